This is an optimization exercise on Yosys and OpenROAD, whose aim is small area and few clock cycles, not a production implementation. Only simulation tests tie the RTL to the original design; equivalence was not proved. Order is by start time. A run may have started before the one above it ended, and the first run may already hold edits. Some runs may be left out. An edit can pass the tests and still lose a function that they never use. Power and IR drop assume default switching activity.

===== flow/constraint.sdc =====
create_clock -name core_clock -period 10.0 [get_ports {aclk}]
set_input_delay 2.0000 -clock core_clock [delete_from_list [all_inputs] [get_ports {aclk}]]
set_output_delay 2.0000 -clock core_clock [all_outputs]
set_load 0.01 [all_outputs]

===== flow/design.v =====
module mux
#(
    parameter NINPUTS = 1,
	parameter WIDTH = 16
)
(
	input [NINPUTS*WIDTH-1:0] in,
	output [WIDTH-1:0] out,
	input [$clog2(NINPUTS)-1:0] sel
);
assign out = in >> (sel*WIDTH);
endmodule
module ramb18_wf_dualport
#(
    parameter ID = 0,
    parameter DWIDTH = 18,
    parameter AWIDTH = 10,
    parameter DEPTH = 2**AWIDTH,
    parameter MEM_INIT = "",
    parameter RAM_STYLE = "auto"
)
(
	input clk,
	input wea,
    input ena,
    input enqa,
	input [AWIDTH-1:0] addra,
	input [DWIDTH-1:0] wdataa,
	output reg [DWIDTH-1:0] rdqa,
	input web,
    input enb,
    input enqb,
	input [AWIDTH-1:0] addrb,
	input [DWIDTH-1:0] wdatab,
	output reg [DWIDTH-1:0] rdqb
);
reg [DWIDTH-1:0] mem[0:DEPTH-1];
reg [DWIDTH-1:0] rdataa;
reg [DWIDTH-1:0] rdatab;
always @(posedge clk) begin
    if(ena) begin
        if(wea)
            mem[addra] <= wdataa;
        rdataa <= mem[addra];
    end
    if(enqa)
        rdqa <= rdataa;
end
always @(posedge clk) begin
    if(enb) begin
        if(web)
            mem[addrb] <= wdatab;
        rdatab <= mem[addrb];
    end
    if(enqb)
        rdqb <= rdatab;
end
endmodule
module memstream_region
#(
    parameter OFFSET = 0,
    parameter DEPTH = 64,
    parameter AW = $clog2(DEPTH)
)
(
    input clk,
    input rst,
    input we,
    input [8:0] waddr,
    input [7:0] wdata,
    input afull,
    output tvalid,
    output [7:0] tdata
);
reg [7:0] mem [0:DEPTH-1];
wire [8:0] widx = waddr - OFFSET;
wire hit = we & (waddr >= OFFSET) & (waddr < OFFSET + DEPTH);
always @(posedge clk)
    if (hit)
        mem[widx[AW-1:0]] <= wdata;
reg afull_q, afull_qq, run;
always @(posedge clk) begin
    afull_q <= afull;
    afull_qq <= afull_q;
    run <= ~rst;
end
reg [AW-1:0] ptr;
assign tvalid = ~afull_qq;
always @(posedge clk)
    if (~run)
        ptr <= 0;
    else if (tvalid)
        ptr <= (ptr == DEPTH-1) ? 0 : ptr + 1;
assign tdata = mem[ptr];
endmodule
module memstream_multiblock
#(
    parameter CONFIG_EN = 1,
    parameter NSTREAMS = 6,
    parameter MEM_DEPTH = 512,
    parameter MEM_WIDTH = 8,
    parameter MEM_INIT = "./",
    parameter RAM_STYLE = "auto",
	parameter STRM0_WIDTH = 8,
	parameter STRM1_WIDTH = 8,
	parameter STRM2_WIDTH = 8,
	parameter STRM3_WIDTH = 8,
	parameter STRM4_WIDTH = 8,
	parameter STRM5_WIDTH = 8,
	parameter STRM0_DEPTH = 64,
	parameter STRM1_DEPTH = 96,
	parameter STRM2_DEPTH = 80,
	parameter STRM3_DEPTH = 112,
	parameter STRM4_DEPTH = 72,
	parameter STRM5_DEPTH = 88,
	parameter STRM0_OFFSET = 0,
	parameter STRM1_OFFSET = 64,
	parameter STRM2_OFFSET = 160,
	parameter STRM3_OFFSET = 240,
	parameter STRM4_OFFSET = 352,
	parameter STRM5_OFFSET = 424
)
(
    input aclk,
    input aresetn,
	input [31:0] config_address,
	input config_ce,
	input config_we,
	input [31:0] config_d0,
	output [31:0] config_q0,
    input m_axis_0_afull,
    input m_axis_0_tready,
    output m_axis_0_tvalid,
    output [((STRM0_WIDTH+7)/8)*8-1:0] m_axis_0_tdata,
    input m_axis_1_afull,
    input m_axis_1_tready,
    output m_axis_1_tvalid,
    output [((STRM1_WIDTH+7)/8)*8-1:0] m_axis_1_tdata,
    input m_axis_2_afull,
    input m_axis_2_tready,
    output m_axis_2_tvalid,
    output [((STRM2_WIDTH+7)/8)*8-1:0] m_axis_2_tdata,
    input m_axis_3_afull,
    input m_axis_3_tready,
    output m_axis_3_tvalid,
    output [((STRM3_WIDTH+7)/8)*8-1:0] m_axis_3_tdata,
    input m_axis_4_afull,
    input m_axis_4_tready,
    output m_axis_4_tvalid,
    output [((STRM4_WIDTH+7)/8)*8-1:0] m_axis_4_tdata,
    input m_axis_5_afull,
    input m_axis_5_tready,
    output m_axis_5_tvalid,
    output [((STRM5_WIDTH+7)/8)*8-1:0] m_axis_5_tdata
);
wire rst = ~aresetn;
wire we = config_ce & config_we & (config_address[31:9] == 0);
wire [8:0] waddr = config_address[8:0];
wire [7:0] wdata = config_d0[7:0];
memstream_region #(.OFFSET(STRM0_OFFSET), .DEPTH(STRM0_DEPTH)) r0 (
    .clk(aclk), .rst(rst), .we(we), .waddr(waddr), .wdata(wdata),
    .afull(m_axis_0_afull), .tvalid(m_axis_0_tvalid), .tdata(m_axis_0_tdata));
memstream_region #(.OFFSET(STRM1_OFFSET), .DEPTH(STRM1_DEPTH)) r1 (
    .clk(aclk), .rst(rst), .we(we), .waddr(waddr), .wdata(wdata),
    .afull(m_axis_1_afull), .tvalid(m_axis_1_tvalid), .tdata(m_axis_1_tdata));
memstream_region #(.OFFSET(STRM2_OFFSET), .DEPTH(STRM2_DEPTH)) r2 (
    .clk(aclk), .rst(rst), .we(we), .waddr(waddr), .wdata(wdata),
    .afull(m_axis_2_afull), .tvalid(m_axis_2_tvalid), .tdata(m_axis_2_tdata));
memstream_region #(.OFFSET(STRM3_OFFSET), .DEPTH(STRM3_DEPTH)) r3 (
    .clk(aclk), .rst(rst), .we(we), .waddr(waddr), .wdata(wdata),
    .afull(m_axis_3_afull), .tvalid(m_axis_3_tvalid), .tdata(m_axis_3_tdata));
memstream_region #(.OFFSET(STRM4_OFFSET), .DEPTH(STRM4_DEPTH)) r4 (
    .clk(aclk), .rst(rst), .we(we), .waddr(waddr), .wdata(wdata),
    .afull(m_axis_4_afull), .tvalid(m_axis_4_tvalid), .tdata(m_axis_4_tdata));
memstream_region #(.OFFSET(STRM5_OFFSET), .DEPTH(STRM5_DEPTH)) r5 (
    .clk(aclk), .rst(rst), .we(we), .waddr(waddr), .wdata(wdata),
    .afull(m_axis_5_afull), .tvalid(m_axis_5_tvalid), .tdata(m_axis_5_tdata));
assign config_q0 = 0;
endmodule

===== flow/run.sh =====
#!/bin/bash
# synth_recipe.tcl (not shown) runs the flow's synth.tcl, then flattens the netlist and writes it again
# the make line also repeats each setting of config.mk as NAME=value (left out here)
make -C /OpenROAD-flow-scripts/flow DESIGN_CONFIG=/design/flow/config.mk WORK_HOME=/design/flow/orfs CLKGATE_MAP_FILE= SYNTH_SCRIPT=/design/flow/synth_recipe.tcl finish

===== flow/config.mk =====
export PLATFORM = sky130hd
export DESIGN_NAME = memstream_multiblock
export DESIGN_NICKNAME = memstream_multiblock
export VERILOG_FILES = /design/flow/design.v
export SDC_FILE = /design/flow/constraint.sdc
export NUM_CORES = 4
export LEC_CHECK = 0
export CAP_MARGIN = 20
export CORE_MARGIN = 2
export CORE_UTILIZATION = 45
export PLACE_DENSITY = 0.6
export SLEW_MARGIN = 20

==> summary.txt, run 1 <==
STA
  • Slew headroom: between 20% and 30%
  • RSZ-0062 raised after global routing: no
  • Setup TNS: 0 ns
  • Max Slew Vio Count: 0
  • Period utilisation layout: 72.8%
  • Clk_skew: 0.0242 ns
  • Worst hold margin: roughly 0.33 ns
  • Max Freq: 137 MHz
  • Min Tclk post-route: 7.28 ns
  • # setup viols final: 0
  • Measured slew at the worst slew-check pin: ~1.2 ns
  • Fin. Hold Viols: 0

Yosys
  • Post-synth ARST share: 0%
  • Share of the synthesized area in the top cell type: between 70% and 80%
  • Yosys warnings: 6
  • Post-synth top flop: edfxtp_1
  • Leading area contributor after synthesis: edfxtp_1
  • Sequential cell area fraction in the yosys report: about 77%
  • Synth area leaders: edfxtp_1 76%, mux4_2 14%, nor2_1 1.4%, mux2i_1 1.3%, dfxtp_1 1.2%
  • Mapped Cells: 7,630
  • Synth Cell Area: roughly 0.16 mm^2
  • Number of synthesized flops with an enable pin: around 4k
  • Flops & latches, synth: about 4.2k
  • Distinct cell type count after synthesis: 69
  • Mean Syn Cell Area: 21.2 um^2

Worst setup path
  • Crit start category: register
  • Critical Path RT: about 8 ns
  • Maximum fanout along the worst path: between 80 and 90
  • Max stage delay on crit path: just over 0.9 ns
  • Worst EP arrival: approximately 5.3 ns
  • Kind of critical path: reg2out
  • Worst Path Buf+Inv: 2
  • Crit path max-delay family: compound AO/OA/AOI/OAI gates
  • Crit. End Element: primary output
  • Worst-path cell chain: buf_12 -> mux4_2 -> a22o_1 -> a221oi_1 -> o22ai_1 -> a311o_1 -> clkdlybuf4s50_1
  • Max stage delay cell, worst path: dfxtp_4

Clock tree
  • # Post-CTS Setup Buffers: 0
  • Hold buffers post-CTS: 0
  • Clock-pin slew on the worst setup and hold paths: about 0.060 ns
  • Clk latency of the worst-skew pair: between 0.9 and 1 ns
  • TritonCTS Sinks: ~4.2k
  • Cts bufs inserted: 426
  • CTS tree: done
  • CTS root buffer: clkbuf_16
  • Deepest clock path buffer count: 4
  • H-tree levels: 5
  • Resized Gates After CTS: 0

Power and ir drop
  • Peak supply drop: 0.000157 V
  • Pleak: approximately 54 nW
  • PD cells: 203 mW/mm^2
  • Pwr Total: around 37 mW

Flow run
  • Max Cap Viol: 0

Die
  • Die area: about 0.36 mm^2
  • Die Ht: approximately 600 um
  • Core area: around 0.36 mm^2
  • Ports: 166
  • Die X: approximately 600 um
  • Num rows: 220
  • Starting Density: a little under half

GRT
  • Total gr overflow: 0
  • Pin count of the biggest net entering global routing: about 200
  • Initial antenna violation count: 10
  • Global-route wire length before repair: 545 mm
  • Tot GR Track Use: slightly above 20%
  • Vias in the first global route: just under 80k

Placed design
  • DP Wirelength: approximately 220 mm
  • Port Buffers: just over 100
  • RePlAce Congestion: slightly above 0.8
  • Post-DP Area: between 0.15 and 0.2 mm^2

Detailed routing
  • Vias: 76.4k
  • DR DRC count: 0
  • WL/cell: 28.8 um
  • Initial DRC Count: 8,077
  • Via density: 5.88
  • WL final: roughly 370 mm
  • Routed Antenna Nets: 0
  • Drt first pass iters: 6

Cells and area
  • Layout Nets: between 7k and 8k
  • Fraction of layout cells with a size suffix above 1: about 23%
  • Area occupied by multi-input gates: 0.0352 mm^2
  • Seq. cell area: approximately 0.12 mm^2
  • Area Growth Syn to Fin: 12.3%
  • Final instance area: 0.182 mm^2
  • Fillcell total: about 28k

Hold path
  • Worst Hold Class: reg2reg

Outcome
  • Status: finished clean
-- synthesized netlist by cell type, types with 11 or more instances --
cell type	count
nor2_1	603
o211ai_1	28
xnor2_1	15
a21oi_1	35
edfxtp_1	4096
nor3_1	30
a22oi_1	115
clkbuf_1	200
mux2i_1	204
a22o_1	15
xor2_1	16
mux4_1	21
nand4_1	15
nand2_1	202
o22ai_1	75
buf_2	132
mux2_2	80
and2_1	27
nor2b_1	58
mux4_2	1004
nand2b_1	29
o21ai_0	63
dfxtp_1	95
a221oi_1	36
buf_1	61
a31oi_1	11
o221ai_1	13
nand3_1	103
or3_1	13
and3_1	14
a211oi_1	23
buf_4	49
-- worst register-to-register path: stages (launching register included) --
cell and delay (ns):
dfxtp_1 0.43, inv_1 0.18, and3_1 0.23, nand2_1 0.09
o41ai_1 0.53, nor2_1 0.14
-- routing by layer --
metal,GRT usage (%),up-vias,wire length [um]
met4,5.80,4,11200
met5,0,-,33
met3,3.12,607,24300
li1,-,32200,-
met1,28.9,40800,157000
met2,32.9,2756,182000
-- kinds of logic after synthesis --
| family | Yosys count | share of synthesized area, % |
|---|---|---|
| flops | 4191 | 77.1 |
| mux | 1309 | 16.1 |
| simple gates | 1149 | 3.14 |
| compound gates | 478 | 2.10 |
| buf+inv | 461 | 1.32 |
| xor+xnor | 31 | 0.168 |
| fa+ha+maj | 10 | 0.0772 |
| other cells | 1 | 0.00231 |
-- layout by cell type, fill, tap and decap left out, types with 16 or more instances in the layout --
cell,instances
a221oi_1,36
mux4_1,21
clkinv_2,82
bufinv_16,35
xor2_1,16
buf_4,104
o21ai_0,63
a21oi_1,35
a22oi_1,115
edfxtp_1,4096
and2_1,26
a211oi_1,23
nor3_1,26
o211ai_1,28
clkbuf_16,433
mux2i_1,204
conb_1,32
nand3_1,96
clkbuf_1,99
dfxtp_1,74
nand2_1,201
o22ai_1,75
clkdlybuf4s50_1,95
mux4_2,1004
clkinv_1,87
nor2_1,598
nor2b_1,55
buf_12,18
nand2b_1,29
mux2_2,80
-- layout make-up --
type	instances	area share, %
clock buffer	545	6.25
multi-input combinational	3009	19.3
tap	4773	3.28
clock inverter	244	1.23
sequential	4191	68.6
antenna	7	0.00962
timing repair buffer	225	1.22
inverter	11	0.0227
-- state kept, by name (all words and copies together) (netlist names), 6 cells and up, named ones only --
register / flops
r0.mem: 512
r4.ptr: 7
r4.mem: 576
r2.mem: 640
r3.ptr: 7
r1.mem: 768
r0.ptr: 6
r5.ptr: 7
r5.mem: 704
r3.mem: 896
r2.ptr: 7
r1.ptr: 7
-- metrics by stage --
| step | setup WS [ns] | util, % | cells |
|---|---|---|---|
| after CTS | 2.65 | 50.7 | 13000 |
| after detailed placement | 3.16 | 46.9 | 12200 |
| final | 2.72 | 50.8 | 13000 |
| after global placement | 3.03 | 46.9 | 12200 |
| after floorplan | 5.62 | - | 7661 |
| after global routing | 2.47 | 50.8 | 13000 |
-- power breakdown --
| part | total, mW | switching (mW) | internal (mW) |
|---|---|---|---|
| clock network | 15.6 | 6.61 | 8.94 |
| logic | 1.97 | 1.14 | 0.829 |
| registers | 19.4 | 0.0726 | 19.3 |
-- worst paths after layout --
check | cells past startpoint | to | from | slack, ns
worst max-delay path | 7 | m_axis_3_tdata[2] | register | 2.72
worst max register to register | 5 | register | r4.afull_qq | 8.23
worst min-delay path | 0 | r2.afull_qq | r2.afull_q | 0.33
worst min register to register | 0 | r2.afull_qq | r2.afull_q | 0.33
Testbench counts, summed over its fixed seeds: cycles 1,920.
==> inputs of run 2 (changes only) <==
--- a/flow/design.v
+++ b/flow/design.v
@@ -60,5 +60,7 @@
 #(
-    parameter OFFSET = 0,
     parameter DEPTH = 64,
-    parameter AW = $clog2(DEPTH)
+    parameter RING = 4,
+    parameter LW = 2,
+    parameter NR = DEPTH / RING,
+    parameter RW = $clog2(NR)
 )
@@ -67,5 +69,4 @@
     input rst,
-    input we,
-    input [8:0] waddr,
-    input [7:0] wdata,
+    input [LW-1:0] g,
+    input [8*DEPTH-1:0] words,    
     input afull,
@@ -74,8 +75,2 @@
 );
-reg [7:0] mem [0:DEPTH-1];
-wire [8:0] widx = waddr - OFFSET;
-wire hit = we & (waddr >= OFFSET) & (waddr < OFFSET + DEPTH);
-always @(posedge clk)
-    if (hit)
-        mem[widx[AW-1:0]] <= wdata;
 reg afull_q, afull_qq, run;
@@ -86,10 +81,41 @@
 end
-reg [AW-1:0] ptr;
 assign tvalid = ~afull_qq;
+reg [RW-1:0] nk;
+reg [LW-1:0] ni;
 always @(posedge clk)
-    if (~run)
-        ptr <= 0;
-    else if (tvalid)
-        ptr <= (ptr == DEPTH-1) ? 0 : ptr + 1;
-assign tdata = mem[ptr];
+    if (~run) begin
+        nk <= 0;
+        ni <= 0;
+    end else if (tvalid) begin
+        ni <= ni + 1;
+        if (ni == RING-1)
+            nk <= (nk == NR-1) ? 0 : nk + 1;
+    end
+wire [LW-1:0] phi = ni - g;
+wire [RW-1:0] nk1 = (nk == NR-1) ? 0 : nk + 1;
+wire [RW-1:0] sel = (g < ni) ? nk1 : nk;
+reg [7:0] tap;
+integer k;
+always @* begin
+    tap = 8'd0;
+    for (k = 0; k < NR; k = k + 1)
+        if (sel == k)
+            tap = words[8*RING*k +: 8];
+end
+reg [7:0] dl [0:RING-2];
+always @(posedge clk) begin
+    dl[0] <= tap;
+    for (k = 1; k < RING-1; k = k + 1)
+        dl[k] <= dl[k-1];
+end
+reg [7:0] rd;
+always @* begin
+    if (nk == 0)
+        rd = words[8*phi +: 8] ^ {8{phi[0]}};
+    else if (phi == 0)
+        rd = tap;
+    else
+        rd = dl[RING-1-phi];
+end
+assign tdata = rd;
 endmodule
@@ -155,23 +181,37 @@
 );
+localparam RING = 4;
+localparam LW = 2;
 wire rst = ~aresetn;
+reg [LW-1:0] g;
+always @(posedge aclk)
+    g <= g + 1;
 wire we = config_ce & config_we & (config_address[31:9] == 0);
-wire [8:0] waddr = config_address[8:0];
-wire [7:0] wdata = config_d0[7:0];
-memstream_region #(.OFFSET(STRM0_OFFSET), .DEPTH(STRM0_DEPTH)) r0 (
-    .clk(aclk), .rst(rst), .we(we), .waddr(waddr), .wdata(wdata),
+wire [LW-1:0] wpos = config_address[LW-1:0] - g - 1;
+wire [8-LW:0] wring = config_address[8:LW];
+reg [8*MEM_DEPTH-1:0] mem;
+integer r, p;
+always @(posedge aclk)
+    for (r = 0; r < MEM_DEPTH/RING; r = r + 1)
+        for (p = 0; p < RING; p = p + 1)
+            if (we && wring == r && wpos == p)
+                mem[8*(r*RING+p) +: 8] <= config_d0[7:0] ^ {8{p[0]}};
+            else
+                mem[8*(r*RING+p) +: 8] <= ~mem[8*(r*RING+(p+1)%RING) +: 8];
+memstream_region #(.DEPTH(STRM0_DEPTH), .RING(RING), .LW(LW)) r0 (
+    .clk(aclk), .rst(rst), .g(g), .words(mem[8*STRM0_OFFSET +: 8*STRM0_DEPTH]),
     .afull(m_axis_0_afull), .tvalid(m_axis_0_tvalid), .tdata(m_axis_0_tdata));
-memstream_region #(.OFFSET(STRM1_OFFSET), .DEPTH(STRM1_DEPTH)) r1 (
-    .clk(aclk), .rst(rst), .we(we), .waddr(waddr), .wdata(wdata),
+memstream_region #(.DEPTH(STRM1_DEPTH), .RING(RING), .LW(LW)) r1 (
+    .clk(aclk), .rst(rst), .g(g), .words(mem[8*STRM1_OFFSET +: 8*STRM1_DEPTH]),
     .afull(m_axis_1_afull), .tvalid(m_axis_1_tvalid), .tdata(m_axis_1_tdata));
-memstream_region #(.OFFSET(STRM2_OFFSET), .DEPTH(STRM2_DEPTH)) r2 (
-    .clk(aclk), .rst(rst), .we(we), .waddr(waddr), .wdata(wdata),
+memstream_region #(.DEPTH(STRM2_DEPTH), .RING(RING), .LW(LW)) r2 (
+    .clk(aclk), .rst(rst), .g(g), .words(mem[8*STRM2_OFFSET +: 8*STRM2_DEPTH]),
     .afull(m_axis_2_afull), .tvalid(m_axis_2_tvalid), .tdata(m_axis_2_tdata));
-memstream_region #(.OFFSET(STRM3_OFFSET), .DEPTH(STRM3_DEPTH)) r3 (
-    .clk(aclk), .rst(rst), .we(we), .waddr(waddr), .wdata(wdata),
+memstream_region #(.DEPTH(STRM3_DEPTH), .RING(RING), .LW(LW)) r3 (
+    .clk(aclk), .rst(rst), .g(g), .words(mem[8*STRM3_OFFSET +: 8*STRM3_DEPTH]),
     .afull(m_axis_3_afull), .tvalid(m_axis_3_tvalid), .tdata(m_axis_3_tdata));
-memstream_region #(.OFFSET(STRM4_OFFSET), .DEPTH(STRM4_DEPTH)) r4 (
-    .clk(aclk), .rst(rst), .we(we), .waddr(waddr), .wdata(wdata),
+memstream_region #(.DEPTH(STRM4_DEPTH), .RING(RING), .LW(LW)) r4 (
+    .clk(aclk), .rst(rst), .g(g), .words(mem[8*STRM4_OFFSET +: 8*STRM4_DEPTH]),
     .afull(m_axis_4_afull), .tvalid(m_axis_4_tvalid), .tdata(m_axis_4_tdata));
-memstream_region #(.OFFSET(STRM5_OFFSET), .DEPTH(STRM5_DEPTH)) r5 (
-    .clk(aclk), .rst(rst), .we(we), .waddr(waddr), .wdata(wdata),
+memstream_region #(.DEPTH(STRM5_DEPTH), .RING(RING), .LW(LW)) r5 (
+    .clk(aclk), .rst(rst), .g(g), .words(mem[8*STRM5_OFFSET +: 8*STRM5_DEPTH]),
     .afull(m_axis_5_afull), .tvalid(m_axis_5_tvalid), .tdata(m_axis_5_tdata));
==> summary.txt, run 2 <==
Cells and area
  • Fillcell total: 29.5k (was 28.1k)
  • Fin util: 50.8% (about the same)
  • Top reg by flops: mem (was r3.mem)
  • Commonest non-fill, non-tap cell in the layout: dfxtp_1 (was edfxtp_1)
  • Commonest non-fill, non-tap cells in the layout: 4,294 x dfxtp_1, 2,523 x nor2_1, 2,296 x a21oi_1, 2,124 x mux2i_1, 637 x nand2_1 (was 4,096 x edfxtp_1, 1,004 x mux4_2, 598 x nor2_1, 433 x clkbuf_16, 204 x mux2i_1)
  • Layout Nets: 14.5k (was 7,954)
  • Fraction of layout cells with a size suffix above 1: 7.29% (was 22.9%)
  • Max FFs per register: 4,096 (was 896)
  • Seq. cell area: 0.0860 mm^2 (was 0.125 mm^2)
  • Area occupied by multi-input gates: 0.0575 mm^2 (was 0.0352 mm^2)
  • Area Growth Syn to Fin: 12.4% (was 12.3%)

Clock tree
  • TritonCTS Sinks: 4,296 (was 4,191)
  • Deepest clock path buffer count: 4 (unchanged)
  • CTS root buffer: clkbuf_16 (unchanged)
  • Resized Gates After CTS: 0 (unchanged)
  • # Post-CTS Setup Buffers: 0 (unchanged)
  • Cts bufs inserted: 420 (was 426)
  • H-tree levels: 5 (unchanged)
  • Clock-pin slew on the worst setup and hold paths: 0.06 ns (about the same)
  • CTS tree: done (unchanged)
  • Hold buffers post-CTS: 0 (unchanged)
  • Clk latency of the worst-skew pair: 0.99 ns (was 0.96 ns)

Yosys
  • Post-synth top flop: dfxtp_1 (was edfxtp_1)
  • Mean Syn Cell Area: 10.1 um^2 (was 21.2 um^2)
  • Count leader, synth: dfxtp_1 (was edfxtp_1)
  • Post-synth ARST share: 0% (unchanged)
  • Mux share of post-synthesis cell area: 15.1% (was 16.1%)
  • Number of synthesized flops with an enable pin: 0 (was 4,096)
  • Distinct cell type count after synthesis: 125 (was 69)
  • Synth cell count leaders: 4,296 x dfxtp_1, 2,561 x nor2_1, 2,296 x a21oi_1 (was 4,096 x edfxtp_1, 1,004 x mux4_2, 603 x nor2_1)
  • Post-Synth Adder-Cell Area: 0.513% (was 0.0772%)
  • Synth area leaders: dfxtp_1 58%, mux2i_1 14%, a21oi_1 7.8%, nor2_1 6.5%, clkbuf_1 2.1% (was edfxtp_1 76%, mux4_2 14%, nor2_1 1.4%, mux2i_1 1.3%, dfxtp_1 1.2%)
  • Mapped Cells: 14.7k (was 7,630)
  • Leading area contributor after synthesis: dfxtp_1 (was edfxtp_1)
  • Post-synthesis compound-gate area fraction: 12.5% (was 2.10%)
  • Flops & latches, synth: 4,296 (was 4,191)
  • Share of the synthesized area in the top cell type: 58.2% (was 75.9%)
  • Post-Synth XOR/XNOR Area: 0.0830% (was 0.168%)
  • Largest family of logic cells by synthesized area: multiplexers (unchanged)
  • Sequential cell area fraction in the yosys report: 58.2% (was 77.1%)
  • Simple-gate area share of the yosys netlist: 10.3% (was 3.14%)
  • Yosys warnings: 13 (was 6)
  • Synth Cell Area: 0.148 mm^2 (was 0.162 mm^2)

Hold path
  • Hold path cells: 0 (unchanged)
  • Hold Path Origin: r2.afull_q (unchanged)
  • Worst Hold Class: reg2reg (unchanged)
  • Hold Path Sink: r2.afull_qq (unchanged)

Worst setup path
  • Reg2reg path depth: 12 (was 5)
  • Maximum fanout along the worst path: 31 (was 86)
  • Critical Path RT: 8.00 ns (about the same)
  • Setup slack, reg-to-reg: 4.80 ns (was 8.23 ns)
  • Crit. End Element: primary output (unchanged)
  • Kind of critical path: reg2out (unchanged)
  • Crit start category: register (unchanged)
  • Critical register-to-register path startpoint: g[1] (was r4.afull_qq)
  • Worst EP arrival: 6.80 ns (was 5.28 ns)
  • R2r endpoint: r3.dl[0][2]

Die
  • Die X: 577 um (was 604 um)
  • Ports: 166 (unchanged)
  • Starting Density: 45.2% (about the same)
  • Num rows: 210 (was 220)
  • Die Ht: 577 um (was 604 um)
  • Core area: 0.327 mm^2 (was 0.359 mm^2)
  • Die area: 0.333 mm^2 (was 0.365 mm^2)

STA
  • Slew headroom: 18.2% (was 22.6%)
  • Min Tclk post-route: 8.80 ns (was 7.28 ns)
  • Fin worst setup slack: 1.20 ns (was 2.72 ns)
  • Max Freq: 114 MHz (was 137 MHz)
  • Setup TNS: 0 ns (unchanged)
  • Period utilisation layout: 88.0% (was 72.8%)
  • RSZ-0062 raised after global routing: no (unchanged)
  • Max Slew Vio Count: 0 (unchanged)
  • Measured slew at the worst slew-check pin: 1.22 ns (was 1.16 ns)
  • Fin. Hold Viols: 0 (unchanged)
  • # setup viols final: 0 (unchanged)
  • Clk_skew: 0.0422 ns (was 0.0242 ns)

Placed design
  • RePlAce Congestion: 0.923 (was 0.829)
  • Port Buffers: 103 (unchanged)
  • DP Wirelength: 280 mm (was 220 mm)
  • Setup Slack @ Placement: 2.42 ns (was 3.16 ns)

Power and ir drop
  • Pwr Total: 34.4 mW (was 36.9 mW)
  • Pleak: 60.7 nW (was 54.4 nW)
  • PD cells: 207 mW/mm^2 (was 203 mW/mm^2)
  • Peak supply drop: 0.000163 V (was 0.000157 V)

GRT
  • Vias in the first global route: 94.5k (was 78.3k)
  • Total gr overflow: 0 (unchanged)
  • Global-route wire length before repair: 637 mm (was 545 mm)
  • Tot GR Track Use: 25.3% (was 20.3%)
  • Initial antenna violation count: 40 (was 10)
  • Pin count of the biggest net entering global routing: 181 (was 197)

Detailed routing
  • Routed Antenna Nets: 0 (unchanged)
  • Via density: 5.46 (was 5.88)
  • WL final: 437 mm (was 375 mm)
  • Vias: 104k (was 76.4k)
  • DR DRC count: 0 (unchanged)
  • WL/cell: 22.9 um (was 28.8 um)
  • Initial DRC Count: 9,712 (was 8,077)
  • Drt first pass iters: 6 (unchanged)

Outcome
  • Status: finished clean (unchanged)

Flow run
  • Max Cap Viol: 0 (unchanged)
-- run 2: cell types whose count changed in the layout (fill, tap and decap cells not counted), moves of 139 or more --
cell,delta
nand2_1,+436
nor2_1,+1925
o21ai_0,+139
mux4_2,-963
a21oi_1,+2261
edfxtp_1,-4096
mux2i_1,+1920
dfxtp_1,+4220
-- run 2: per-stage QoR --
stage	cells	hold slack, ns	instance area, um^2
6_report	19100	0.326	166000
5_1_grt	19000	0.335	166000
4_1_cts	19000	0.326	166000
3_5_place_dp	18300	0.312	152000
3_3_place_gp	18300	0.310	152000
2_1_floorplan	14700	0.310	148000
-- run 2: final cells by class --
cell class / instances / share of cell area (%)
Timing Repair Buffer: 243 / 1.35
Antenna cell: 24 / 0.0362
Tap cell: 4346 / 3.28
Multi-Input combinational cell: 9258 / 34.7
Sequential cell: 4296 / 51.8
Clock inverter: 132 / 1.05
Clock buffer: 628 / 7.55
Inverter: 124 / 0.280
-- run 2: how the worst max path moves through the flow --
stage / startpoint / to / cells after the start
floorplan: g[1] / m_axis_5_tdata[6] / 13
global placement: g[0] / m_axis_3_tdata[2] / 14
detailed placement: g[1] / m_axis_3_tdata[2] / 15
CTS: g[1] / m_axis_3_tdata[2] / 15
global route: g[1] / m_axis_3_tdata[2] / 15
finish: g[1] / m_axis_3_tdata[2] / 15
-- run 2: layer usage --
metal	GRT usage, %	routed length (um)	up-vias
met2	38.9	192000	3280
met5	0	46	-
met3	3.68	28900	735
met4	9.29	16700	8
met1	36.0	199000	50100
li1	-	-	49900
-- run 2: cell families after synthesis --
group / count (synthesis)
other cells: 1
flops: 4296
xor+xnor: 14
simple gates: 3739
compound gates: 3234
mux: 2182
fa+ha+maj: 57
buf+inv: 1150
-- run 2: worst max-delay path: stages, from the launching register on --
cell	delay, ns
dfxtp_1	0.32
inv_2	0.52
buf_4	0.41
fa_1	0.29
a21boi_2	0.20
buf_4	0.26
mux2i_4	0.93
a31o_2	0.42
o21ai_0	0.15
a222oi_1	0.33
o2111ai_1	0.21
a211oi_1	0.65
o21ai_1	0.30
a21oi_1	0.20
a21oi_1	0.08
clkdlybuf4s50_1	0.53
-- run 2: power breakdown --
group          internal [mW]  leakage [nW]  switching, mW
logic                  0.254          14.4          0.695
registers               17.2          39.3         0.0316
clock network           9.46          7.03           6.80
Testbench counts for the RTL of run 2, summed over its fixed seeds: cycles 1,920.
==> inputs of run 3 (changes only) <==
--- a/flow/config.mk
+++ b/flow/config.mk
@@ -10,2 +10,5 @@
 export CORE_UTILIZATION = 45
+export CTS_BUF_LIST = sky130_fd_sc_hd__clkbuf_8
+export CTS_CLUSTER_DIAMETER = 50
+export CTS_CLUSTER_SIZE = 15
 export PLACE_DENSITY = 0.6
==> summary.txt, run 3 <==
Outcome
  • Status: finished clean (unchanged)

Clock tree
  • CTS root buffer: clkbuf_8 (was clkbuf_16)
  • Resized Gates After CTS: 0 (unchanged)
  • H-tree levels: 5 (unchanged)
  • CTS tree: done (unchanged)
  • TritonCTS Sinks: 4,296 (unchanged)
  • Deepest clock path buffer count: 4 (unchanged)
  • # Post-CTS Setup Buffers: 0 (unchanged)
  • Clock-pin slew on the worst setup and hold paths: 0.09 ns (was 0.06 ns)
  • Hold buffers post-CTS: 0 (unchanged)
  • Clk latency of the worst-skew pair: 1.14 ns (was 0.99 ns)
  • Cts bufs inserted: 399 (was 420)

Detailed routing
  • Top routing layer used: met5 (unchanged)
  • Initial DRC Count: 9,936 (was 9,712)
  • Metal2 WL: 191 mm (was 192 mm)
  • DR DRC count: 0 (unchanged)
  • WL final: 434 mm (was 437 mm)
  • Met3 routed WL: 26.8 mm (was 28.9 mm)
  • WL/cell: 22.9 um (about the same)
  • Met1 WL: 200 mm (was 199 mm)
  • Routed Antenna Nets: 0 (unchanged)
  • Drt first pass iters: 9 (was 6)
  • Vias: 103k (was 104k)
  • Via density: 5.44 (was 5.46)

Worst setup path
  • R2r endpoint: r3.dl[0][2] (unchanged)
  • Reg2reg path depth: 11 (was 12)
  • Max stage delay cell, worst path: dfxtp_4 (was mux2i_4)
  • Crit path max-delay family: compound AO/OA/AOI/OAI gates (unchanged)
  • Critical Path RT: 8.00 ns (about the same)
  • Worst Path Buf+Inv: 2 (was 4)
  • Kind of critical path: reg2out (unchanged)
  • Maximum fanout along the worst path: 30 (was 31)
  • Crit start category: register (unchanged)
  • Crit. End Element: primary output (unchanged)
  • Worst-path cell chain: ha_1 -> inv_1 -> fa_1 -> a21boi_2 -> mux2_2 -> mux2_2 -> a222oi_1 -> nor2_1 -> or4b_1 -> a211oi_1 -> o21ai_1 -> a21oi_1 -> a21oi_1 -> clkdlybuf4s50_1 (was inv_2 -> buf_4 -> fa_1 -> a21boi_2 -> buf_4 -> mux2i_4 -> a31o_2 -> o21ai_0 -> a222oi_1 -> o2111ai_1 -> a211oi_1 -> o21ai_1 -> a21oi_1 -> a21oi_1 -> clkdlybuf4s50_1)
  • Setup slack, reg-to-reg: 4.86 ns (was 4.80 ns)
  • Worst EP arrival: 6.91 ns (was 6.80 ns)
  • Critical register-to-register path startpoint: g[0] (was g[1])
  • Max stage delay on crit path: 0.82 ns (was 0.93 ns)

Cells and area
  • Seq. cell area: 0.0860 mm^2 (unchanged)
  • Fraction of layout cells with a size suffix above 1: 7.19% (was 7.29%)
  • Top reg by flops: mem (unchanged)
  • Max FFs per register: 4,096 (unchanged)
  • Area Growth Syn to Fin: 8.87% (was 12.4%)
  • Area occupied by multi-input gates: 0.0575 mm^2 (about the same)
  • Layout Nets: 14.5k (about the same)
  • Commonest non-fill, non-tap cells in the layout: 4,294 x dfxtp_1, 2,524 x nor2_1, 2,296 x a21oi_1, 2,124 x mux2i_1, 637 x nand2_1 (was 4,294 x dfxtp_1, 2,523 x nor2_1, 2,296 x a21oi_1, 2,124 x mux2i_1, 637 x nand2_1)
  • Fillcell total: 30.1k (was 29.5k)
  • Commonest non-fill, non-tap cell in the layout: dfxtp_1 (unchanged)

Die
  • Die Ht: 577 um (unchanged)
  • Starting Density: 45.2% (unchanged)
  • Num rows: 210 (unchanged)
  • Ports: 166 (unchanged)
  • Core area: 0.327 mm^2 (unchanged)
  • Die X: 577 um (unchanged)
  • Die area: 0.333 mm^2 (unchanged)

Yosys
  • Distinct cell type count after synthesis: 125 (unchanged)
  • Post-synthesis compound-gate area fraction: 12.5% (unchanged)
  • Mapped Cells: 14.7k (unchanged)
  • Leading area contributor after synthesis: dfxtp_1 (unchanged)
  • Yosys warnings: 13 (unchanged)
  • Mean Syn Cell Area: 10.1 um^2 (unchanged)
  • Sequential cell area fraction in the yosys report: 58.2% (unchanged)
  • Number of synthesized flops with an enable pin: 0 (unchanged)
  • Synth Cell Area: 0.148 mm^2 (unchanged)
  • Synth cell count leaders: 4,296 x dfxtp_1, 2,561 x nor2_1, 2,296 x a21oi_1 (unchanged)
  • Flops & latches, synth: 4,296 (unchanged)
  • Post-synth top flop: dfxtp_1 (unchanged)
  • Post-Synth Adder-Cell Area: 0.513% (unchanged)
  • Mux share of post-synthesis cell area: 15.1% (unchanged)
  • Simple-gate area share of the yosys netlist: 10.3% (unchanged)
  • Synth area leaders: dfxtp_1 58%, mux2i_1 14%, a21oi_1 7.8%, nor2_1 6.5%, clkbuf_1 2.1% (unchanged)
  • Largest family of logic cells by synthesized area: multiplexers (unchanged)
  • Count leader, synth: dfxtp_1 (unchanged)
  • Post-Synth XOR/XNOR Area: 0.0830% (unchanged)
  • Share of the synthesized area in the top cell type: 58.2% (unchanged)
  • Post-synth ARST share: 0% (unchanged)

GRT
  • Initial antenna violation count: 42 (was 40)
  • Total gr overflow: 0 (unchanged)
  • Global-route wire length before repair: 633 mm (was 637 mm)
  • Tot GR Track Use: 25.2% (was 25.3%)
  • Vias in the first global route: 93.6k (was 94.5k)
  • Pin count of the biggest net entering global routing: 181 (unchanged)

Flow run
  • Max Cap Viol: 0 (unchanged)

Power and ir drop
  • Peak supply drop: 0.000128 V (was 0.000163 V)
  • PD cells: 186 mW/mm^2 (was 207 mW/mm^2)
  • Pleak: 58.3 nW (was 60.7 nW)

STA
  • Measured slew at the worst slew-check pin: 1.34 ns (was 1.22 ns)
  • RSZ-0062 raised after global routing: no (unchanged)
  • Max Freq: 112 MHz (was 114 MHz)
  • Max Slew Vio Count: 0 (unchanged)
  • # setup viols final: 0 (unchanged)
  • Period utilisation layout: 89.1% (was 88.0%)
  • Clk_skew: 0.0586 ns (was 0.0422 ns)
  • Fin. Hold Viols: 0 (unchanged)
  • Slew headroom: 10.5% (was 18.2%)
  • Setup TNS: 0 ns (unchanged)
  • Min Tclk post-route: 8.91 ns (was 8.80 ns)
  • Worst hold margin: 0.329 ns (was 0.326 ns)

Placed design
  • DP Wirelength: 280 mm (unchanged)
  • Port Buffers: 103 (unchanged)
  • RePlAce Congestion: 0.923 (unchanged)

Hold path
  • Hold Path Sink: r1.afull_qq (was r2.afull_qq)
  • Hold path cells: 0 (unchanged)
  • Hold Path Origin: r1.afull_q (was r2.afull_q)
  • Worst Hold Class: reg2reg (unchanged)
## run 3: worst max-delay path by stage
stage	startpoint	cells past startpoint	slack, ns	to
floorplan	g[1]	13	4.63	m_axis_5_tdata[6]
global placement	g[0]	14	2.07	m_axis_3_tdata[2]
detailed placement	g[1]	15	2.42	m_axis_3_tdata[2]
CTS	g[1]	15	1.13	m_axis_3_tdata[2]
global route	g[1]	15	0.71	m_axis_3_tdata[2]
finish	g[0]	14	1.09	m_axis_3_tdata[2]
## run 3: cells by family after synthesis
family          Yosys count
flops                  4296
simple gates           3739
compound gates         3234
mux                    2182
buf+inv                1150
fa+ha+maj                57
xor+xnor                 14
other cells               1
## run 3: final cells by class
cell class / count / share of cell area (%)
clock inverters: 236 / 1.78
diodes: 25 / 0.0389
clock buffers: 451 / 3.86
multi-input cells: 9258 / 35.8
flip-flops and latches: 4296 / 53.5
well taps: 4346 / 3.38
repair buffers: 243 / 1.39
inverters: 124 / 0.289
## run 3: through the flow
step                      std cells  instance area [um^2]  worst slack (ns)  power (mW)  util (%)
after detailed placement      18300                152000              2.42        18.5      46.4
final                         19000                161000              1.09        30.0      49.2
after floorplan               14700                148000              4.63        18.2         -
after global placement        18300                152000              2.07        18.5      46.4
after global routing          19000                161000             0.705        30.9      49.2
after CTS                     19000                161000              1.13        30.2      49.2
## run 3: per-layer routing
| layer | vias to the layer above | track usage [%] |
|---|---|---|
| li1 | 49700 | - |
| met5 | - | 0 |
| met2 | 3266 | 38.7 |
| met3 | 721 | 3.81 |
| met1 | 49600 | 35.8 |
| met4 | 8 | 8.67 |
## run 3: worst reg2reg max path: cells and delay by family (launching register included)
kind / cells / cell delay, ns
adder cells (fa/ha/maj): 2 / 0.70
multiplexers: 2 / 1.25
buffers and inverters: 1 / 0.05
flip-flops: 1 / 0.82
AO/OA/AOI/OAI: 4 / 1.48
AND/OR/NAND/NOR: 2 / 0.68
## run 3: report_power, final
group / switching [mW] / internal (mW)
logic: 0.695 / 0.254
clock network: 6.32 / 5.55
registers: 0.0317 / 17.1
total: 7.04 / 22.9
==> inputs of run 4 (changes only) <==
--- a/flow/design.v
+++ b/flow/design.v
@@ -188,13 +188,38 @@
 wire we = config_ce & config_we & (config_address[31:9] == 0);
-wire [LW-1:0] wpos = config_address[LW-1:0] - g - 1;
-wire [8-LW:0] wring = config_address[8:LW];
+wire [LW-1:0] wpos = config_address[LW-1:0] - g - 2;
+wire [RING-1:0] wpos_oh = 1 << wpos;
+reg wv, wv_n;
+reg [8-LW:0] wr, wr_n;
+reg [RING-1:0] wp, wp_n;
+reg [7:0] wd, wd_n;
+always @(posedge aclk) begin
+    wv <= we;
+    wv_n <= ~we;
+    wr <= config_address[8:LW];
+    wr_n <= ~config_address[8:LW];
+    wp <= wpos_oh;
+    wp_n <= ~wpos_oh;
+    wd <= config_d0[7:0];
+    wd_n <= ~config_d0[7:0];
+end
+localparam NRING = MEM_DEPTH / RING;
+reg [NRING-1:0] rs, rs_n;
+reg [MEM_DEPTH-1:0] en, en_n;
+integer r, p;
+always @* begin
+    for (r = 0; r < NRING; r = r + 1) begin
+        rs[r] = wv & (wr == r);
+        rs_n[r] = wv_n | (wr_n != ~r[8-LW:0]);
+        for (p = 0; p < RING; p = p + 1) begin
+            en[r*RING+p] = rs[r] & wp[p];
+            en_n[r*RING+p] = rs_n[r] | wp_n[p];
+        end
+    end
+end
 reg [8*MEM_DEPTH-1:0] mem;
-integer r, p;
 always @(posedge aclk)
-    for (r = 0; r < MEM_DEPTH/RING; r = r + 1)
+    for (r = 0; r < NRING; r = r + 1)
         for (p = 0; p < RING; p = p + 1)
-            if (we && wring == r && wpos == p)
-                mem[8*(r*RING+p) +: 8] <= config_d0[7:0] ^ {8{p[0]}};
-            else
-                mem[8*(r*RING+p) +: 8] <= ~mem[8*(r*RING+(p+1)%RING) +: 8];
+            mem[8*(r*RING+p) +: 8] <= ~(({8{en_n[r*RING+p]}} | (p[0] ? wd : wd_n)) &
+                                        ({8{en[r*RING+p]}} | mem[8*(r*RING+(p+1)%RING) +: 8]));
 memstream_region #(.DEPTH(STRM0_DEPTH), .RING(RING), .LW(LW)) r0 (
--- a/flow/config.mk
+++ b/flow/config.mk
@@ -7,9 +7,10 @@
 export LEC_CHECK = 0
+export ABC_AREA = 1
 export CAP_MARGIN = 20
 export CORE_MARGIN = 2
-export CORE_UTILIZATION = 45
+export CORE_UTILIZATION = 55
 export CTS_BUF_LIST = sky130_fd_sc_hd__clkbuf_8
 export CTS_CLUSTER_DIAMETER = 50
-export CTS_CLUSTER_SIZE = 15
-export PLACE_DENSITY = 0.6
+export CTS_CLUSTER_SIZE = 18
+export PLACE_DENSITY = 0.65
 export SLEW_MARGIN = 20
==> summary.txt, run 4 <==
Outcome
  • Status: finished clean (unchanged)

Worst setup path
  • Kind of critical path: reg2out (unchanged)
  • Worst EP arrival: 7.00 ns (was 6.91 ns)
  • Crit path max-delay family: simple AND/OR/NAND/NOR gates (was compound AO/OA/AOI/OAI gates)
  • Crit start category: register (unchanged)
  • Worst Path Buf+Inv: 4 (was 2)
  • Maximum fanout along the worst path: 9 (was 30)
  • Max stage delay on crit path: 0.58 ns (was 0.82 ns)
  • Critical Path RT: 8.00 ns (about the same)
  • Crit. End Element: primary output (unchanged)
  • CP most frequent cell: nand2_1
  • Max stage delay cell, worst path: inv_2 (was dfxtp_4)

Cells and area
  • Layout Nets: 13.4k (was 14.5k)
  • Fin cells: 16.7k (was 19.0k)
  • Top reg by flops: mem (unchanged)
  • Fraction of layout cells with a size suffix above 1: 7.02% (was 7.19%)
  • Fillcell total: 20.4k (was 30.1k)
  • Area Growth Syn to Fin: 8.42% (was 8.87%)
  • Commonest non-fill, non-tap cells in the layout: 4,317 x dfxtp_1, 4,106 x o22ai_1, 1,202 x nand2_1, 880 x nor2_1, 645 x nand3_1 (was 4,294 x dfxtp_1, 2,524 x nor2_1, 2,296 x a21oi_1, 2,124 x mux2i_1, 637 x nand2_1)
  • Max FFs per register: 4,096 (unchanged)
  • Commonest non-fill, non-tap cell in the layout: dfxtp_1 (unchanged)

STA
  • RSZ-0062 raised after global routing: no (unchanged)
  • Worst hold margin: 0.335 ns (was 0.329 ns)
  • Max Slew Vio Count: 0 (unchanged)
  • Slew headroom: 18.9% (was 10.5%)
  • Min Tclk post-route: 9.00 ns (was 8.91 ns)
  • Clk_skew: 0.0721 ns (was 0.0586 ns)
  • Fin worst setup slack: 0.996 ns (was 1.09 ns)
  • Period utilisation layout: 90.0% (was 89.1%)
  • # setup viols final: 0 (unchanged)
  • Setup TNS: 0 ns (unchanged)
  • Fin. Hold Viols: 0 (unchanged)
  • Max Freq: 111 MHz (was 112 MHz)
  • Measured slew at the worst slew-check pin: 1.21 ns (was 1.34 ns)

Placed design
  • Setup Slack @ Placement: 2.35 ns (was 2.42 ns)
  • DP Wirelength: 272 mm (was 280 mm)
  • RePlAce Congestion: 0.936 (was 0.923)
  • Port Buffers: 103 (unchanged)
  • Placed Instances: 16.1k (was 18.3k)

Power and ir drop
  • PD cells: 206 mW/mm^2 (was 186 mW/mm^2)
  • Pleak: 58.9 nW (was 58.3 nW)
  • Peak supply drop: 0.000160 V (was 0.000128 V)
  • Pwr Total: 30.2 mW (was 30.0 mW)

Yosys
  • Yosys warnings: 13 (unchanged)
  • Leading area contributor after synthesis: dfxtp_1 (unchanged)
  • Synth cell count leaders: 4,336 x dfxtp_1, 4,106 x o22ai_1, 1,202 x nand2_1 (was 4,296 x dfxtp_1, 2,561 x nor2_1, 2,296 x a21oi_1)
  • Post-synth ARST share: 0% (unchanged)
  • Distinct cell type count after synthesis: 63 (was 125)
  • Share of the synthesized area in the top cell type: 64.3% (was 58.2%)
  • Mean Syn Cell Area: 10.1 um^2 (about the same)
  • Synth area leaders: dfxtp_1 64%, o22ai_1 19%, nand2_1 3.3%, nor2_1 2.5%, nand3_1 2.4% (was dfxtp_1 58%, mux2i_1 14%, a21oi_1 7.8%, nor2_1 6.5%, clkbuf_1 2.1%)
  • Sequential cell area fraction in the yosys report: 64.3% (was 58.2%)
  • Post-synth top flop: dfxtp_1 (unchanged)
  • Mapped Cells: 13.4k (was 14.7k)
  • Synth Cell Area: 0.135 mm^2 (was 0.148 mm^2)
  • Count leader, synth: dfxtp_1 (unchanged)
  • Flops & latches, synth: 4,336 (was 4,296)
  • Number of synthesized flops with an enable pin: 0 (unchanged)

Clock tree
  • CTS tree: done (unchanged)
  • TritonCTS Sinks: 4,336 (was 4,296)
  • # Post-CTS Setup Buffers: 0 (unchanged)
  • H-tree levels: 5 (unchanged)
  • Hold buffers post-CTS: 0 (unchanged)
  • Cts bufs inserted: 368 (was 399)
  • Resized Gates After CTS: 0 (unchanged)
  • Deepest clock path buffer count: 4 (unchanged)
  • Clk latency of the worst-skew pair: 1.16 ns (was 1.14 ns)
  • CTS root buffer: clkbuf_8 (unchanged)
  • Clock-pin slew on the worst setup and hold paths: 0.09 ns (about the same)

Die
  • Ports: 166 (unchanged)
  • Core area: 0.244 mm^2 (was 0.327 mm^2)
  • Starting Density: 55.4% (was 45.2%)
  • Die X: 500 um (was 577 um)
  • Die area: 0.250 mm^2 (was 0.333 mm^2)
  • Die Ht: 500 um (was 577 um)
  • Num rows: 181 (was 210)

Detailed routing
  • Routed Antenna Nets: 0 (unchanged)
  • Vias: 113k (was 103k)
  • Via density: 6.73 (was 5.44)
  • WL final: 475 mm (was 434 mm)
  • Initial DRC Count: 13.5k (was 9,936)
  • WL/cell: 28.3 um (was 22.9 um)
  • Drt first pass iters: 8 (was 9)
  • DR DRC count: 0 (unchanged)

Hold path
  • Worst Hold Class: reg2reg (unchanged)

GRT
  • Total gr overflow: 0 (unchanged)
  • Tot GR Track Use: 36.3% (was 25.2%)
  • Global-route wire length before repair: 689 mm (was 633 mm)
  • Vias in the first global route: 107k (was 93.6k)
  • Initial antenna violation count: 21 (was 42)
  • Pin count of the biggest net entering global routing: 129 (was 181)

Flow run
  • Max Cap Viol: 0 (unchanged)
## run 4: kinds of logic (layout without fill, tap and decap cells)
family	Yosys count	count (layout)	synth area share, %
AOI/OAI and AO/OA	4731	4731	21.7
xor gates and xnor gates	6	6	0.0389
adders and majority gates	57	57	0.561
buffers and inverters	1160	1247	3.33
DFF	4336	4336	64.3
muxes	8	8	0.0593
other	1	45	0.00278
and+or+nand+nor	3111	3111	10.0
## run 4: worst paths after layout
kind,start,endpoint,slack [ns],cells after the start
worst max-delay path,g[1],m_axis_3_tdata[7],1.0,28
worst min-delay path,r0.afull_q,r0.afull_qq,0.34,0
worst max register to register,g[1],r3.dl[0][7],4.74,25
worst min register to register,r0.afull_q,r0.afull_qq,0.34,0
## run 4: layout make-up
class | instances | area [um^2] | area share (%)
flip-flops and latches | 4336 | 86900 | 59.3
diodes | 13 | 32.5 | 0.0222
multi-input cells | 7945 | 44100 | 30.1
repair buffers | 223 | 2160 | 1.47
well taps | 3202 | 4010 | 2.74
clock inverters | 227 | 2300 | 1.57
inverters | 408 | 1590 | 1.09
clock buffers | 389 | 5350 | 3.66
## run 4: through the flow
stage | utilization (%) | cell area [um^2]
final | 60.1 | 146000
after floorplan | - | 135000
after detailed placement | 56.9 | 139000
after global routing | 60.1 | 146000
after global placement | 56.9 | 139000
after CTS | 60.1 | 146000
## run 4: where the power goes
part / switching [mW] / internal, mW / leakage, nW
Sequential: 0.133 / 17.4 / 36.6
Clock: 6.33 / 4.32 / 3.93
Combinational: 1.59 / 0.482 / 18.4
Total: 8.05 / 22.2 / 58.9
## run 4: per-layer routing
metal	GRT usage, %	up-vias	routed length [um]
met2	56.1	6956	208000
met5	0	-	116
met4	19.6	16	29100
met3	7.14	1496	49600
met1	48.0	54500	188000
li1	-	49700	-
Testbench counts for the RTL of run 4, summed over its fixed seeds: cycles 1,920.
==> inputs of run 5 (changes only) <==
--- a/flow/config.mk
+++ b/flow/config.mk
@@ -10,7 +10,7 @@
 export CORE_MARGIN = 2
-export CORE_UTILIZATION = 55
+export CORE_UTILIZATION = 45
 export CTS_BUF_LIST = sky130_fd_sc_hd__clkbuf_8
 export CTS_CLUSTER_DIAMETER = 50
-export CTS_CLUSTER_SIZE = 18
-export PLACE_DENSITY = 0.65
+export CTS_CLUSTER_SIZE = 15
+export PLACE_DENSITY = 0.6
 export SLEW_MARGIN = 20
==> summary.txt, run 5 <==
Die
  • Core area: 0.299 mm^2 (was 0.244 mm^2)
  • Die X: 552 um (was 500 um)
  • Die Ht: 552 um (was 500 um)
  • Ports: 166 (unchanged)
  • Starting Density: 45.1% (was 55.4%)
  • Die area: 0.305 mm^2 (was 0.250 mm^2)
  • Num rows: 201 (was 181)

Yosys
  • Count leader, synth: dfxtp_1 (unchanged)
  • Sequential cell area fraction in the yosys report: 64.3% (unchanged)
  • Synth area leaders: dfxtp_1 64%, o22ai_1 19%, nand2_1 3.3%, nor2_1 2.5%, nand3_1 2.4% (unchanged)
  • Leading area contributor after synthesis: dfxtp_1 (unchanged)
  • Mean Syn Cell Area: 10.1 um^2 (unchanged)
  • Flops & latches, synth: 4,336 (unchanged)
  • Post-synth top flop: dfxtp_1 (unchanged)
  • Distinct cell type count after synthesis: 63 (unchanged)
  • Share of the synthesized area in the top cell type: 64.3% (unchanged)
  • Synth cell count leaders: 4,336 x dfxtp_1, 4,106 x o22ai_1, 1,202 x nand2_1 (unchanged)
  • Number of synthesized flops with an enable pin: 0 (unchanged)
  • Post-synth ARST share: 0% (unchanged)
  • Mapped Cells: 13.4k (unchanged)
  • Synth Cell Area: 0.135 mm^2 (unchanged)
  • Yosys warnings: 13 (unchanged)

Placed design
  • Post-DP Area: 0.140 mm^2 (was 0.139 mm^2)
  • DP Wirelength: 284 mm (was 272 mm)
  • RePlAce Congestion: 0.895 (was 0.936)
  • Setup Slack @ Placement: 2.42 ns (was 2.35 ns)
  • Port Buffers: 103 (unchanged)

Worst setup path
  • Critical Path RT: 8.00 ns (about the same)
  • Setup slack, reg-to-reg: 4.93 ns (was 4.74 ns)
  • Crit. End Element: primary output (unchanged)
  • Maximum fanout along the worst path: 9 (unchanged)
  • Max stage delay cell, worst path: inv_2 (unchanged)
  • Max stage delay on crit path: 0.73 ns (was 0.58 ns)
  • Crit start category: register (unchanged)
  • Kind of critical path: reg2out (unchanged)
  • Worst EP arrival: 6.83 ns (was 7.00 ns)

Clock tree
  • Hold buffers post-CTS: 0 (unchanged)
  • CTS tree: done (unchanged)
  • TritonCTS Sinks: 4,336 (unchanged)
  • Deepest clock path buffer count: 4 (unchanged)
  • Clock-pin slew on the worst setup and hold paths: 0.09 ns (about the same)
  • Resized Gates After CTS: 0 (unchanged)
  • CTS root buffer: clkbuf_8 (unchanged)
  • # Post-CTS Setup Buffers: 0 (unchanged)
  • Clk latency of the worst-skew pair: 1.18 ns (was 1.16 ns)
  • H-tree levels: 5 (unchanged)
  • Cts bufs inserted: 408 (was 368)

Power and ir drop
  • Sequential Power Share: 55.9% (was 57.9%)
  • Clk pwr share: 37.4% (was 35.2%)
  • Pleak: 59.5 nW (was 58.9 nW)
  • Combinational group share of total power: 6.7% (was 6.9%)
  • Net Sw Power: 8.15 mW (was 8.05 mW)
  • Peak supply drop: 0.000142 V (was 0.000160 V)
  • Net Sw Frac: 26.1% (was 26.6%)
  • Internal power: 23.1 mW (was 22.2 mW)
  • PD cells: 210 mW/mm^2 (was 206 mW/mm^2)
  • Pwr Total: 31.3 mW (was 30.2 mW)

GRT
  • Pin count of the biggest net entering global routing: 126 (was 129)
  • Vias in the first global route: 108k (was 107k)
  • Tot GR Track Use: 30.7% (was 36.3%)
  • Global-route wire length before repair: 707 mm (was 689 mm)
  • Initial antenna violation count: 17 (was 21)
  • Total gr overflow: 0 (unchanged)

Cells and area
  • Commonest non-fill, non-tap cell in the layout: dfxtp_1 (unchanged)
  • Commonest non-fill, non-tap cells in the layout: 4,317 x dfxtp_1, 4,106 x o22ai_1, 1,202 x nand2_1, 883 x nor2_1, 645 x nand3_1 (was 4,317 x dfxtp_1, 4,106 x o22ai_1, 1,202 x nand2_1, 880 x nor2_1, 645 x nand3_1)
  • Max FFs per register: 4,096 (unchanged)
  • Area occupied by multi-input gates: 0.0441 mm^2 (about the same)
  • Top reg by flops: mem (unchanged)
  • Layout Nets: 13.5k (was 13.4k)
  • Area Growth Syn to Fin: 10.1% (was 8.42%)
  • Fillcell total: 27.1k (was 20.4k)
  • Fraction of layout cells with a size suffix above 1: 7.50% (was 7.02%)
  • Final instance area: 0.149 mm^2 (was 0.146 mm^2)
  • Seq. cell area: 0.0869 mm^2 (about the same)

STA
  • RSZ-0062 raised after global routing: no (unchanged)
  • Fin worst setup slack: 1.17 ns (was 0.996 ns)
  • Clk_skew: 0.0958 ns (was 0.0721 ns)
  • # setup viols final: 0 (unchanged)
  • Period utilisation layout: 88.3% (was 90.0%)
  • Setup TNS: 0 ns (unchanged)
  • Fin. Hold Viols: 0 (unchanged)
  • Min Tclk post-route: 8.83 ns (was 9.00 ns)
  • Max Freq: 113 MHz (was 111 MHz)
  • Measured slew at the worst slew-check pin: 1.19 ns (was 1.21 ns)
  • Max Slew Vio Count: 0 (unchanged)
  • Slew headroom: 20.6% (was 18.9%)

Hold path
  • Worst Hold Class: reg2reg (unchanged)

Detailed routing
  • WL final: 489 mm (was 475 mm)
  • Routed Antenna Nets: 0 (unchanged)
  • Via density: 6.40 (was 6.73)
  • Drt first pass iters: 8 (unchanged)
  • WL/cell: 27.8 um (was 28.3 um)
  • Vias: 113k (about the same)
  • DR DRC count: 0 (unchanged)
  • Initial DRC Count: 13.6k (was 13.5k)

Flow run
  • Max Cap Viol: 0 (unchanged)

Outcome
  • Status: finished clean (unchanged)
## run 5: kinds of logic (layout without fill, tap and decap cells)
group	after synthesis	count (layout)	share of synthesized area (%)
other cells	1	54	0.00278
simple gates	3111	3111	10.0
mux	8	8	0.0593
xor+xnor	6	6	0.0389
buf+inv	1160	1334	3.33
fa+ha+maj	57	57	0.561
flops	4336	4336	64.3
compound gates	4731	4731	21.7
## run 5: final cells by class
type / instances / area share [%]
flip-flops and latches: 4336 / 58.4
diodes: 22 / 0.0370
repair buffers: 231 / 1.46
multi-input cells: 7945 / 29.7
well taps: 3958 / 3.33
clock buffers: 451 / 4.17
clock inverters: 244 / 1.80
inverters: 408 / 1.07
## run 5: metal layers
layer | global-route usage [%] | part of all wire [%] | vias up
met2 | 47.7 | 44 | 6750
met5 | 0.688 | 0.082 | -
met1 | 40.7 | 40 | 54600
li1 | - | - | 49800
met3 | 6.34 | 10 | 1308
met4 | 14.3 | 5.1 | 16
## run 5: path summary, 6_finish.rpt
path	to	cells past startpoint	startpoint
worst min register to register	r1.dl[1][3]	0	r1.dl[0][3]
worst min-delay path	r1.dl[1][3]	0	r1.dl[0][3]
worst max register to register	r2.dl[0][3]	22	g[1]
worst max-delay path	m_axis_2_tdata[0]	25	g[1]
## run 5: worst max-delay path: cells and delay by family (launching register included)
| kind | cells | cell delay, ns |
|---|---|---|
| and+or+nand+nor | 15 | 2.22 |
| DFF | 1 | 0.35 |
| adders and majority gates | 1 | 0.38 |
| buffers and inverters | 5 | 1.62 |
| AOI/OAI and AO/OA | 4 | 1.04 |
## run 5: through the flow
stage | utilization (%) | instances | hold slack, ns
6_report | 49.7 | 17600 | 0.323
5_1_grt | 49.7 | 17600 | 0.330
4_1_cts | 49.7 | 17600 | 0.327
3_5_place_dp | 46.7 | 16900 | 0.312
3_3_place_gp | 46.7 | 16900 | 0.314
2_1_floorplan | - | 13400 | 0.310
## run 5: power by group through the flow
stage          clock, mW  sequential, mW  combinational [mW]
2_1_floorplan          0            17.8                1.09
3_3_place_gp           0            17.9                2.01
3_5_place_dp           0            17.9                2.01
4_1_cts             11.7            17.5                2.02
5_1_grt             12.4            17.5                2.16
6_report            11.7            17.5                2.09
==> inputs of run 6 (changes only) <==
==> flow/flow/run.sh (new file) <==
#!/bin/bash
# Standard layout flow, except that clock tree synthesis inserts no dummy
# loads. Every tool's output goes to a log file in the work folder.
set -o pipefail
cp standard.sh standard_sh.log
export CTS_ARGS="-sink_clustering_enable -repair_clock_nets -dont_use_dummy_load -buf_list sky130_fd_sc_hd__clkbuf_8 -sink_clustering_size 15 -sink_clustering_max_diameter 50"
bash standard.sh > standard.log 2>&1
==> flow/standard.sh (new file) <==
#!/bin/bash
# synth_recipe.tcl (not shown) runs the flow's synth.tcl, then flattens the netlist and writes it again
# the make line also repeats each setting of config.mk as NAME=value (left out here)
make -C /OpenROAD-flow-scripts/flow DESIGN_CONFIG=/design/flow/config.mk WORK_HOME=/design/flow/orfs CLKGATE_MAP_FILE= SYNTH_SCRIPT=/design/flow/synth_recipe.tcl "${@:-finish}"
removed: flow/run.sh
==> summary.txt, run 6 <==
Worst setup path
  • Worst EP arrival: 6.82 ns (was 6.83 ns)
  • Critical register-to-register path startpoint: g[1] (unchanged)
  • Max stage delay cell, worst path: inv_2 (unchanged)
  • Setup slack, reg-to-reg: 4.98 ns (was 4.93 ns)
  • Crit path max-delay family: simple AND/OR/NAND/NOR gates (unchanged)
  • Critical Path RT: 8.00 ns (about the same)
  • Crit start category: register (unchanged)
  • R2r endpoint: r2.dl[0][3] (unchanged)
  • Reg2reg path depth: 22 (unchanged)
  • Max stage delay on crit path: 0.71 ns (was 0.73 ns)
  • Crit. End Element: primary output (unchanged)
  • Maximum fanout along the worst path: 9 (unchanged)
  • Worst Path Buf+Inv: 5 (unchanged)
  • Kind of critical path: reg2out (unchanged)

Clock tree
  • # Post-CTS Setup Buffers: 0 (unchanged)
  • Cts bufs inserted: 408 (unchanged)
  • Deepest clock path buffer count: 4 (unchanged)
  • CTS root buffer: clkbuf_8 (unchanged)
  • Resized Gates After CTS: 0 (unchanged)
  • H-tree levels: 5 (unchanged)
  • Hold buffers post-CTS: 0 (unchanged)
  • Clk latency of the worst-skew pair: 1.17 ns (was 1.18 ns)
  • TritonCTS Sinks: 4,336 (unchanged)
  • Clock-pin slew on the worst setup and hold paths: 0.09 ns (about the same)
  • CTS tree: done (unchanged)

GRT
  • Pin count of the biggest net entering global routing: 126 (unchanged)
  • Initial antenna violation count: 19 (was 17)
  • Vias in the first global route: 107k (was 108k)
  • Total gr overflow: 0 (unchanged)
  • Tot GR Track Use: 30.6% (was 30.7%)
  • Global-route wire length before repair: 705 mm (was 707 mm)

Detailed routing
  • Routed Antenna Nets: 0 (unchanged)
  • Met3 routed WL: 50.4 mm (was 50.1 mm)
  • Metal2 WL: 216 mm (about the same)
  • WL/cell: 28.2 um (was 27.8 um)
  • DR DRC count: 0 (unchanged)
  • Via density: 6.47 (was 6.40)
  • Top routing layer used: met5 (unchanged)
  • WL final: 488 mm (was 489 mm)
  • Met1 WL: 197 mm (was 198 mm)
  • Drt first pass iters: 7 (was 8)
  • Initial DRC Count: 13.5k (was 13.6k)
  • Vias: 112k (was 113k)

Yosys
  • Count leader, synth: dfxtp_1 (unchanged)
  • Post-synthesis compound-gate area fraction: 21.7% (unchanged)
  • Yosys warnings: 13 (unchanged)
  • Sequential cell area fraction in the yosys report: 64.3% (unchanged)
  • Simple-gate area share of the yosys netlist: 10.0% (unchanged)
  • Distinct cell type count after synthesis: 63 (unchanged)
  • Mux share of post-synthesis cell area: 0.0593% (unchanged)
  • Largest family of logic cells by synthesized area: compound AO/OA/AOI/OAI gates (unchanged)
  • Post-Synth Adder-Cell Area: 0.561% (unchanged)
  • Post-synth top flop: dfxtp_1 (unchanged)
  • Number of synthesized flops with an enable pin: 0 (unchanged)
  • Synth cell count leaders: 4,336 x dfxtp_1, 4,106 x o22ai_1, 1,202 x nand2_1 (unchanged)
  • Flops & latches, synth: 4,336 (unchanged)
  • Post-Synth XOR/XNOR Area: 0.0389% (unchanged)
  • Leading area contributor after synthesis: dfxtp_1 (unchanged)
  • Synth area leaders: dfxtp_1 64%, o22ai_1 19%, nand2_1 3.3%, nor2_1 2.5%, nand3_1 2.4% (unchanged)
  • Synth Cell Area: 0.135 mm^2 (unchanged)
  • Share of the synthesized area in the top cell type: 64.3% (unchanged)
  • Mean Syn Cell Area: 10.1 um^2 (unchanged)
  • Post-synth ARST share: 0% (unchanged)
  • Mapped Cells: 13.4k (unchanged)

Placed design
  • Placed Instances: 16.9k (unchanged)
  • DP Wirelength: 284 mm (unchanged)
  • RePlAce Congestion: 0.895 (unchanged)
  • Setup Slack @ Placement: 2.42 ns (unchanged)
  • Port Buffers: 103 (unchanged)
  • Post-DP Area: 0.140 mm^2 (unchanged)

STA
  • Clk_skew: 0.139 ns (was 0.0958 ns)
  • # setup viols final: 0 (unchanged)
  • RSZ-0062 raised after global routing: no (unchanged)
  • Period utilisation layout: 88.2% (was 88.3%)
  • Max Freq: 113 MHz (about the same)
  • Fin worst setup slack: 1.18 ns (was 1.17 ns)
  • Min Tclk post-route: 8.82 ns (was 8.83 ns)
  • Max Slew Vio Count: 0 (unchanged)
  • Measured slew at the worst slew-check pin: 1.22 ns (was 1.19 ns)
  • Fin. Hold Viols: 0 (unchanged)
  • Worst hold margin: 0.307 ns (was 0.323 ns)
  • Slew headroom: 18.4% (was 20.6%)
  • Setup TNS: 0 ns (unchanged)

Power and ir drop
  • Pwr Total: 28.8 mW (was 31.3 mW)
  • Peak supply drop: 0.000142 V (about the same)
  • Pleak: 57.9 nW (was 59.5 nW)
  • PD cells: 198 mW/mm^2 (was 210 mW/mm^2)

Hold path
  • Hold Path Origin: r1.dl[0][3] (unchanged)
  • Hold path cells: 0 (unchanged)
  • Hold Path Sink: r1.dl[1][3] (unchanged)
  • Worst Hold Class: reg2reg (unchanged)

Die
  • Die Ht: 552 um (unchanged)
  • Num rows: 201 (unchanged)
  • Starting Density: 45.1% (unchanged)
  • Ports: 166 (unchanged)
  • Core area: 0.299 mm^2 (unchanged)
  • Die area: 0.305 mm^2 (unchanged)
  • Die X: 552 um (unchanged)

Cells and area
  • Commonest non-fill, non-tap cell in the layout: dfxtp_1 (unchanged)
  • Fin util: 48.6% (was 49.7%)
  • Fin cells: 17.3k (was 17.6k)
  • Fraction of layout cells with a size suffix above 1: 5.79% (was 7.50%)
  • Final instance area: 0.145 mm^2 (was 0.149 mm^2)
  • Area Growth Syn to Fin: 7.63% (was 10.1%)
  • Layout Nets: 13.5k (unchanged)
  • Commonest non-fill, non-tap cells in the layout: 4,317 x dfxtp_1, 4,106 x o22ai_1, 1,202 x nand2_1, 883 x nor2_1, 645 x nand3_1 (unchanged)
  • Top reg by flops: mem (unchanged)
  • Max FFs per register: 4,096 (unchanged)

Outcome
  • Status: finished clean (unchanged)

Flow run
  • Max Cap Viol: 0 (unchanged)
## run 6: cell counts after synthesis
Identical to the previous run, type by type.
## run 6: where the power goes
part / internal, mW / switching, mW / total [mW]
clock: 3.62 / 5.56 / 9.18
combinational: 0.483 / 1.61 / 2.09
sequential: 17.4 / 0.136 / 17.5
total: 21.5 / 7.30 / 28.8
## run 6: worst max-delay path by stage
stage | startpoint | to | cells past startpoint
floorplan | g[1] | m_axis_5_tdata[1] | 17
global placement | g[1] | m_axis_3_tdata[5] | 25
detailed placement | g[1] | m_axis_5_tdata[1] | 26
CTS | g[1] | m_axis_5_tdata[1] | 26
global route | g[0] | m_axis_0_tdata[4] | 21
finish | g[1] | m_axis_2_tdata[0] | 25
## run 6: metal layers
layer | vias to the layer above | track usage [%]
met1 | 54400 | 40.8
met5 | - | 0
met4 | 10 | 14.0
met2 | 6766 | 47.8
li1 | 49500 | -
met3 | 1292 | 6.18
## run 6: cells by family (layout without fill, tap and decap cells)
group | Yosys count | in the layout
other | 1 | 49
buffers and inverters | 1160 | 1047
adders and majority gates | 57 | 57
DFF | 4336 | 4336
muxes | 8 | 8
xor gates and xnor gates | 6 | 6
and+or+nand+nor | 3111 | 3111
AOI/OAI and AO/OA | 4731 | 4731
## run 6: worst register-to-register path, stage by stage, from the launching register on
cell       delay (ns)
dfxtp_1          0.35
inv_2            0.71
ha_1             0.43
nand2_1          0.07
nand2_1          0.20
inv_2            0.19
nand2_1          0.08
o21ai_2          0.09
nor2_1           0.10
nand2_2          0.24
nor2_2           0.14
nand2_1          0.08
o21ai_0          0.09
a21oi_1          0.23
nand3_1          0.17
o22ai_1          0.31
nand4_1          0.23
nor2_1           0.16
o2111ai_1        0.19
nor2_1           0.35
nand4_1          0.21
nor2_1           0.24
nand2_1          0.08
## run 6: layout make-up
class | count | area, um^2
diodes | 17 | 42.5
multi-input cells | 7945 | 44100
flip-flops and latches | 4336 | 86900
well taps | 3958 | 4950
clock buffers | 408 | 5620
fillers | 27300 | 154000
inverters | 408 | 1590
repair buffers | 231 | 2170
==> inputs of run 7 (changes only) <==
--- a/flow/design.v
+++ b/flow/design.v
@@ -206,5 +206,8 @@
 reg [NRING-1:0] rs, rs_n;
-reg [MEM_DEPTH-1:0] en, en_n;
+reg [MEM_DEPTH-1:0] en;
+reg [7:0] wb [0:RING-1];
 integer r, p;
 always @* begin
+    for (p = 0; p < RING; p = p + 1)
+        wb[p] = {8{wp_n[p]}} | (p[0] ? wd : wd_n);
     for (r = 0; r < NRING; r = r + 1) begin
@@ -212,6 +215,4 @@
         rs_n[r] = wv_n | (wr_n != ~r[8-LW:0]);
-        for (p = 0; p < RING; p = p + 1) begin
+        for (p = 0; p < RING; p = p + 1)
             en[r*RING+p] = rs[r] & wp[p];
-            en_n[r*RING+p] = rs_n[r] | wp_n[p];
-        end
     end
@@ -222,3 +223,3 @@
         for (p = 0; p < RING; p = p + 1)
-            mem[8*(r*RING+p) +: 8] <= ~(({8{en_n[r*RING+p]}} | (p[0] ? wd : wd_n)) &
+            mem[8*(r*RING+p) +: 8] <= ~(({8{rs_n[r]}} | wb[p]) &
                                         ({8{en[r*RING+p]}} | mem[8*(r*RING+(p+1)%RING) +: 8]));
==> flow/run.sh (new file) <==
#!/bin/bash
# synth_recipe.tcl (not shown) runs the flow's synth.tcl, then flattens the netlist and writes it again
# the make line also repeats each setting of config.mk as NAME=value (left out here)
make -C /OpenROAD-flow-scripts/flow DESIGN_CONFIG=/design/flow/config.mk WORK_HOME=/design/flow/orfs CLKGATE_MAP_FILE= SYNTH_SCRIPT=/design/flow/synth_recipe.tcl finish
--- a/flow/config.mk
+++ b/flow/config.mk
@@ -10,7 +10,7 @@
 export CORE_MARGIN = 2
-export CORE_UTILIZATION = 45
+export CORE_UTILIZATION = 60
 export CTS_BUF_LIST = sky130_fd_sc_hd__clkbuf_8
 export CTS_CLUSTER_DIAMETER = 50
-export CTS_CLUSTER_SIZE = 15
-export PLACE_DENSITY = 0.6
+export CTS_CLUSTER_SIZE = 18
+export PLACE_DENSITY = 0.7
 export SLEW_MARGIN = 20
removed: flow/flow/run.sh
removed: flow/standard.sh
==> summary.txt, run 7 <==
Outcome
  • Status: finished clean (unchanged)

Clock tree
  • H-tree levels: 5 (unchanged)
  • Resized Gates After CTS: 0 (unchanged)
  • Hold buffers post-CTS: 0 (unchanged)
  • CTS tree: done (unchanged)
  • Deepest clock path buffer count: 4 (unchanged)
  • TritonCTS Sinks: 4,336 (unchanged)
  • CTS root buffer: clkbuf_8 (unchanged)
  • # Post-CTS Setup Buffers: 0 (unchanged)
  • Cts bufs inserted: 348 (was 408)
  • Clock-pin slew on the worst setup and hold paths: 0.11 ns (was 0.09 ns)
  • Clk latency of the worst-skew pair: 1.18 ns (was 1.17 ns)

Die
  • Die area: 0.228 mm^2 (was 0.305 mm^2)
  • Die X: 477 um (was 552 um)
  • Ports: 166 (unchanged)
  • Core area: 0.222 mm^2 (was 0.299 mm^2)
  • Num rows: 173 (was 201)
  • Starting Density: 60.4% (was 45.1%)
  • Die Ht: 477 um (was 552 um)

Detailed routing
  • Initial DRC Count: 16.4k (was 13.5k)
  • WL/cell: 30.4 um (was 28.2 um)
  • DR DRC count: 0 (unchanged)
  • WL final: 492 mm (was 488 mm)
  • Via density: 6.98 (was 6.47)
  • Drt first pass iters: 8 (was 7)
  • Routed Antenna Nets: 0 (unchanged)
  • Vias: 113k (was 112k)

Worst setup path
  • R2r endpoint: r2.dl[0][3] (unchanged)
  • Crit start category: register (unchanged)
  • CP most frequent cell: nand2_1
  • Crit. End Element: primary output (unchanged)
  • Critical Path RT: 8.00 ns (about the same)
  • Worst-path cell chain: ha_1 -> inv_1 -> fa_1 -> nand2_1 -> nand2_1 -> o21ai_0 -> inv_1 -> nand3_1 -> nor2_2 -> a21oi_1 -> nand2_1 -> o21ai_1 -> nand4_1 -> o21ai_1 -> nand3_1 -> a21oi_1 -> nand4_1 -> nor2_1 -> nand3_1 -> o22ai_1 -> nand3_1 -> nand2_1 -> nand2_1 -> clkdlybuf4s50_1
  • Kind of critical path: reg2out (unchanged)
  • Max stage delay cell, worst path: dfxtp_2 (was inv_2)
  • Setup slack, reg-to-reg: 4.52 ns (was 4.98 ns)
  • Max stage delay on crit path: 1.11 ns (was 0.71 ns)
  • Maximum fanout along the worst path: 8 (was 9)
  • CP Launch Point: g[0] (was g[1])
  • Worst setup path endpoint: m_axis_2_tdata[3] (was m_axis_2_tdata[0])
  • Reg2reg path depth: 21 (was 22)
  • Critical register-to-register path startpoint: g[0] (was g[1])
  • Worst EP arrival: 7.20 ns (was 6.82 ns)

Placed design
  • DP Wirelength: 271 mm (was 284 mm)
  • Port Buffers: 103 (unchanged)
  • Setup Slack @ Placement: 2.30 ns (was 2.42 ns)
  • RePlAce Congestion: 0.941 (was 0.895)
  • Post-DP Area: 0.137 mm^2 (was 0.140 mm^2)
  • Placed Instances: 15.6k (was 16.9k)

Yosys
  • Post-synth top flop: dfxtp_1 (unchanged)
  • Simple-gate area share of the yosys netlist: 8.78% (was 10.0%)
  • Leading area contributor after synthesis: dfxtp_1 (unchanged)
  • Mean Syn Cell Area: 10.1 um^2 (about the same)
  • Mapped Cells: 13.3k (was 13.4k)
  • Post-Synth XOR/XNOR Area: 0.0391% (was 0.0389%)
  • Flops & latches, synth: 4,336 (unchanged)
  • Post-synthesis compound-gate area fraction: 21.8% (was 21.7%)
  • Mux share of post-synthesis cell area: 0.0596% (was 0.0593%)
  • Synth cell count leaders: 4,336 x dfxtp_1, 4,104 x o22ai_1, 1,349 x nand2_1 (was 4,336 x dfxtp_1, 4,106 x o22ai_1, 1,202 x nand2_1)
  • Post-synth ARST share: 0% (unchanged)
  • Largest family of logic cells by synthesized area: compound AO/OA/AOI/OAI gates (unchanged)
  • Share of the synthesized area in the top cell type: 64.6% (was 64.3%)
  • Count leader, synth: dfxtp_1 (unchanged)
  • Sequential cell area fraction in the yosys report: 64.6% (was 64.3%)
  • Distinct cell type count after synthesis: 59 (was 63)
  • Number of synthesized flops with an enable pin: 0 (unchanged)
  • Synth Cell Area: 0.134 mm^2 (was 0.135 mm^2)
  • Yosys warnings: 14 (was 13)
  • Synth area leaders: dfxtp_1 65%, o22ai_1 19%, nand2_1 3.8%, clkbuf_1 2.7%, nor2_1 2.4% (was dfxtp_1 64%, o22ai_1 19%, nand2_1 3.3%, nor2_1 2.5%, nand3_1 2.4%)
  • Post-Synth Adder-Cell Area: 0.565% (was 0.561%)

GRT
  • Tot GR Track Use: 41.2% (was 30.6%)
  • GR Util met2: 59.0% (was 47.8%)
  • M1 GR Usage: 56.8% (was 40.8%)
  • Busiest grt layer: met2 (unchanged)
  • Pin count of the biggest net entering global routing: 102 (was 126)
  • GR Layer Usage met3: 10.9% (was 6.18%)
  • Global-route wire length before repair: 707 mm (was 705 mm)
  • Initial antenna violation count: 19 (unchanged)
  • Vias in the first global route: 105k (was 107k)
  • Total gr overflow: 0 (unchanged)

STA
  • Period utilisation layout: 92.0% (was 88.2%)
  • RSZ-0062 raised after global routing: no (unchanged)
  • Fin. Hold Viols: 0 (unchanged)
  • Max Freq: 109 MHz (was 113 MHz)
  • Clk_skew: 0.0789 ns (was 0.139 ns)
  • Measured slew at the worst slew-check pin: 1.30 ns (was 1.22 ns)
  • Fin worst setup slack: 0.800 ns (was 1.18 ns)
  • # setup viols final: 0 (unchanged)
  • Max Slew Vio Count: 0 (unchanged)
  • Slew headroom: 13.3% (was 18.4%)
  • Setup TNS: 0 ns (unchanged)
  • Min Tclk post-route: 9.20 ns (was 8.82 ns)

Flow run
  • Max Cap Viol: 0 (unchanged)

Cells and area
  • Final instance area: 0.144 mm^2 (was 0.145 mm^2)
  • Fraction of layout cells with a size suffix above 1: 7.13% (was 5.79%)
  • Commonest non-fill, non-tap cell in the layout: dfxtp_1 (unchanged)
  • Max FFs per register: 4,096 (unchanged)
  • Commonest non-fill, non-tap cells in the layout: 4,333 x dfxtp_1, 4,104 x o22ai_1, 1,314 x nand2_1, 863 x nor2_1, 383 x inv_1 (was 4,317 x dfxtp_1, 4,106 x o22ai_1, 1,202 x nand2_1, 883 x nor2_1, 645 x nand3_1)
  • Fin cells: 16.2k (was 17.3k)
  • Area Growth Syn to Fin: 7.25% (was 7.63%)
  • Layout Nets: 13.1k (was 13.5k)
  • Top reg by flops: mem (unchanged)

Power and ir drop
  • Pleak: 57.6 nW (was 57.9 nW)
  • Peak supply drop: 0.000168 V (was 0.000142 V)
  • PD cells: 207 mW/mm^2 (was 198 mW/mm^2)

Hold path
  • Worst Hold Class: reg2reg (unchanged)
  • Hold Path Origin: r3.afull_q (was r1.dl[0][3])
[run 7: cell types whose count changed in the layout (fill, tap and decap cells not counted), moves of 17 or more]
cell	before	now
clkbuf_8	408	366
nand2_4	7	40
clkinvlp_4	0	30
nor2_1	883	863
nand3_1	645	187
nor2_2	27	45
inv_1	351	383
inv_6	0	37
clkinv_2	0	20
dfxtp_4	17	0
nand2_1	1202	1314
bufinv_16	0	22
inv_8	8	31
[run 7: stage by stage]
step                utilization [%]  power, mW  hold slack [ns]
finish                         64.8       29.8            0.329
global route                   64.8       30.5            0.337
CTS                            64.7       29.6            0.333
detailed placement             61.6       19.8            0.314
global placement               61.6       19.8            0.314
floorplan                         -       18.8            0.310
[run 7: cell families (layout without fill, tap and decap cells)]
kind of cell / after synthesis / in the layout
other cells: 1 / 57
flops: 4336 / 4336
fa+ha+maj: 57 / 57
buf+inv: 1438 / 1214
xor+xnor: 6 / 6
compound gates: 4713 / 4713
simple gates: 2786 / 2786
mux: 8 / 8
[run 7: worst min-delay path by stage]
stage                       end  slack (ns)  cells after the start
floorplan           r0.afull_qq        0.31                      0
global route        r3.afull_qq        0.34                      0
finish              r3.afull_qq        0.33                      0
CTS                 r3.afull_qq        0.33                      0
detailed placement  r2.afull_qq        0.31                      0
global placement    r2.afull_qq        0.31                      0
[run 7: worst max-delay path: cells and delay by family, from the launching register on]
family                     cells  cell delay (ns)
AOI/OAI and AO/OA              6             1.36
adders and majority gates      2             0.64
DFF                            1             1.11
and+or+nand+nor               13             2.24
buffers and inverters          3             0.71
[run 7: power breakdown]
| part | switching (mW) | total, mW | internal [mW] |
|---|---|---|---|
| combinational | 1.64 | 2.12 | 0.481 |
| sequential | 0.0637 | 17.4 | 17.4 |
| clock | 6.12 | 10.3 | 4.15 |
[run 7: final cells by class]
type	count	area, um^2
antenna	25	62.6
clock buffer	366	5040
clock inverter	176	1970
fill	17700	78300
inverter	430	1650
multi-input combinational	7602	42600
sequential	4336	86800
tap	2975	3720
timing repair buffer	242	2210
[run 7: metal layers]
layer / vias up / part of all wire [%]
met1: 54400 / 38
met4: 22 / 6.4
li1: 48100 / -
met3: 1859 / 14
met2: 8296 / 42
met5: - / 0.032
Testbench counts for the RTL of run 7, summed over its fixed seeds: cycles 1,920.
==> inputs of run 8 (changes only) <==
==> flow/flow/run.sh (new file) <==
#!/bin/bash
# Standard layout flow, except that clock tree synthesis inserts no dummy
# loads. Every tool's output goes to a log file in the work folder.
set -o pipefail
cp standard.sh standard_sh.log
export CTS_ARGS="-sink_clustering_enable -repair_clock_nets -dont_use_dummy_load -buf_list sky130_fd_sc_hd__clkbuf_8 -sink_clustering_size 18 -sink_clustering_max_diameter 50"
bash standard.sh > standard.log 2>&1
==> flow/standard.sh (new file) <==
#!/bin/bash
# synth_recipe.tcl (not shown) runs the flow's synth.tcl, then flattens the netlist and writes it again
# the make line also repeats each setting of config.mk as NAME=value (left out here)
make -C /OpenROAD-flow-scripts/flow DESIGN_CONFIG=/design/flow/config.mk WORK_HOME=/design/flow/orfs CLKGATE_MAP_FILE= SYNTH_SCRIPT=/design/flow/synth_recipe.tcl "${@:-finish}"
removed: flow/run.sh
==> summary.txt, run 8 <==
Outcome
  • Status: finished clean (unchanged)

Clock tree
  • H-tree levels: 5 (unchanged)
  • Clk latency of the worst-skew pair: 1.16 ns (was 1.18 ns)
  • CTS root buffer: clkbuf_8 (unchanged)
  • CTS tree: done (unchanged)
  • Deepest clock path buffer count: 4 (unchanged)
  • TritonCTS Sinks: 4,336 (unchanged)
  • Resized Gates After CTS: 0 (unchanged)
  • Hold buffers post-CTS: 0 (unchanged)
  • Cts bufs inserted: 348 (unchanged)
  • Clock-pin slew on the worst setup and hold paths: 0.10 ns (was 0.11 ns)
  • # Post-CTS Setup Buffers: 0 (unchanged)

Worst setup path
  • Crit start category: register (unchanged)
  • Crit. End Element: primary output (unchanged)
  • Worst EP arrival: 7.21 ns (was 7.20 ns)
  • Maximum fanout along the worst path: 8 (unchanged)
  • Max stage delay on crit path: 1.07 ns (was 1.11 ns)
  • CP most frequent cell: nand2_1 (unchanged)
  • Worst Path Buf+Inv: 3 (unchanged)
  • Crit path max-delay family: simple AND/OR/NAND/NOR gates (unchanged)
  • Max stage delay cell, worst path: dfxtp_2 (unchanged)
  • Kind of critical path: reg2out (unchanged)
  • Critical Path RT: 8.00 ns (about the same)

Yosys
  • Synth Cell Area: 0.134 mm^2 (unchanged)
  • Number of synthesized flops with an enable pin: 0 (unchanged)
  • Mean Syn Cell Area: 10.1 um^2 (unchanged)
  • Distinct cell type count after synthesis: 59 (unchanged)
  • Post-synth top flop: dfxtp_1 (unchanged)
  • Count leader, synth: dfxtp_1 (unchanged)
  • Synth cell count leaders: 4,336 x dfxtp_1, 4,104 x o22ai_1, 1,349 x nand2_1 (unchanged)
  • Mapped Cells: 13.3k (unchanged)
  • Leading area contributor after synthesis: dfxtp_1 (unchanged)
  • Synth area leaders: dfxtp_1 65%, o22ai_1 19%, nand2_1 3.8%, clkbuf_1 2.7%, nor2_1 2.4% (unchanged)
  • Yosys warnings: 14 (unchanged)
  • Share of the synthesized area in the top cell type: 64.6% (unchanged)
  • Post-synth ARST share: 0% (unchanged)
  • Sequential cell area fraction in the yosys report: 64.6% (unchanged)
  • Flops & latches, synth: 4,336 (unchanged)

GRT
  • Busiest grt layer: met2 (unchanged)
  • Initial antenna violation count: 22 (was 19)
  • Vias in the first global route: 105k (about the same)
  • Pin count of the biggest net entering global routing: 102 (unchanged)
  • Total gr overflow: 0 (unchanged)
  • GR Layer Usage met3: 10.7% (was 10.9%)
  • M1 GR Usage: 56.7% (was 56.8%)
  • GR Util met2: 59.1% (was 59.0%)
  • Tot GR Track Use: 41.1% (was 41.2%)
  • Global-route wire length before repair: 706 mm (was 707 mm)

STA
  • Setup TNS: 0 ns (unchanged)
  • # setup viols final: 0 (unchanged)
  • Min Tclk post-route: 9.21 ns (was 9.20 ns)
  • Slew headroom: 15.2% (was 13.3%)
  • Max Slew Vio Count: 0 (unchanged)
  • RSZ-0062 raised after global routing: no (unchanged)
  • Clk_skew: 0.105 ns (was 0.0789 ns)
  • Max Freq: 109 MHz (about the same)
  • Period utilisation layout: 92.1% (was 92.0%)
  • Measured slew at the worst slew-check pin: 1.27 ns (was 1.30 ns)
  • Fin. Hold Viols: 0 (unchanged)

Cells and area
  • Commonest non-fill, non-tap cell in the layout: dfxtp_1 (unchanged)
  • Fin util: 63.8% (was 64.8%)
  • Layout Nets: 13.1k (unchanged)
  • Fraction of layout cells with a size suffix above 1: 5.84% (was 7.13%)
  • Area Growth Syn to Fin: 5.59% (was 7.25%)
  • Top reg by flops: mem (unchanged)
  • Commonest non-fill, non-tap cells in the layout: 4,333 x dfxtp_1, 4,104 x o22ai_1, 1,315 x nand2_1, 863 x nor2_1, 368 x inv_1 (was 4,333 x dfxtp_1, 4,104 x o22ai_1, 1,314 x nand2_1, 863 x nor2_1, 383 x inv_1)
  • Max FFs per register: 4,096 (unchanged)

Die
  • Core area: 0.222 mm^2 (unchanged)
  • Die area: 0.228 mm^2 (unchanged)
  • Ports: 166 (unchanged)
  • Num rows: 173 (unchanged)
  • Die Ht: 477 um (unchanged)
  • Starting Density: 60.4% (unchanged)
  • Die X: 477 um (unchanged)

Power and ir drop
  • Pwr Total: 28.1 mW (was 29.8 mW)
  • Sequential Power Share: 62.1% (was 58.5%)
  • Internal power: 21.0 mW (was 22.0 mW)
  • Pleak: 56.5 nW (was 57.6 nW)
  • PD cells: 198 mW/mm^2 (was 207 mW/mm^2)
  • Peak supply drop: 0.000163 V (was 0.000168 V)
  • Clk pwr share: 30.4% (was 34.4%)
  • Net Sw Frac: 25.3% (was 26.2%)
  • Net Sw Power: 7.12 mW (was 7.82 mW)
  • Combinational group share of total power: 7.5% (was 7.1%)

Detailed routing
  • WL/cell: 30.7 um (was 30.4 um)
  • DR DRC count: 0 (unchanged)
  • Vias: 113k (about the same)
  • Drt first pass iters: 8 (unchanged)
  • Via density: 7.05 (was 6.98)
  • WL final: 490 mm (was 492 mm)
  • Routed Antenna Nets: 0 (unchanged)
  • Initial DRC Count: 16.9k (was 16.4k)

Placed design
  • RePlAce Congestion: 0.941 (unchanged)
  • Port Buffers: 103 (unchanged)
  • DP Wirelength: 271 mm (unchanged)

Flow run
  • Max Cap Viol: 0 (unchanged)

Hold path
  • Worst Hold Class: reg2reg (unchanged)
-- run 8: worst reg2reg max path, stage by stage (launching register included) --
cell     delay (ns)
dfxtp_2        1.07
ha_1           0.30
inv_1          0.05
fa_1           0.35
nand2_1        0.21
inv_1          0.17
o21ai_2        0.24
nor2_2         0.07
nand2_2        0.29
nor2_2         0.19
nand2_1        0.10
o21ai_1        0.07
a21oi_1        0.29
nand2_1        0.11
o21ai_1        0.19
nand4_1        0.14
o21ai_1        0.18
nand3_1        0.17
a21oi_1        0.18
nand4_1        0.17
nor2_1         0.21
nand3_1        0.14
o22ai_1        0.35
nand2_1        0.12
-- run 8: power by group through the flow --
stage	clock network (mW)	logic, mW	registers (mW)
after floorplan	0	1.01	17.8
after global placement	0	1.98	17.8
after detailed placement	0	1.99	17.8
after CTS	8.48	2.00	17.4
after global routing	9.11	2.13	17.5
final	8.54	2.12	17.4
-- run 8: cell type report --
| class | count | area (um^2) |
|---|---|---|
| fill | 17900 | 80500 |
| multi-input combinational | 7602 | 42600 |
| tap | 2975 | 3720 |
| sequential | 4336 | 86800 |
| antenna | 21 | 52.6 |
| clock buffer | 348 | 4790 |
| timing repair buffer | 242 | 2210 |
| inverter | 430 | 1650 |
-- run 8: metrics by stage --
step	instance area [um^2]	hold slack, ns	cells	setup WS [ns]
6_report	142000	0.285	16000	0.793
5_1_grt	142000	0.287	15900	0.703
4_1_cts	142000	0.283	15900	1.13
3_5_place_dp	137000	0.314	15600	2.30
3_3_place_gp	137000	0.314	15600	2.28
2_1_floorplan	134000	0.310	13400	4.98
-- run 8: kinds of logic (layout without fill, tap and decap cells) --
family / after synthesis / count (layout) / share of synthesized area [%]
other: 1 / 53 / 0.00279
xor gates and xnor gates: 6 / 6 / 0.0391
AOI/OAI and AO/OA: 4713 / 4713 / 21.8
adders and majority gates: 57 / 57 / 0.565
and+or+nand+nor: 2786 / 2786 / 8.78
buffers and inverters: 1438 / 1020 / 4.14
DFF: 4336 / 4336 / 64.6
muxes: 8 / 8 / 0.0596
-- run 8: metal layers --
| layer | share of wire (%) | wire [um] |
|---|---|---|
| met3 | 14 | 67800 |
| met4 | 6.3 | 30800 |
| met2 | 42 | 204000 |
| met1 | 38 | 187000 |
| met5 | 0.021 | 102 |
-- run 8: worst paths after layout --
path                             to  depth (start not counted)        start  slack, ns
setup reg to reg        r2.dl[0][3]                         23         g[0]       4.51
hold reg to reg         r3.dl[2][2]                          0  r3.dl[1][2]       0.29
setup / recovery  m_axis_2_tdata[3]                         26         g[0]       0.79
hold / removal          r3.dl[2][2]                          0  r3.dl[1][2]       0.29
==> inputs of run 9 (changes only) <==
--- a/flow/config.mk
+++ b/flow/config.mk
@@ -10,3 +10,3 @@
 export CORE_MARGIN = 2
-export CORE_UTILIZATION = 60
+export CORE_UTILIZATION = 66
 export CTS_BUF_LIST = sky130_fd_sc_hd__clkbuf_8
@@ -14,3 +14,3 @@
 export CTS_CLUSTER_SIZE = 18
-export PLACE_DENSITY = 0.7
+export PLACE_DENSITY = 0.75
 export SLEW_MARGIN = 20
==> summary.txt, run 9 <==
STA
  • Measured slew at the worst slew-check pin: 1.28 ns (was 1.27 ns)
  • Period utilisation layout: 93.2% (was 92.1%)
  • Min Tclk post-route: 9.32 ns (was 9.21 ns)
  • RSZ-0062 raised after global routing: no (unchanged)
  • Clk_skew: 0.115 ns (was 0.105 ns)
  • Slew headroom: 14.7% (was 15.2%)
  • # setup viols final: 0 (unchanged)
  • Max Freq: 107 MHz (was 109 MHz)
  • Setup TNS: 0 ns (unchanged)
  • Worst hold margin: 0.294 ns (was 0.285 ns)
  • Fin. Hold Viols: 0 (unchanged)
  • Max Slew Vio Count: 0 (unchanged)

Detailed routing
  • DR DRC count: 0 (unchanged)
  • Initial DRC Count: 16.7k (was 16.9k)
  • WL/cell: 30.5 um (was 30.7 um)
  • Via density: 7.15 (was 7.05)
  • Vias: 112k (was 113k)
  • Drt first pass iters: 9 (was 8)
  • Routed Antenna Nets: 0 (unchanged)
  • WL final: 477 mm (was 490 mm)

Power and ir drop
  • Peak supply drop: 0.000174 V (was 0.000163 V)
  • Pwr Total: 27.7 mW (was 28.1 mW)
  • PD cells: 197 mW/mm^2 (was 198 mW/mm^2)
  • Pleak: 56.3 nW (was 56.5 nW)

Yosys
  • Mean Syn Cell Area: 10.1 um^2 (unchanged)
  • Yosys warnings: 14 (unchanged)
  • Post-synth top flop: dfxtp_1 (unchanged)
  • Mapped Cells: 13.3k (unchanged)
  • Distinct cell type count after synthesis: 59 (unchanged)
  • Synth area leaders: dfxtp_1 65%, o22ai_1 19%, nand2_1 3.8%, clkbuf_1 2.7%, nor2_1 2.4% (unchanged)
  • Share of the synthesized area in the top cell type: 64.6% (unchanged)
  • Sequential cell area fraction in the yosys report: 64.6% (unchanged)
  • Leading area contributor after synthesis: dfxtp_1 (unchanged)
  • Flops & latches, synth: 4,336 (unchanged)
  • Post-synth ARST share: 0% (unchanged)
  • Synth Cell Area: 0.134 mm^2 (unchanged)
  • Count leader, synth: dfxtp_1 (unchanged)
  • Synth cell count leaders: 4,336 x dfxtp_1, 4,104 x o22ai_1, 1,349 x nand2_1 (unchanged)
  • Number of synthesized flops with an enable pin: 0 (unchanged)

Worst setup path
  • Crit start category: register (unchanged)
  • Kind of critical path: reg2out (unchanged)
  • Crit. End Element: primary output (unchanged)
  • Maximum fanout along the worst path: 14 (was 8)
  • Critical Path RT: 8.00 ns (about the same)
  • Worst EP arrival: 7.32 ns (was 7.21 ns)
  • Setup slack, reg-to-reg: 4.25 ns (was 4.51 ns)
  • Critical register-to-register path startpoint: g[1] (was g[0])
  • CP Launch Point: g[1] (was g[0])

Hold path
  • Hold Path Origin: r4.dl[0][0] (was r3.dl[1][2])
  • Worst Hold Class: reg2reg (unchanged)

Clock tree
  • Resized Gates After CTS: 0 (unchanged)
  • CTS tree: done (unchanged)
  • TritonCTS Sinks: 4,336 (unchanged)
  • Cts bufs inserted: 319 (was 348)
  • Clock-pin slew on the worst setup and hold paths: 0.10 ns (about the same)
  • # Post-CTS Setup Buffers: 0 (unchanged)
  • Clk latency of the worst-skew pair: 1.16 ns (about the same)
  • H-tree levels: 5 (unchanged)
  • Deepest clock path buffer count: 4 (unchanged)
  • CTS root buffer: clkbuf_8 (unchanged)
  • Hold buffers post-CTS: 0 (unchanged)

Outcome
  • Status: finished clean (unchanged)

Die
  • Die Ht: 455 um (was 477 um)
  • Num rows: 165 (was 173)
  • Die X: 455 um (was 477 um)
  • Ports: 166 (unchanged)
  • Starting Density: 66.4% (was 60.4%)
  • Core area: 0.202 mm^2 (was 0.222 mm^2)
  • Die area: 0.207 mm^2 (was 0.228 mm^2)

Placed design
  • RePlAce Congestion: 0.944 (was 0.941)
  • DP Wirelength: 263 mm (was 271 mm)
  • Port Buffers: 103 (unchanged)

Flow run
  • Max Cap Viol: 0 (unchanged)

Cells and area
  • Top reg by flops: mem (unchanged)
  • Seq. cell area: 0.0868 mm^2 (unchanged)
  • Commonest non-fill, non-tap cells in the layout: 4,333 x dfxtp_1, 4,104 x o22ai_1, 1,316 x nand2_1, 864 x nor2_1, 368 x inv_1 (was 4,333 x dfxtp_1, 4,104 x o22ai_1, 1,315 x nand2_1, 863 x nor2_1, 368 x inv_1)
  • Layout Nets: 13.1k (about the same)
  • Area occupied by multi-input gates: 0.0426 mm^2 (about the same)
  • Area Growth Syn to Fin: 5.01% (was 5.59%)
  • Fillcell total: 15.3k (was 17.9k)
  • Commonest non-fill, non-tap cell in the layout: dfxtp_1 (unchanged)
  • Max FFs per register: 4,096 (unchanged)
  • Fraction of layout cells with a size suffix above 1: 5.52% (was 5.84%)

GRT
  • Pin count of the biggest net entering global routing: 114 (was 102)
  • Tot GR Track Use: 44.0% (was 41.1%)
  • Initial antenna violation count: 22 (unchanged)
  • Global-route wire length before repair: 681 mm (was 706 mm)
  • Total gr overflow: 0 (unchanged)
  • Vias in the first global route: 103k (was 105k)
==> run 9: cell type report <==
type                    instances  share of cell area [%]
repair buffers                225                    1.52
well taps                    2672                    2.37
diodes                         34                  0.0603
clock buffers                 319                    3.11
flip-flops and latches       4336                    61.6
multi-input cells            7602                    30.2
inverters                     430                    1.17
==> run 9: kinds of logic (layout without fill, tap and decap cells) <==
logic type      Yosys count  count (layout)  synth area share (%)
other cells               1              66               0.00279
buf+inv                1438             974                  4.14
compound gates         4713            4713                  21.8
flops                  4336            4336                  64.6
mux                       8               8                0.0596
xor+xnor                  6               6                0.0391
fa+ha+maj                57              57                 0.565
simple gates           2786            2786                  8.78
==> run 9: per-stage QoR <==
stage | instance area, um^2 | std cells | util (%) | setup WS (ns)
2_1_floorplan | 134000 | 13400 | - | 4.98
3_3_place_gp | 136000 | 15300 | 67.5 | 2.30
3_5_place_dp | 136000 | 15300 | 67.5 | 2.30
4_1_cts | 141000 | 15600 | 69.7 | 1.07
5_1_grt | 141000 | 15600 | 69.7 | 0.531
6_report | 141000 | 15600 | 69.8 | 0.679
==> run 9: critical path, stage by stage (launching register included) <==
cell and delay [ns]:
dfxtp_1 0.42, clkinv_2 0.84, fa_1 0.82, nand2_4 0.16, inv_6 0.06, nand3_1 0.08, nand2_1 0.12, nand3_1 0.35
nor2_2 0.15, nand2_1 0.09, nand2_1 0.07, nor2_1 0.18, nand4_1 0.19, nand2_1 0.16, nand4_1 0.11, nor2_1 0.18
nand4_1 0.19, nand2_1 0.12, nand3_1 0.07, nand2_1 0.09, nand4_1 0.17, nor2_1 0.30, nand4_1 0.15, nor2_1 0.26
nand4_1 0.14, nand2_1 0.10, nand2_1 0.05, clkdlybuf4s50_1 0.48
==> run 9: final timing paths <==
path,end,cells past startpoint
worst max-delay path,m_axis_3_tdata[0],27
worst min-delay path,r4.dl[1][0],0
worst max register to register,r3.dl[0][0],24
worst min register to register,r4.dl[1][0],0
==> run 9: report_power, final <==
| part | switching [mW] | internal, mW |
|---|---|---|
| sequential | 0.0643 | 17.4 |
| combinational | 1.59 | 0.481 |
| clock | 5.33 | 2.88 |
| total | 6.98 | 20.7 |
==> run 9: per-layer routing <==
layer / global-route usage [%] / vias up / share of wire [%]
met2: 62.5 / 8516 / 41
met1: 59.6 / 53300 / 37
met4: 25.6 / 10 / 6.9
met5: 0 / - / 0.018
met3: 13.2 / 1997 / 15
li1: - / 47800 / -

-- re-timing with driven ports --
The results above use ideal ports. As a check the final layouts listed here were re-extracted and re-timed, cells and wires unchanged. Step 1: set_driving_cell puts a clkbuf_16 on aclk and a buf_2 on each other input, an assumption about the parent block. Step 2, shift: input delay + t, output delay - t, t = (earliest + latest rising clock arrival at the registers) / 2. This alone moves slack from input paths to output paths. Three values: no drivers, after step 1, after step 2; two values: the first two.
| run | t, ns | slack for setup (ns) | hold WS [ns] | clock arrival spread, ns | worst slew at a driven data input, ns |
|---|---|---|---|---|---|
| run 1 | 1.043 | 2.718 / 2.616 / 3.174 | 0.326 / 0.326 / 0.326 | 0.051 / 0.051 | 0.20 |
| run 2 | 1.067 | 1.204 / 1.103 / 2.170 | 0.326 / 0.326 / 0.326 | 0.055 / 0.055 | 0.17 |
| run 3 | 1.213 | 1.089 / 0.991 / 2.204 | 0.329 / 0.329 / 0.329 | 0.077 / 0.078 | 0.16 |
| run 4 | 1.221 | 0.996 / 0.901 / 2.122 | 0.335 / 0.335 / 0.335 | 0.083 / 0.083 | 0.12 |
| run 5 | 1.232 | 1.166 / 1.068 / 2.299 | 0.323 / 0.323 / 0.323 | 0.096 / 0.097 | 0.11 |
| run 6 | 1.198 | 1.182 / 1.084 / 2.282 | 0.307 / 0.307 / 0.307 | 0.144 / 0.144 | 0.11 |
| run 7 | 1.240 | 0.800 / 0.701 / 1.941 | 0.329 / 0.329 / 0.329 | 0.091 / 0.091 | 0.04 |
| run 8 | 1.219 | 0.793 / 0.692 / 1.911 | 0.285 / 0.285 / 0.285 | 0.131 / 0.131 | 0.04 |
| run 9 | 1.201 | 0.679 / 0.591 / 1.792 | 0.294 / 0.294 / 0.294 | 0.132 / 0.132 | 0.05 |
After both steps every run listed still meets setup and hold.
